Background: an optimization exercise with open tools, aiming at small area. Do not read the settings as production practice.
RTL that was checked went through simulation tests only; none was proved equivalent to the original.
Order is by start time. A run may have started before the one above it ended, and the first run may already hold edits.
Some runs may be left out. An edit can pass the tests and still lose a function that they never use.
Function not checked in runs 2, 3 and 5: the RTL went through the layout flow alone.
Power is estimated from default activity; no workload was simulated.

File: flow/config.mk
export PLATFORM = sky130hd
export DESIGN_NAME = cross_bar_top
export DESIGN_NICKNAME = cross_bar_top
export VERILOG_FILES = /design/flow/design.v
export SDC_FILE = /design/flow/constraint.sdc
export NUM_CORES = 4
export LEC_CHECK = 0
export CAP_MARGIN = 20
export CORE_AREA = 6 6 294 294
export DIE_AREA = 0 0 300 300
export SLEW_MARGIN = 20
File: flow/constraint.sdc
create_clock -name core_clock -period 5.0 [get_ports {clk}]
set_input_delay 1.0000 -clock core_clock [delete_from_list [all_inputs] [get_ports {clk}]]
set_output_delay 1.0000 -clock core_clock [all_outputs]
set_load 0.01 [all_outputs]
File: flow/design.v
module cross_bar_rr_arbiter
#(
    parameter MASTER_N = 4  
)
(
    input  wire                  clk,
    input  wire                  aresetn,
    input  wire [MASTER_N - 1: 0] req,
    output reg  [MASTER_N - 1: 0] grant
);
reg  [MASTER_N - 1: 0] rotate_ptr;
wire [MASTER_N - 1: 0] mask_req;
wire [MASTER_N - 1: 0] mask_grant;
wire [MASTER_N - 1: 0] grant_comb;
wire                   nomask_req;
wire [MASTER_N - 1: 0] nomask_grant;
wire                   update_ptr;
reg [MASTER_N - 1: 0] rsync0;
always @(posedge clk or negedge aresetn)
  if (!aresetn)
      rsync0 <= {MASTER_N{1'b0}};
  else
      rsync0 <= req;
reg [MASTER_N - 1: 0] rsync1;
always @(posedge clk or negedge aresetn)
  if (!aresetn)
      rsync1 <= {MASTER_N{1'b0}};
  else
      rsync1 <= rsync0;
reg [MASTER_N - 1: 0] rsync2;
always @(posedge clk or negedge aresetn)
  if (!aresetn)
      rsync2 <= {MASTER_N{1'b0}};
  else
      rsync2 <= rsync1;
wire [MASTER_N - 1: 0] rsync;
assign rsync = ~rsync1 & rsync2;               
reg lsync0;
always @(posedge clk or negedge aresetn)
  if (!aresetn)
      lsync0 <= 1'b0;
  else
      lsync0 <= |req;
reg lsync1;
always @(posedge clk or negedge aresetn)
  if (!aresetn)
      lsync1 <= 1'b0;
  else
      lsync1 <= lsync0;
reg lsync2;
always @(posedge clk or negedge aresetn)
  if (!aresetn)
      lsync2 <= 1'b0;
  else
      lsync2 <= lsync1;
wire   lsync;
assign lsync = lsync1 & ~lsync2;               
wire   roll;
assign roll = |rsync | lsync;
assign update_ptr = |grant[MASTER_N - 1: 0];
always @(posedge clk or negedge aresetn)
  if (!aresetn)
  begin
      rotate_ptr[0] <= 1'b1;
      rotate_ptr[1] <= 1'b1;
  end
  else if (update_ptr)
  begin
      rotate_ptr[0] <= grant[MASTER_N - 1];
      rotate_ptr[1] <= grant[MASTER_N - 1] | grant[0];
  end
genvar i;
generate
  for (i = 2; i < MASTER_N; i = i + 1) begin: rotate_ptr_gen
      always @(posedge clk or negedge aresetn)
        if (!aresetn)
            rotate_ptr[i] <= 1'b1;
        else if (update_ptr)
            rotate_ptr[i] <= grant[MASTER_N - 1] | (|grant[i - 1: 0]);
  end
endgenerate
assign mask_req[MASTER_N - 1: 0] = req[MASTER_N - 1: 0] & rotate_ptr[MASTER_N - 1: 0];
assign mask_grant[0] = mask_req[0];
generate
  for (i = 1; i < MASTER_N; i = i + 1) begin: mask_grant_gen
      assign mask_grant[i] = (~(|mask_req[i - 1: 0])) & mask_req[i];
  end
endgenerate
assign nomask_grant[0] = req[0];
generate
  for (i = 1; i < MASTER_N; i = i + 1) begin: nomask_grant_gen
      assign nomask_grant[i] = (~(|req[i - 1: 0])) & req[i];
  end
endgenerate
assign nomask_req = ~(|mask_req[MASTER_N - 1: 0]);
assign grant_comb[MASTER_N - 1: 0] = mask_grant[MASTER_N - 1: 0] |
                                  (nomask_grant[MASTER_N - 1: 0] & {MASTER_N{nomask_req}});
always @(posedge clk or negedge aresetn)
  if (!aresetn)
      grant[MASTER_N - 1: 0] <= {MASTER_N{1'b0}};
  else if (roll)
      grant[MASTER_N - 1: 0] <= grant_comb[MASTER_N - 1: 0] & ~grant[MASTER_N - 1: 0];
endmodule
module cross_bar_master
#(
    parameter SLAVE_N = 4,
    parameter DATA_W  = 32
)
(
    output reg                            master_ack,
    output reg  [DATA_W - 1: 0]           master_rdata,
    input  wire [SLAVE_N - 1: 0]          slave_ack,
    input  wire [SLAVE_N * DATA_W - 1: 0] slave_rdata,
    input  wire [SLAVE_N - 1: 0]          sgrant
);
integer index;
always @*
begin
    master_ack   =         1'b0;
    master_rdata = {DATA_W{1'b0}};
    for (index = 0; index < SLAVE_N; index = index + 1)
    begin
        master_ack   = master_ack   | (        sgrant[index]   &   slave_ack[index]);
        master_rdata = master_rdata | ({DATA_W{sgrant[index]}} & slave_rdata[index * DATA_W +: DATA_W]);
    end
end
endmodule
module cross_bar_slave
#(
    parameter MASTER_N = 4,
    parameter SLAVE_N  = 4,
    parameter SLAVE_W  = 2,
    parameter ADDR_W   = 32,
    parameter DATA_W   = 32
)
(
    input  wire                             clk,
    input  wire                             aresetn,
    input  wire [MASTER_N - 1: 0]           master_req,
    input  wire [MASTER_N * ADDR_W - 1: 0]  master_addr,
    input  wire [MASTER_N - 1: 0]           master_cmd,
    input  wire [MASTER_N * DATA_W - 1: 0]  master_wdata,
    output reg                              slave_req,
    output reg  [ADDR_W - 1: 0]             slave_addr,
    output reg                              slave_cmd,
    output reg  [DATA_W - 1: 0]             slave_wdata,
    input  wire [SLAVE_N - 1: 0]            saddr,                       
    output wire [MASTER_N * SLAVE_N - 1: 0] msgrant
);
wire [MASTER_N - 1: 0] req;
wire [MASTER_N - 1: 0] grant;
genvar i;
generate
  for (i = 0; i < MASTER_N; i = i + 1) begin: req_gen
      assign req[i] =
                  (master_req[i] && saddr == (1 << master_addr[i * ADDR_W + ADDR_W - 1 -: SLAVE_W])) ? 1'b1 : 1'b0;
  end
endgenerate
cross_bar_rr_arbiter #(.MASTER_N(MASTER_N)) arbiter (
                              .clk     (clk),
                              .aresetn (aresetn),
                              .req     (req),
                              .grant   (grant)
                             );
integer index;
always @*
begin
    slave_req   =         1'b0;
    slave_addr  = {ADDR_W{1'b0}};
    slave_cmd   =         1'b0;
    slave_wdata = {DATA_W{1'b0}};
    for (index = 0; index < MASTER_N; index = index + 1)
    begin
        slave_req   = slave_req   | (        grant[index]   &   master_req[index]);
        slave_addr  = slave_addr  | ({ADDR_W{grant[index]}} &  master_addr[index * ADDR_W +: ADDR_W]);
        slave_cmd   = slave_cmd   | (        grant[index]   &   master_cmd[index]);
        slave_wdata = slave_wdata | ({DATA_W{grant[index]}} & master_wdata[index * DATA_W +: DATA_W]);
    end
end
generate
  for (i = 0; i < MASTER_N; i = i + 1) begin: msgrant_gen
      assign msgrant[i * SLAVE_N +: SLAVE_N] = (grant[i]) ? saddr : {SLAVE_N{1'b0}};
  end
endgenerate
endmodule
module cross_bar_top
(
    input  wire           clk,
    input  wire           aresetn,
    input  wire [3:0]     master_req,
    input  wire [127:0]   master_addr,
    input  wire [3:0]     master_cmd,
    input  wire [127:0]   master_wdata,
    output wire [3:0]     master_ack,
    output wire [127:0]   master_rdata,
    output wire [3:0]     slave_req,
    output wire [127:0]   slave_addr,
    output wire [3:0]     slave_cmd,
    output wire [127:0]   slave_wdata,
    input  wire [3:0]     slave_ack,
    input  wire [127:0]   slave_rdata
);
localparam MASTER_N = 4;                   
localparam SLAVE_N  = 4;                   
localparam SLAVE_W  = 2;                   
localparam ADDR_W   = 32;
localparam DATA_W   = 32;
wire [MASTER_N * SLAVE_N - 1: 0] msgrant [SLAVE_N - 1: 0];
reg  [MASTER_N * SLAVE_N - 1: 0] sgrant;
integer index;
always @*
begin
    sgrant = 0;
    for (index = 0; index < SLAVE_N; index = index + 1)
    begin
        sgrant = sgrant | msgrant[index];
    end
end
genvar i;
generate
  for (i = 0; i < MASTER_N; i = i + 1) begin: master_instance_gen
      cross_bar_master #(.SLAVE_N(SLAVE_N), .DATA_W(DATA_W)) mst (
                              .master_ack   (master_ack[i]),
                              .master_rdata (master_rdata[i * DATA_W +: DATA_W]),
                              .slave_ack    (slave_ack),
                              .slave_rdata  (slave_rdata),
                              .sgrant       (sgrant[i * SLAVE_N +: SLAVE_N])
                           );
  end
endgenerate
wire [SLAVE_N - 1: 0] saddr [SLAVE_N - 1: 0];
generate
  for (i = 0; i < SLAVE_N; i = i + 1) begin: slave_instance_gen
      assign saddr[i] = 1 << i;
      cross_bar_slave #(.MASTER_N(MASTER_N), .SLAVE_N(SLAVE_N), .SLAVE_W(SLAVE_W),
                        .ADDR_W(ADDR_W), .DATA_W(DATA_W)) slv (
                              .clk          (clk),
                              .aresetn      (aresetn),
                              .master_req   (master_req),
                              .master_addr  (master_addr),
                              .master_cmd   (master_cmd),
                              .master_wdata (master_wdata),
                              .slave_req    (slave_req[i]),
                              .slave_addr   (slave_addr[i * ADDR_W +: ADDR_W]),
                              .slave_cmd    (slave_cmd[i]),
                              .slave_wdata  (slave_wdata[i * DATA_W +: DATA_W]),
                              .saddr        (saddr[i]),  
                              .msgrant      (msgrant[i])
                           );
  end
endgenerate
endmodule
File: flow/run.sh
#!/bin/bash
# synth_recipe.tcl (not shown) runs the flow's synth.tcl, then flattens the netlist and writes it again
# the make line also repeats each setting of config.mk as NAME=value (left out here)
make -C /OpenROAD-flow-scripts/flow DESIGN_CONFIG=/design/flow/config.mk WORK_HOME=/design/flow/orfs CLKGATE_MAP_FILE= SYNTH_SCRIPT=/design/flow/synth_recipe.tcl finish
==> flow_summary.yaml, run 1 <==
clocking:
  cts_post_setup_buffers_inserted: 0
  cts_tree: "yes"
  cts_hold_buf: 0
  clock-sinks: 92
  htreeDepth: 3
  cts-root-buf: "clkbuf_16"
  numCtsBuffers: 9
  clkSlewWorstSetupHoldPaths_ps: 70
  clkLatencyLatePin_ps: 350
  cts_resized: 0
  clockBufferDepth: 2
worst_setup_path:
  endpoint_kind: "output pin"
  cpPeakStageDelay_ps: 970
  startpoint_type: "flop"
  cp.buffers_inverters: 2
  critical_path_class: "reg -> out"
  cp_slowest_cell: "dfrtp_4"
  path_cells: "buf_4, a22oi_1, nand2_1, clkdlybuf4s50_1"
  crit_arrival_ps: 2900
  required_ps: 4000
  crit_fanout: 45
  path_delay_family: "buffers and inverters"
synth:
  ys_seq_area_share_pct: 19.8
  synthTopCellsByCount: "a22oi_1, nand2_1, clkbuf_1"
  yosysWarningCount: 4
  async_flop_share_pct: 100
  ys_top_cells_by_area: "a22oi_1, dfrtp_1, nand2_1"
  synth_top_area_share_pct: 50.8
  syn_area_per_cell_um2: 7.07
  ys_types: 60
  synth_area_mm2: 0.0118
  ys.flop_type: "dfrtp_1"
  yosysMostFrequentCell: "a22oi_1"
  synth_edf_count: 0
  yosys.area.top_type: "a22oi_1"
  netlist_instances: 1664
  ys_ff_latch: 92
  synth.net_count: 2062
sta:
  setup-tns-final_ps: 0
  clock_skew_ps: 5.33
  period_needed_ps: 3900
  fmax_mhz: 256
  rsz0062_at_grt: "false"
  worst_slew_pin_slew_ps: 984
  timing.slew.headroom_pct: 34.4
  hold_viol: 0
  slew_viol_final: 0
  period_share_pct: 78.1
  setup_violations: 0
floorplanning:
  std_cell_rows: 105
  fp.dieW_um: 300
  die-area_mm2: 0.0900
  core_area_mm2: 0.0821
  io_pins: 794
  die_h_um: 300
  initial_core_util_pct: 14.3
finish:
  num-nets-final: 2720
  drive_gt1_share_pct: 5.41
  area_growth_pct: 81.0
  fin_util_pct: 25.9
  final_area_mm2: 0.0213
  final_cells: 3407
  fillerInstances: 8964
global_route:
  overflow: 0
  grt_pass1_vias: 17400
  grt_pass1_wl_mm: 140
  track_usage_pct: 20.9
  grt_max_degree: 68
  antenna_found_initial: 13
routing:
  drtIter0Drc: 2199
  drcViolationCount: 0
  first_pass_iters: 6
  vias: 18300
  wl_per_cell_um: 30.0
  drt-total-wl_mm: 102
  avgViaCountPerCell: 5.37
  ant_nets: 0
placement:
  place_inst: 3381
  portBuffers: 793
  gp_congestion: 0.958
  placed_area_mm2: 0.0209
  dpl.hpwl_mm: 78.7
power:
  vdd_drop_max_uv: 167
  p_leak_nw: 8.43
  powerDensity_mw_per_mm2: 287
run:
  maxCapViolCount: 0
min_path:
  hold_path_class: "reg -> reg"
run_status:
  status: "no timing/DRC/antenna violations"
==> report_power, final <==
part	internal (mW)	switching, mW
Combinational	1.99	2.17
Sequential	0.869	0.322
Clock	0.453	0.314
==> state kept, by name, indices dropped and copies added (netlist names) <==
name,count
slave_instance_gen.slv.arbiter.grant,16
slave_instance_gen.slv.arbiter.rotate_ptr,16
slave_instance_gen.slv.arbiter.rsync0,16
slave_instance_gen.slv.arbiter.rsync1,16
slave_instance_gen.slv.arbiter.rsync2,16
slave_instance_gen.slv.arbiter.lsync0,4
slave_instance_gen.slv.arbiter.lsync1,4
slave_instance_gen.slv.arbiter.lsync2,4
==> layout make-up <==
cell class	instances	area, um^2	share of cell area, %
antenna	10	25.0	0.118
clock buffer	9	225	1.06
clock inverter	7	116	0.547
inverter	37	139	0.653
multi-input combinational	1326	8420	39.6
sequential	92	2380	11.2
tap	1070	1340	6.29
timing repair buffer	856	8630	40.6
==> metal layers <==
layer  global-route usage (%)  routed length (um)
met5                        0                  43
met4                     4.38                2540
met3                     6.49               11100
met2                     33.1               46400
met1                     28.2               42200
==> cells by family after synthesis <==
kind of cell | share of synthesized area, %
compound gates | 54.6
buf+inv | 8.66
mux | 0.383
flops | 19.8
simple gates | 16.6
==> stage by stage <==
stage / total power [mW] / hold WS (ps) / worst slack, ps
6_report: 6.12 / 349 / 1100
5_1_grt: 6.40 / 354 / 1000
4_1_cts: 6.15 / 349 / 1120
3_5_place_dp: 5.36 / 335 / 1120
3_3_place_gp: 5.36 / 331 / 1130
2_1_floorplan: 2.56 / 331 / 2490
==> cells in the final DEF (no fill, tap or decap), types with 4 or more instances in the layout <==
cell	synthesis	routed
a211o_1	4	4
a21oi_1	6	6
a22o_1	5	5
a22oi_1	795	795
a31oi_1	5	5
a32o_1	6	6
buf_12	0	18
buf_4	18	46
clkbuf_16	0	9
clkdlybuf4s50_1	0	792
dfrtp_1	76	60
dfrtp_4	0	16
dfstp_2	16	16
diode_2	0	10
inv_1	36	36
nand2_1	409	409
nand3_1	6	6
nand3b_1	5	5
nand4b_1	4	4
nor2_1	13	13
nor3_1	4	4
==> path summary, 6_finish.rpt <==
kind / from / to / slack [ps] / depth (start not counted)
setup / recovery: slave_instance_gen[2].slv.arbiter.grant[2] / slave_wdata[68] / 1100 / 4
max in group asynchronous: aresetn / slave_instance_gen[0].slv.arbiter.rotate_ptr[0] / 3320 / 2
setup reg to reg: slave_instance_gen[2].slv.arbiter.grant[2] / slave_instance_gen[2].slv.arbiter.rotate_ptr[1] / 3210 / 3
hold / removal: slave_instance_gen[3].slv.arbiter.lsync0 / slave_instance_gen[3].slv.arbiter.lsync1 / 350 / 0
hold reg to reg: slave_instance_gen[3].slv.arbiter.lsync0 / slave_instance_gen[3].slv.arbiter.lsync1 / 350 / 0
min in group asynchronous: aresetn / slave_instance_gen[3].slv.arbiter.rsync2[3] / 740 / 1
==> inputs of run 2 (changes only) <==
==> flow/design.v (replaced) <==
module cross_bar_rr_arbiter
#(
    parameter SLAVE = 0                     
)
(
    input  wire [3:0] master_req,           
    input  wire [7:0] master_sel,           
    input  wire [3:0] preq_v,               
    input  wire [7:0] preq_s,
    input  wire       roll,
    input  wire [3:0] grant,
    input  wire [2:0] nptr,                 
    output wire       roll_early,
    output wire [3:0] grant_next,
    output wire [2:0] nptr_next
);
wire [3:0] req;
wire [3:0] preq;
genvar j;
generate
  for (j = 0; j < 4; j = j + 1) begin: req_gen
      assign req[j]  = master_req[j] & (master_sel[2 * j +: 2] == SLAVE);
      assign preq[j] = preq_v[j]     & (preq_s[2 * j +: 2]     == SLAVE);
  end
endgenerate
assign roll_early = (|(preq & ~req)) | (~(|preq) & (|req));
wire       update_ptr = |grant;
assign nptr_next[0] = update_ptr ? ~grant[3]                        : nptr[0];
assign nptr_next[1] = update_ptr ? ~(grant[3] | grant[0])           : nptr[1];
assign nptr_next[2] = update_ptr ? ~(grant[3] | grant[0] | grant[1]) : nptr[2];
wire [3:0] mask_req   = req & {1'b1, ~nptr};
wire [3:0] sel_req    = (|mask_req) ? mask_req : req;
wire [3:0] grant_comb = sel_req & ~(sel_req - 1'b1);
assign grant_next = roll ? (grant_comb & ~grant) : grant;
endmodule
module cross_bar_master
#(
    parameter SLAVE_N = 4,
    parameter DATA_W  = 32
)
(
    output wire                           master_ack,
    output wire [DATA_W - 1: 0]           master_rdata,
    input  wire [SLAVE_N - 1: 0]          slave_ack,
    input  wire [SLAVE_N * DATA_W - 1: 0] slave_rdata,
    input  wire [SLAVE_N - 1: 0]          sgrant
);
cross_bar_ao4 #(.W(1 + DATA_W)) mux (
                              .sel (sgrant),
                              .in0 ({slave_ack[0], slave_rdata[0 * DATA_W +: DATA_W]}),
                              .in1 ({slave_ack[1], slave_rdata[1 * DATA_W +: DATA_W]}),
                              .in2 ({slave_ack[2], slave_rdata[2 * DATA_W +: DATA_W]}),
                              .in3 ({slave_ack[3], slave_rdata[3 * DATA_W +: DATA_W]}),
                              .out ({master_ack, master_rdata})
                           );
endmodule
module cross_bar_ao4
#(
    parameter W = 1
)
(
    input  wire [3:0]     sel,
    input  wire [W - 1:0] in0,
    input  wire [W - 1:0] in1,
    input  wire [W - 1:0] in2,
    input  wire [W - 1:0] in3,
    output wire [W - 1:0] out
);
genvar b;
generate
  for (b = 0; b < W; b = b + 1) begin: bit_gen
      wire n012;
      wire n3;
      cross_bar_aoi222 g012 (.a0(sel[0]), .b0(in0[b]), .a1(sel[1]), .b1(in1[b]), .a2(sel[2]), .b2(in2[b]), .y(n012));
      cross_bar_nand2  g3   (.a(sel[3]), .b(in3[b]), .y(n3));
      cross_bar_nand2  gout (.a(n012),   .b(n3),     .y(out[b]));
  end
endgenerate
endmodule
module cross_bar_aoi222
(
    input  wire a0, b0, a1, b1, a2, b2,
    output wire y
);
assign y = ~((a0 & b0) | (a1 & b1) | (a2 & b2));
endmodule
module cross_bar_nand2
(
    input  wire a, b,
    output wire y
);
assign y = ~(a & b);
endmodule
module cross_bar_slave
#(
    parameter MASTER_N = 4,
    parameter ADDR_W   = 32,
    parameter DATA_W   = 32
)
(
    input  wire [MASTER_N - 1: 0]           grant,
    input  wire [MASTER_N - 1: 0]           master_req,
    input  wire [MASTER_N * ADDR_W - 1: 0]  master_addr,
    input  wire [MASTER_N - 1: 0]           master_cmd,
    input  wire [MASTER_N * DATA_W - 1: 0]  master_wdata,
    output wire                             slave_req,
    output wire [ADDR_W - 1: 0]             slave_addr,
    output wire                             slave_cmd,
    output wire [DATA_W - 1: 0]             slave_wdata
);
localparam W = 2 + ADDR_W + DATA_W;
wire [W - 1: 0] in0 = {master_req[0], master_cmd[0], master_addr[0 * ADDR_W +: ADDR_W], master_wdata[0 * DATA_W +: DATA_W]};
wire [W - 1: 0] in1 = {master_req[1], master_cmd[1], master_addr[1 * ADDR_W +: ADDR_W], master_wdata[1 * DATA_W +: DATA_W]};
wire [W - 1: 0] in2 = {master_req[2], master_cmd[2], master_addr[2 * ADDR_W +: ADDR_W], master_wdata[2 * DATA_W +: DATA_W]};
wire [W - 1: 0] in3 = {master_req[3], master_cmd[3], master_addr[3 * ADDR_W +: ADDR_W], master_wdata[3 * DATA_W +: DATA_W]};
cross_bar_ao4 #(.W(W)) mux (
                              .sel (grant),
                              .in0 (in0),
                              .in1 (in1),
                              .in2 (in2),
                              .in3 (in3),
                              .out ({slave_req, slave_cmd, slave_addr, slave_wdata})
                           );
endmodule
module cross_bar_top
(
    input  wire           clk,
    input  wire           aresetn,
    input  wire [3:0]     master_req,
    input  wire [127:0]   master_addr,
    input  wire [3:0]     master_cmd,
    input  wire [127:0]   master_wdata,
    output wire [3:0]     master_ack,
    output wire [127:0]   master_rdata,
    output wire [3:0]     slave_req,
    output wire [127:0]   slave_addr,
    output wire [3:0]     slave_cmd,
    output wire [127:0]   slave_wdata,
    input  wire [3:0]     slave_ack,
    input  wire [127:0]   slave_rdata
);
localparam MASTER_N = 4;
localparam SLAVE_N  = 4;
localparam ADDR_W   = 32;
localparam DATA_W   = 32;
reg [MASTER_N - 1: 0]     preq_v;
reg [2 * MASTER_N - 1: 0] preq_s;
integer m;
always @(posedge clk or negedge aresetn)
  if (!aresetn)
  begin
      preq_v <= {MASTER_N{1'b0}};
      preq_s <= {2 * MASTER_N{1'b0}};
  end
  else
  begin
      preq_v <= master_req;
      for (m = 0; m < MASTER_N; m = m + 1)
          preq_s[2 * m +: 2] <= master_addr[m * ADDR_W + ADDR_W - 1 -: 2];
  end
reg  [SLAVE_N - 1: 0]            roll_d1;
reg  [SLAVE_N - 1: 0]            roll;
reg  [SLAVE_N * MASTER_N - 1: 0] grant;              
reg  [SLAVE_N * 3 - 1: 0]        nptr;               
wire [SLAVE_N - 1: 0]            roll_early;
wire [SLAVE_N * MASTER_N - 1: 0] grant_next;
wire [SLAVE_N * 3 - 1: 0]        nptr_next;
genvar i;
generate
  for (i = 0; i < SLAVE_N; i = i + 1) begin: arbiter_gen
      cross_bar_rr_arbiter #(.SLAVE(i)) arbiter (
                              .master_req (master_req),
                              .master_sel ({master_addr[3 * ADDR_W + ADDR_W - 1 -: 2],
                                            master_addr[2 * ADDR_W + ADDR_W - 1 -: 2],
                                            master_addr[1 * ADDR_W + ADDR_W - 1 -: 2],
                                            master_addr[0 * ADDR_W + ADDR_W - 1 -: 2]}),
                              .preq_v     (preq_v),
                              .preq_s     (preq_s),
                              .roll       (roll[i]),
                              .grant      (grant[i * MASTER_N +: MASTER_N]),
                              .nptr       (nptr[i * 3 +: 3]),
                              .roll_early (roll_early[i]),
                              .grant_next (grant_next[i * MASTER_N +: MASTER_N]),
                              .nptr_next  (nptr_next[i * 3 +: 3])
                             );
  end
endgenerate
always @(posedge clk or negedge aresetn)
  if (!aresetn)
  begin
      roll_d1 <= {SLAVE_N{1'b0}};
      roll    <= {SLAVE_N{1'b0}};
      grant   <= {SLAVE_N * MASTER_N{1'b0}};
      nptr    <= {SLAVE_N * 3{1'b0}};
  end
  else
  begin
      roll_d1 <= roll_early;
      roll    <= roll_d1;
      grant   <= grant_next;
      nptr    <= nptr_next;
  end
generate
  for (i = 0; i < SLAVE_N; i = i + 1) begin: slave_instance_gen
      cross_bar_slave #(.MASTER_N(MASTER_N), .ADDR_W(ADDR_W), .DATA_W(DATA_W)) slv (
                              .grant        (grant[i * MASTER_N +: MASTER_N]),
                              .master_req   (master_req),
                              .master_addr  (master_addr),
                              .master_cmd   (master_cmd),
                              .master_wdata (master_wdata),
                              .slave_req    (slave_req[i]),
                              .slave_addr   (slave_addr[i * ADDR_W +: ADDR_W]),
                              .slave_cmd    (slave_cmd[i]),
                              .slave_wdata  (slave_wdata[i * DATA_W +: DATA_W])
                           );
  end
endgenerate
generate
  for (i = 0; i < MASTER_N; i = i + 1) begin: master_instance_gen
      cross_bar_master #(.SLAVE_N(SLAVE_N), .DATA_W(DATA_W)) mst (
                              .master_ack   (master_ack[i]),
                              .master_rdata (master_rdata[i * DATA_W +: DATA_W]),
                              .slave_ack    (slave_ack),
                              .slave_rdata  (slave_rdata),
                              .sgrant       ({grant[3 * MASTER_N + i], grant[2 * MASTER_N + i],
                                              grant[1 * MASTER_N + i], grant[0 * MASTER_N + i]})
                           );
  end
endgenerate
endmodule
==> flow/flow/run.sh (new file) <==
#!/bin/bash
# Standard layout, with every port buffered by the smallest buffer (buf_1) instead of the default
# choice, and pins allowed on every routing track.
set -euo pipefail
export BUFFER_PORTS_ARGS="-buffer_cell sky130_fd_sc_hd__buf_1"
export PLACE_PINS_ARGS="-min_distance 1 -min_distance_in_tracks"
bash standard.sh > standard.log 2>&1
==> flow/standard.sh (new file) <==
#!/bin/bash
# synth_recipe.tcl (not shown) runs the flow's synth.tcl, then flattens the netlist and writes it again
# the make line also repeats each setting of config.mk as NAME=value (left out here)
make -C /OpenROAD-flow-scripts/flow DESIGN_CONFIG=/design/flow/config.mk WORK_HOME=/design/flow/orfs CLKGATE_MAP_FILE= SYNTH_SCRIPT=/design/flow/synth_recipe.tcl "${@:-finish}"
--- a/flow/config.mk
+++ b/flow/config.mk
@@ -6,6 +6,7 @@
 export NUM_CORES = 4
 export LEC_CHECK = 0
 export CAP_MARGIN = 20
-export CORE_AREA = 6 6 294 294
-export DIE_AREA = 0 0 300 300
+export CORE_AREA = 4 4 156 156
+export DIE_AREA = 0 0 160 160
 export SLEW_MARGIN = 20
+export SYNTH_HIERARCHICAL = 1
removed: flow/run.sh
==> flow_summary.yaml, run 2 <==
synth:
  ys_top_cells_by_area: "a222oi_1, nand2_1, dfrtp_1"
  yosysWarningCount: 7
  yosysMostFrequentCell: "nand2_1"
  ys_types: 41
  synth_edf_count: 0
  yosys.area.top_type: "a222oi_1"
  synthTopCellsByCount: "nand2_1, a222oi_1, dfrtp_1"
  syn_area_per_cell_um2: 6.57
  ys_seq_area_share_pct: 13.0
  synth.net_count: 1806
  netlist_instances: 1408
  synth_area_mm2: 0.00925
  synth_top_area_share_pct: 42.9
  async_flop_share_pct: 100
  ys.flop_type: "dfrtp_1"
  ys_ff_latch: 48
clocking:
  clock-sinks: 48
  cts_hold_buf: 0
  cts_post_setup_buffers_inserted: 0
  cts-root-buf: "clkbuf_16"
  numCtsBuffers: 5
  clockBufferDepth: 2
  htreeDepth: 2
  cts_resized: 0
global_route:
  overflow: 4
  track_usage_pct: 51.7
  grt_pass1_wl_mm: 107
  grt_pass1_vias: 18500
  grt_max_degree: 86
placement:
  pre_cts_slack_ps: 1980
  dpl.hpwl_mm: 47.2
  portBuffers: 793
  gp_congestion: 1.18
run_status:
  haltStage: "5_1_grt"
  status: "stopped before the end"
  tool.error: "[ERROR GRT-0116] Global routing finished with congestion. Check the congestion regions in the DRC Viewer."
floorplanning:
  initial_core_util_pct: 40.7
  std_cell_rows: 55
  fp.dieW_um: 160
  die_h_um: 160
  io_pins: 794
==> run 2: power by group through the flow <==
stage                     Sequential (mW)  Combinational (mW)  Clock [mW]
after detailed placement            0.834                2.38           0
after CTS                           0.827                2.39       0.434
after floorplan                     0.763                1.23           0
after global placement              0.832                2.38           0
==> run 2: logic make-up after synthesis <==
| kind of cell | after synthesis | share of synthesized area (%) |
|---|---|---|
| flip-flops | 48 | 13.0 |
| AO/OA/AOI/OAI | 451 | 47.2 |
| buffers and inverters | 9 | 0.365 |
| AND/OR/NAND/NOR | 900 | 39.4 |
==> run 2: per-module statistics from Yosys, one instance, submodules excluded, a selection <==
module            cell area, um^2  copies in the design  cells  flip-flops and latches
cross_bar_aoi222             10.0                   396      1                       0
cross_bar_nand2              3.75                   792      1                       0
cross_bar_top                1200                     1     48                      48
==> run 2: worst min-delay path by stage <==
stage	startpoint	to	slack (ps)	cells past startpoint
after floorplan	roll_d1[0]	roll[0]	330	0
after global placement	roll_d1[2]	roll[2]	330	0
after detailed placement	roll_d1[3]	roll[3]	340	0
after CTS	roll_d1[0]	roll[0]	350	0
==> run 2: per-layer routing <==
metal	track usage, %	GRT overflow
met4	40.8	2
met2	74.8	2
met1	56.6	0
met3	26.5	0
met5	2.84	0
==> run 2: through the flow <==
stage | power (mW) | hold slack [ps] | cells | utilization [%] | area [um^2]
2_1_floorplan | 2.00 | 331 | 1408 | - | 9250
4_1_cts | 3.65 | 352 | 2522 | 57.6 | 13100
3_3_place_gp | 3.21 | 334 | 2514 | 56.8 | 12900
3_5_place_dp | 3.22 | 340 | 2514 | 56.8 | 12900
==> inputs of run 3 (changes only) <==
==> flow/run.sh (new file) <==
#!/bin/bash
# synth_recipe.tcl (not shown) runs the flow's synth.tcl, then flattens the netlist and writes it again
# the make line also repeats each setting of config.mk as NAME=value (left out here)
make -C /OpenROAD-flow-scripts/flow DESIGN_CONFIG=/design/flow/config.mk WORK_HOME=/design/flow/orfs CLKGATE_MAP_FILE= SYNTH_SCRIPT=/design/flow/synth_recipe.tcl finish
--- a/flow/config.mk
+++ b/flow/config.mk
@@ -6,7 +6,7 @@
 export NUM_CORES = 4
 export LEC_CHECK = 0
 export CAP_MARGIN = 20
-export CORE_AREA = 4 4 156 156
-export DIE_AREA = 0 0 160 160
+export CORE_AREA = 6 6 294 294
+export DIE_AREA = 0 0 300 300
 export SLEW_MARGIN = 20
 export SYNTH_HIERARCHICAL = 1
removed: flow/flow/run.sh
removed: flow/standard.sh
==> flow_summary.yaml, run 3 <==
run_status:
  status: "no timing/DRC/antenna violations"
worst_setup_path:
  path_delay_family: "buffers and inverters"
  endpoint_kind: "output pin"
  path_cells: "clkdlybuf4s50_1, a222oi_1, nand2_1, clkdlybuf4s50_1"
  cpPeakStageDelay_ps: 720
  critical_path_class: "in -> out"
  crit_arrival_ps: 3050
  crit_fanout: 4
  critPathMostFrequentCell: "clkdlybuf4s50_1"
  cp.buffers_inverters: 2
  startpoint_type: "input pin"
  required_ps: 4000
  reg2reg_slack_ps: 3190
  cp_slowest_cell: "a222oi_1"
power:
  powerDensity_mw_per_mm2: 261
  p_total_mw: 5.03
  p_leak_nw: 7.75
  vdd_drop_max_uv: 138
sta:
  hold_viol: 0
  worst_slew_pin_slew_ps: 1000
  slew_viol_final: 0
  period_needed_ps: 4050
  rsz0062_at_grt: "false"
  clock_skew_ps: 8.42
  fmax_mhz: 247
  setup-tns-final_ps: 0
  timing.slew.headroom_pct: 33.2
  setup_violations: 0
  period_share_pct: 81.0
  fin_ws_ps: 950
placement:
  place_inst: 3314
  gp_congestion: 0.965
  pre_cts_slack_ps: 954
  dpl.hpwl_mm: 74.0
  portBuffers: 793
floorplanning:
  die-area_mm2: 0.0900
  core_area_mm2: 0.0821
  io_pins: 794
  fp.dieW_um: 300
  initial_core_util_pct: 11.3
  std_cell_rows: 105
  die_h_um: 300
global_route:
  grt_max_degree: 59
  grt_pass1_vias: 17000
  grt_pass1_wl_mm: 133
  antenna_found_initial: 25
  track_usage_pct: 19.6
  overflow: 0
routing:
  first_pass_iters: 15
  wl_per_cell_um: 29.5
  drtIter0Drc: 4091
  drt-total-wl_mm: 98.4
  vias: 18300
  avgViaCountPerCell: 5.50
  ant_nets: 0
  drcViolationCount: 0
synth:
  ys_top_cells_by_area: "a222oi_1, nand2_1, dfrtp_1"
  synth_area_mm2: 0.00925
  synthTopCellsByCount: "nand2_1, a222oi_1, dfrtp_1"
  yosys.area.top_type: "a222oi_1"
  ys_ff_latch: 48
  synth_top_area_share_pct: 42.9
  synth.net_count: 1806
  ys_seq_area_share_pct: 13.0
  ys_types: 41
  netlist_instances: 1408
  yosysWarningCount: 7
  yosysMostFrequentCell: "nand2_1"
  syn_area_per_cell_um2: 6.57
  async_flop_share_pct: 100
  ys.flop_type: "dfrtp_1"
  synth_edf_count: 0
clocking:
  cts_tree: "yes"
  clock-sinks: 48
  cts_post_setup_buffers_inserted: 0
  cts-root-buf: "clkbuf_16"
  cts_resized: 0
  htreeDepth: 2
  clkLatencyLatePin_ps: 290
  numCtsBuffers: 5
  clockBufferDepth: 2
  cts_hold_buf: 0
  clkSlewWorstSetupHoldPaths_ps: 60
finish:
  fin_util_pct: 23.5
  seqCellArea_mm2: 0.00126
  area_growth_pct: 108
  largestRegisters: "grant (16), nptr (12), preq_s (8)"
  drive_gt1_share_pct: 3.91
  final_common_cell: "nand2_1"
  final_cells: 3331
  largest_reg_flops: 16
  layout_common_cells: "nand2_1, clkdlybuf4s50_1, a222oi_1"
  largest_register: "grant"
  fillerInstances: 9014
  multi_input_area_mm2: 0.00802
  num-nets-final: 2649
run:
  maxCapViolCount: 0
min_path:
  hold_path_class: "reg -> reg"
run 3: final timing paths:
kind / from / cells after the start / endpoint
worst max-delay path: master_addr[85] / 4 / slave_addr[21]
worst min-delay path: roll_d1[2] / 0 / roll[2]
worst max register to register: grant[4] / 4 / grant[4]
worst min register to register: roll_d1[2] / 0 / roll[2]
max in group asynchronous: aresetn / 2 / grant[8]
min in group asynchronous: aresetn / 2 / grant[1]
run 3: power breakdown:
group          internal, mW  switching, mW  total (mW)
Sequential            0.466          0.315       0.781
Clock                 0.287          0.142       0.429
Combinational          1.90           1.92        3.82
run 3: final cells by class:
cell class / instances / area share (%)
inverter: 9 / 0.175
tap: 1070 / 6.94
clock inverter: 2 / 0.312
clock buffer: 6 / 0.668
antenna: 9 / 0.117
timing repair buffer: 836 / 43.7
multi-input combinational: 1351 / 41.6
sequential: 48 / 6.54
run 3: layer usage:
layer	GRT usage (%)	vias up	routed length, um
met5	0	-	122
met4	4.87	18	2980
li1	-	7700	-
met3	8.38	200	14500
met1	24.8	8800	37500
met2	31.0	1601	43300
run 3: kinds of logic (layout without fill, tap and decap cells):
kind of cell,count (synthesis),in the layout,synth area share (%)
AOI/OAI and AO/OA,451,451,47.2
and+or+nand+nor,900,900,39.4
DFF,48,48,13.0
other,0,9,0
buffers and inverters,9,853,0.365
run 3: modules after synthesis (local to each module, per instance), a selection:
module,cells inside,copies in the design,flip-flops and latches,area [um^2]
cross_bar_top,48,1,48,1200
cross_bar_aoi222,1,396,0,10.0
cross_bar_nand2,1,792,0,3.75
run 3: stage by stage:
| stage | hold slack (ps) | cell area (um^2) |
|---|---|---|
| 6_report | 352 | 19300 |
| 5_1_grt | 360 | 19300 |
| 4_1_cts | 358 | 19300 |
| 3_5_place_dp | 341 | 19100 |
| 3_3_place_gp | 333 | 19100 |
| 2_1_floorplan | 331 | 9250 |
==> inputs of run 4 (changes only) <==
==> flow/design.v: back to that of run 1 <==
==> flow/flow/run.sh (new file) <==
#!/bin/bash
# Standard layout, with every port buffered by the smallest buffer (buf_1) instead of the default
# choice.
set -euo pipefail
export BUFFER_PORTS_ARGS="-buffer_cell sky130_fd_sc_hd__buf_1"
bash standard.sh > standard.log 2>&1
==> flow/standard.sh (new file) <==
#!/bin/bash
# synth_recipe.tcl (not shown) runs the flow's synth.tcl, then flattens the netlist and writes it again
# the make line also repeats each setting of config.mk as NAME=value (left out here)
make -C /OpenROAD-flow-scripts/flow DESIGN_CONFIG=/design/flow/config.mk WORK_HOME=/design/flow/orfs CLKGATE_MAP_FILE= SYNTH_SCRIPT=/design/flow/synth_recipe.tcl "${@:-finish}"
--- a/flow/config.mk
+++ b/flow/config.mk
@@ -9,4 +9,3 @@
 export CORE_AREA = 6 6 294 294
 export DIE_AREA = 0 0 300 300
 export SLEW_MARGIN = 20
-export SYNTH_HIERARCHICAL = 1
removed: flow/run.sh
==> flow_summary.yaml, run 4 <==
worst_setup_path:
  crit_arrival_ps: 2450
  startpoint_type: "flop"
  crit_fanout: 70
  path_delay_family: "flip-flops"
  reg2reg_slack_ps: 2790
  critical_path_class: "reg -> out"
  cp.buffers_inverters: 1
  cpPeakStageDelay_ps: 1070
  required_ps: 4000
  path_cells: "a22oi_1, nand2_1, buf_1"
  cp_slowest_cell: "dfrtp_4"
  endpoint_kind: "output pin"
floorplanning:
  die_h_um: 300
  io_pins: 794
  std_cell_rows: 105
  fp.dieW_um: 300
  core_area_mm2: 0.0821
  initial_core_util_pct: 14.3
  die-area_mm2: 0.0900
sta:
  period_share_pct: 69.0
  fmax_mhz: 290
  fin_ws_ps: 1550
  setup-tns-final_ps: 0
  rsz0062_at_grt: "false"
  period_needed_ps: 3450
  worst_slew_pin_slew_ps: 1130
  slew_viol_final: 0
  hold_viol: 0
  timing.slew.headroom_pct: 24.5
  clock_skew_ps: 6.68
  setup_violations: 0
finish:
  layout_common_cells: "a22oi_1, buf_1, nand2_1"
  fillerInstances: 9482
  area_growth_pct: 36.0
  drive_gt1_share_pct: 4.05
  num-nets-final: 2688
  final_common_cell: "a22oi_1"
synth:
  synth_area_mm2: 0.0118
  syn_area_per_cell_um2: 7.07
  async_flop_share_pct: 100
  synthTopCellsByCount: "a22oi_1, nand2_1, clkbuf_1"
  yosysMostFrequentCell: "a22oi_1"
  yosys.area.top_type: "a22oi_1"
  synth_edf_count: 0
  synth.net_count: 2062
  ys_top_cells_by_area: "a22oi_1, dfrtp_1, nand2_1"
  synth_top_area_share_pct: 50.8
  ys.flop_type: "dfrtp_1"
  ys_ff_latch: 92
  ys_seq_area_share_pct: 19.8
  ys_types: 60
  yosysWarningCount: 4
  netlist_instances: 1664
placement:
  gp_congestion: 0.943
  dpl.hpwl_mm: 74.5
  pre_cts_slack_ps: 1420
  portBuffers: 793
clocking:
  cts-root-buf: "clkbuf_16"
  numCtsBuffers: 9
  clock-sinks: 92
  cts_resized: 0
  clockBufferDepth: 2
  clkSlewWorstSetupHoldPaths_ps: 70
  cts_post_setup_buffers_inserted: 0
  clkLatencyLatePin_ps: 340
  htreeDepth: 3
  cts_tree: "yes"
  cts_hold_buf: 0
routing:
  wl_per_cell_um: 28.1
  first_pass_iters: 7
  ant_nets: 0
  drtIter0Drc: 2462
  drt-total-wl_mm: 95.2
  drcViolationCount: 0
  avgViaCountPerCell: 5.43
  vias: 18400
power:
  powerDensity_mw_per_mm2: 302
  p_leak_nw: 6.20
  vdd_drop_max_uv: 171
global_route:
  grt_pass1_vias: 17400
  antenna_found_initial: 23
  grt_pass1_wl_mm: 132
  grt_max_degree: 74
  overflow: 0
  track_usage_pct: 19.4
run_status:
  status: "no timing/DRC/antenna violations"
run:
  maxCapViolCount: 0
min_path:
  hold_path_class: "reg -> reg"
==> run 4: kinds of logic after synthesis <==
family                 share of synthesized area (%)
muxes                                          0.383
AOI/OAI and AO/OA                               54.6
and+or+nand+nor                                 16.6
DFF                                             19.8
buffers and inverters                           8.66
==> run 4: layout make-up <==
cell class / instances / area [um^2] / area share (%)
antenna: 17 / 42.5 / 0.266
sequential: 92 / 2380 / 14.9
clock buffer: 12 / 256 / 1.60
inverter: 37 / 139 / 0.869
clock inverter: 4 / 32.5 / 0.204
timing repair buffer: 824 / 3380 / 21.1
multi-input combinational: 1326 / 8420 / 52.7
tap: 1070 / 1340 / 8.38
==> run 4: routing by layer <==
metal	wire length (um)	up-vias	GRT usage, %
met5	69	-	0
met4	2880	14	4.54
met3	11300	182	6.48
met2	42900	1458	31.2
met1	38000	8905	25.3
li1	-	7812	-
==> run 4: metrics by stage <==
| stage | power, mW | cell area [um^2] | hold slack (ps) | instances | utilization (%) |
|---|---|---|---|---|---|
| 6_report | 4.83 | 16000 | 345 | 3382 | 19.5 |
| 5_1_grt | 5.10 | 16000 | 349 | 3370 | 19.4 |
| 4_1_cts | 4.85 | 15900 | 347 | 3365 | 19.4 |
| 3_5_place_dp | 4.19 | 15700 | 335 | 3349 | 19.1 |
| 3_3_place_gp | 4.18 | 15700 | 332 | 3349 | 19.1 |
| 2_1_floorplan | 2.56 | 11800 | 331 | 1664 | - |
==> run 4: path summary, 6_finish.rpt <==
check,start,endpoint,cells after the start
worst min-delay path,slave_instance_gen[3].slv.arbiter.rsync0[0],slave_instance_gen[3].slv.arbiter.rsync1[0],0
max in group asynchronous,aresetn,slave_instance_gen[2].slv.arbiter.rotate_ptr[0],2
worst max register to register,slave_instance_gen[3].slv.arbiter.grant[1],slave_instance_gen[3].slv.arbiter.rotate_ptr[3],3
worst max-delay path,slave_instance_gen[2].slv.arbiter.grant[0],slave_wdata[85],3
worst min register to register,slave_instance_gen[3].slv.arbiter.rsync0[0],slave_instance_gen[3].slv.arbiter.rsync1[0],0
min in group asynchronous,aresetn,slave_instance_gen[0].slv.arbiter.rsync2[1],1
==> run 4: power by group <==
| part | leakage [nW] | total [mW] | internal [mW] | switching (mW) |
|---|---|---|---|---|
| combinational | 4.91 | 2.97 | 0.919 | 2.05 |
| clock | 0.136 | 0.647 | 0.367 | 0.280 |
| sequential | 1.15 | 1.22 | 0.868 | 0.351 |
| total | 6.20 | 4.83 | 2.15 | 2.68 |
==> inputs of run 5 (changes only) <==
==> flow/design.v (replaced) <==
module cross_bar_rr_arbiter
(
    input  wire [3:0] r,                    
    input  wire [3:0] nq,                   
    input  wire       roll,
    input  wire [3:0] grant,
    input  wire [2:0] ptr,
    output wire       roll_early,
    output wire [3:0] grant_next,
    output wire [2:0] ptr_next
);
wire fall01, fall23, any_q, none_r, rise;
cross_bar_o22ai  u_fall01 (.a1(nq[0]), .a2(r[0]), .b1(nq[1]), .b2(r[1]), .y(fall01));
cross_bar_o22ai  u_fall23 (.a1(nq[2]), .a2(r[2]), .b1(nq[3]), .b2(r[3]), .y(fall23));
cross_bar_nand4  u_any_q  (.a(nq[0]), .b(nq[1]), .c(nq[2]), .d(nq[3]), .y(any_q));
cross_bar_nor4   u_none_r (.a(r[0]), .b(r[1]), .c(r[2]), .d(r[3]), .y(none_r));
cross_bar_nor2   u_rise   (.a(any_q), .b(none_r), .y(rise));
cross_bar_or3    u_roll   (.a(fall01), .b(fall23), .c(rise), .y(roll_early));
wire nm0, nm2, nm01, u0, u1, u2;
wire [3:0] x;
cross_bar_nand2   u_nm0  (.a(r[0]), .b(ptr[0]), .y(nm0));
cross_bar_nand2   u_nm2  (.a(r[2]), .b(ptr[2]), .y(nm2));
cross_bar_a22oi   u_nm01 (.a1(r[0]), .a2(ptr[0]), .b1(r[1]), .b2(ptr[1]), .y(nm01));
cross_bar_and3b   u_u0   (.an(r[3]), .b(nm2), .c(nm01), .y(u0));
cross_bar_nor3b   u_u1   (.a(r[0]), .b(r[3]), .cn(nm2), .y(u1));
cross_bar_nor3    u_u2   (.a(r[0]), .b(r[1]), .c(r[3]), .y(u2));
cross_bar_o211ai  u_x0   (.a1(ptr[0]), .a2(u0), .b1(r[0]), .c1(roll), .y(x[0]));
cross_bar_o2111ai u_x1   (.a1(ptr[1]), .a2(u1), .b1(r[1]), .c1(nm0), .d1(roll), .y(x[1]));
cross_bar_o2111ai u_x2   (.a1(ptr[2]), .a2(u2), .b1(r[2]), .c1(nm01), .d1(roll), .y(x[2]));
cross_bar_nand4   u_x3   (.a(roll), .b(r[3]), .c(nm01), .d(nm2), .y(x[3]));
genvar k;
generate
  for (k = 0; k < 4; k = k + 1) begin: next_gen
      cross_bar_mux2i u_next (.s(grant[k]), .a0(x[k]), .a1(roll), .y(grant_next[k]));
  end
endgenerate
wire h0, h1, h2;
cross_bar_nor2 u_h0 (.a(grant[3]), .b(ptr[0]), .y(h0));
cross_bar_nor4 u_p0 (.a(grant[0]), .b(grant[1]), .c(grant[2]), .d(h0), .y(ptr_next[0]));
cross_bar_nor3 u_h1 (.a(grant[3]), .b(grant[0]), .c(ptr[1]), .y(h1));
cross_bar_nor3 u_p1 (.a(grant[1]), .b(grant[2]), .c(h1), .y(ptr_next[1]));
cross_bar_nor4 u_h2 (.a(grant[3]), .b(grant[0]), .c(grant[1]), .d(ptr[2]), .y(h2));
cross_bar_nor2 u_p2 (.a(grant[2]), .b(h2), .y(ptr_next[2]));
endmodule
module cross_bar_nand3  (input wire a, b, c, output wire y);         assign y = ~(a & b & c);          endmodule
module cross_bar_nand3b (input wire an, b, c, output wire y);        assign y = ~(~an & b & c);        endmodule
module cross_bar_nand4  (input wire a, b, c, d, output wire y);      assign y = ~(a & b & c & d);      endmodule
module cross_bar_and3   (input wire a, b, c, output wire y);         assign y = a & b & c;             endmodule
module cross_bar_and3b  (input wire an, b, c, output wire y);        assign y = ~an & b & c;           endmodule
module cross_bar_nor2   (input wire a, b, output wire y);            assign y = ~(a | b);              endmodule
module cross_bar_nor3   (input wire a, b, c, output wire y);         assign y = ~(a | b | c);          endmodule
module cross_bar_nor3b  (input wire a, b, cn, output wire y);        assign y = ~(a | b | ~cn);        endmodule
module cross_bar_nor4   (input wire a, b, c, d, output wire y);      assign y = ~(a | b | c | d);      endmodule
module cross_bar_or3    (input wire a, b, c, output wire y);         assign y = a | b | c;             endmodule
module cross_bar_or3b   (input wire a, b, cn, output wire y);        assign y = a | b | ~cn;           endmodule
module cross_bar_a22oi  (input wire a1, a2, b1, b2, output wire y);  assign y = ~((a1 & a2) | (b1 & b2)); endmodule
module cross_bar_o22ai  (input wire a1, a2, b1, b2, output wire y);  assign y = ~((a1 | a2) & (b1 | b2)); endmodule
module cross_bar_o211ai (input wire a1, a2, b1, c1, output wire y);  assign y = ~((a1 | a2) & b1 & c1);   endmodule
module cross_bar_o2111ai(input wire a1, a2, b1, c1, d1, output wire y); assign y = ~((a1 | a2) & b1 & c1 & d1); endmodule
module cross_bar_mux2i  (input wire s, a0, a1, output wire y);       assign y = ~(s ? a1 : a0);        endmodule
module cross_bar_master
#(
    parameter SLAVE_N = 4,
    parameter DATA_W  = 32
)
(
    output wire                           master_ack,
    output wire [DATA_W - 1: 0]           master_rdata,
    input  wire [SLAVE_N - 1: 0]          slave_ack,
    input  wire [SLAVE_N * DATA_W - 1: 0] slave_rdata,
    input  wire [SLAVE_N - 1: 0]          sgrant
);
cross_bar_ao4 #(.W(1 + DATA_W)) mux (
                              .sel (sgrant),
                              .in0 ({slave_ack[0], slave_rdata[0 * DATA_W +: DATA_W]}),
                              .in1 ({slave_ack[1], slave_rdata[1 * DATA_W +: DATA_W]}),
                              .in2 ({slave_ack[2], slave_rdata[2 * DATA_W +: DATA_W]}),
                              .in3 ({slave_ack[3], slave_rdata[3 * DATA_W +: DATA_W]}),
                              .out ({master_ack, master_rdata})
                           );
endmodule
module cross_bar_ao4
#(
    parameter W = 1
)
(
    input  wire [3:0]     sel,
    input  wire [W - 1:0] in0,
    input  wire [W - 1:0] in1,
    input  wire [W - 1:0] in2,
    input  wire [W - 1:0] in3,
    output wire [W - 1:0] out
);
genvar b;
generate
  for (b = 0; b < W; b = b + 1) begin: bit_gen
      wire n012;
      wire n3;
      cross_bar_aoi222 g012 (.a0(sel[0]), .b0(in0[b]), .a1(sel[1]), .b1(in1[b]), .a2(sel[2]), .b2(in2[b]), .y(n012));
      cross_bar_nand2  g3   (.a(sel[3]), .b(in3[b]), .y(n3));
      cross_bar_nand2  gout (.a(n012),   .b(n3),     .y(out[b]));
  end
endgenerate
endmodule
module cross_bar_aoi222
(
    input  wire a0, b0, a1, b1, a2, b2,
    output wire y
);
assign y = ~((a0 & b0) | (a1 & b1) | (a2 & b2));
endmodule
module cross_bar_nand2
(
    input  wire a, b,
    output wire y
);
assign y = ~(a & b);
endmodule
module cross_bar_slave
#(
    parameter MASTER_N = 4,
    parameter ADDR_W   = 32,
    parameter DATA_W   = 32
)
(
    input  wire [MASTER_N - 1: 0]           grant,
    input  wire [MASTER_N - 1: 0]           master_req,
    input  wire [MASTER_N * ADDR_W - 1: 0]  master_addr,
    input  wire [MASTER_N - 1: 0]           master_cmd,
    input  wire [MASTER_N * DATA_W - 1: 0]  master_wdata,
    output wire                             slave_req,
    output wire [ADDR_W - 1: 0]             slave_addr,
    output wire                             slave_cmd,
    output wire [DATA_W - 1: 0]             slave_wdata
);
localparam W = 2 + ADDR_W + DATA_W;
wire [W - 1: 0] in0 = {master_req[0], master_cmd[0], master_addr[0 * ADDR_W +: ADDR_W], master_wdata[0 * DATA_W +: DATA_W]};
wire [W - 1: 0] in1 = {master_req[1], master_cmd[1], master_addr[1 * ADDR_W +: ADDR_W], master_wdata[1 * DATA_W +: DATA_W]};
wire [W - 1: 0] in2 = {master_req[2], master_cmd[2], master_addr[2 * ADDR_W +: ADDR_W], master_wdata[2 * DATA_W +: DATA_W]};
wire [W - 1: 0] in3 = {master_req[3], master_cmd[3], master_addr[3 * ADDR_W +: ADDR_W], master_wdata[3 * DATA_W +: DATA_W]};
cross_bar_ao4 #(.W(W)) mux (
                              .sel (grant),
                              .in0 (in0),
                              .in1 (in1),
                              .in2 (in2),
                              .in3 (in3),
                              .out ({slave_req, slave_cmd, slave_addr, slave_wdata})
                           );
endmodule
module cross_bar_top
(
    input  wire           clk,
    input  wire           aresetn,
    input  wire [3:0]     master_req,
    input  wire [127:0]   master_addr,
    input  wire [3:0]     master_cmd,
    input  wire [127:0]   master_wdata,
    output wire [3:0]     master_ack,
    output wire [127:0]   master_rdata,
    output wire [3:0]     slave_req,
    output wire [127:0]   slave_addr,
    output wire [3:0]     slave_cmd,
    output wire [127:0]   slave_wdata,
    input  wire [3:0]     slave_ack,
    input  wire [127:0]   slave_rdata
);
localparam MASTER_N = 4;
localparam SLAVE_N  = 4;
localparam ADDR_W   = 32;
localparam DATA_W   = 32;
reg [MASTER_N - 1: 0] preq_v;
reg [MASTER_N - 1: 0] preq_s1;
reg [MASTER_N - 1: 0] preq_s0;
integer m;
always @(posedge clk or negedge aresetn)
  if (!aresetn)
  begin
      preq_v  <= {MASTER_N{1'b0}};
      preq_s1 <= {MASTER_N{1'b0}};
      preq_s0 <= {MASTER_N{1'b0}};
  end
  else
  begin
      preq_v <= master_req;
      for (m = 0; m < MASTER_N; m = m + 1)
      begin
          preq_s1[m] <= master_addr[m * ADDR_W + ADDR_W - 1];
          preq_s0[m] <= master_addr[m * ADDR_W + ADDR_W - 2];
      end
  end
wire [SLAVE_N * MASTER_N - 1: 0] r;
wire [SLAVE_N * MASTER_N - 1: 0] nq;
genvar i;
generate
  for (i = 0; i < MASTER_N; i = i + 1) begin: decode_gen
      wire v  = master_req[i];
      wire a1 = master_addr[i * ADDR_W + ADDR_W - 1];
      wire a0 = master_addr[i * ADDR_W + ADDR_W - 2];
      cross_bar_nor3b u_r0  (.a(a1), .b(a0), .cn(v), .y(r[0 * MASTER_N + i]));
      cross_bar_and3b u_r1  (.an(a1), .b(a0), .c(v), .y(r[1 * MASTER_N + i]));
      cross_bar_and3b u_r2  (.an(a0), .b(a1), .c(v), .y(r[2 * MASTER_N + i]));
      cross_bar_and3  u_r3  (.a(a1), .b(a0), .c(v), .y(r[3 * MASTER_N + i]));
      cross_bar_or3b  u_nq0 (.a(preq_s1[i]), .b(preq_s0[i]), .cn(preq_v[i]), .y(nq[0 * MASTER_N + i]));
      cross_bar_nand3b u_nq1 (.an(preq_s1[i]), .b(preq_s0[i]), .c(preq_v[i]), .y(nq[1 * MASTER_N + i]));
      cross_bar_nand3b u_nq2 (.an(preq_s0[i]), .b(preq_s1[i]), .c(preq_v[i]), .y(nq[2 * MASTER_N + i]));
      cross_bar_nand3 u_nq3 (.a(preq_s1[i]), .b(preq_s0[i]), .c(preq_v[i]), .y(nq[3 * MASTER_N + i]));
  end
endgenerate
reg  [SLAVE_N - 1: 0]            roll_d1;
reg  [SLAVE_N - 1: 0]            roll;
reg  [SLAVE_N * MASTER_N - 1: 0] grant;              
reg  [SLAVE_N * 3 - 1: 0]        ptr;                
wire [SLAVE_N - 1: 0]            roll_early;
wire [SLAVE_N * MASTER_N - 1: 0] grant_next;
wire [SLAVE_N * 3 - 1: 0]        ptr_next;
generate
  for (i = 0; i < SLAVE_N; i = i + 1) begin: arbiter_gen
      cross_bar_rr_arbiter arbiter (
                              .r          (r[i * MASTER_N +: MASTER_N]),
                              .nq         (nq[i * MASTER_N +: MASTER_N]),
                              .roll       (roll[i]),
                              .grant      (grant[i * MASTER_N +: MASTER_N]),
                              .ptr        (ptr[i * 3 +: 3]),
                              .roll_early (roll_early[i]),
                              .grant_next (grant_next[i * MASTER_N +: MASTER_N]),
                              .ptr_next   (ptr_next[i * 3 +: 3])
                             );
  end
endgenerate
always @(posedge clk or negedge aresetn)
  if (!aresetn)
  begin
      roll_d1 <= {SLAVE_N{1'b0}};
      roll    <= {SLAVE_N{1'b0}};
      grant   <= {SLAVE_N * MASTER_N{1'b0}};
      ptr     <= {SLAVE_N * 3{1'b1}};
  end
  else
  begin
      roll_d1 <= roll_early;
      roll    <= roll_d1;
      grant   <= grant_next;
      ptr     <= ptr_next;
  end
generate
  for (i = 0; i < SLAVE_N; i = i + 1) begin: slave_instance_gen
      cross_bar_slave #(.MASTER_N(MASTER_N), .ADDR_W(ADDR_W), .DATA_W(DATA_W)) slv (
                              .grant        (grant[i * MASTER_N +: MASTER_N]),
                              .master_req   (master_req),
                              .master_addr  (master_addr),
                              .master_cmd   (master_cmd),
                              .master_wdata (master_wdata),
                              .slave_req    (slave_req[i]),
                              .slave_addr   (slave_addr[i * ADDR_W +: ADDR_W]),
                              .slave_cmd    (slave_cmd[i]),
                              .slave_wdata  (slave_wdata[i * DATA_W +: DATA_W])
                           );
  end
endgenerate
generate
  for (i = 0; i < MASTER_N; i = i + 1) begin: master_instance_gen
      cross_bar_master #(.SLAVE_N(SLAVE_N), .DATA_W(DATA_W)) mst (
                              .master_ack   (master_ack[i]),
                              .master_rdata (master_rdata[i * DATA_W +: DATA_W]),
                              .slave_ack    (slave_ack),
                              .slave_rdata  (slave_rdata),
                              .sgrant       ({grant[3 * MASTER_N + i], grant[2 * MASTER_N + i],
                                              grant[1 * MASTER_N + i], grant[0 * MASTER_N + i]})
                           );
  end
endgenerate
endmodule
==> flow/flow/run.sh (replaced) <==
#!/bin/bash
# Standard layout (standard.sh), with two changes:
#  - every port is buffered by the smallest buffer (buf_1) instead of the default choice;
#  - before floorplan, combinational cells that synthesis sized up get their smallest drive strength
#    (flow/downsize.tcl); the flow's own repair steps size up again where timing needs it.
# Each tool's full output stays in orfs/logs/; the output of standard.sh is also kept in standard.log.
set -euo pipefail
export BUFFER_PORTS_ARGS="-buffer_cell sky130_fd_sc_hd__buf_1"
export PRE_FLOORPLAN_TCL="$PWD/flow/downsize.tcl"
bash standard.sh > standard.log 2>&1
==> flow/flow/downsize.tcl (new file) <==
# Sourced before floorplan (PRE_FLOORPLAN_TCL): give every combinational cell that synthesis sized up
# the smallest drive strength of its kind (same function, _0 or _1). Timing repair later in the flow
# sizes cells up again where a path needs it. Registers, taps and fill cells are left alone.
set db [ord::get_db]
set block [ord::get_db_block]
set swapped 0
foreach inst [$block getInsts] {
  set master [$inst getMaster]
  set name [$master getName]
  if {![regexp {^(sky130_fd_sc_hd__([a-z0-9]+))_([0-9]+)$} $name -> base kind drive]} { continue }
  if {[regexp {^(df|sdf|edf|dl|tap|fill|decap|conb|diode|clk)} $kind]} { continue }
  set best $master
  set best_area [expr {[$master getWidth] * [$master getHeight]}]
  foreach d {0 1} {
    set cand [$db findMaster ${base}_$d]
    if {$cand eq "NULL" || $cand eq ""} { continue }
    set area [expr {[$cand getWidth] * [$cand getHeight]}]
    if {$area < $best_area} { set best $cand; set best_area $area }
  }
  if {$best ne $master} {
    $inst swapMaster $best
    incr swapped
  }
}
puts "downsize: $swapped cells given their smallest drive strength"
==> flow/config.mk (replaced) <==
export PLATFORM = sky130hd
export DESIGN_NAME = cross_bar_top
export DESIGN_NICKNAME = cross_bar_top
export VERILOG_FILES = /design/flow/design.v
export SDC_FILE = /design/flow/constraint.sdc
export NUM_CORES = 4
export LEC_CHECK = 0
export CAP_MARGIN = 5
export CELL_PAD_IN_SITES_DETAIL_PLACEMENT = 1
export CELL_PAD_IN_SITES_GLOBAL_PLACEMENT = 2
export CORE_AREA = 4 4 196 196
export CTS_BUF_LIST = sky130_fd_sc_hd__clkbuf_8
export DIE_AREA = 0 0 200 200
export GPL_TIMING_DRIVEN = 0
export SLEW_MARGIN = 5
export SYNTH_HIERARCHICAL = 1
==> flow_summary.yaml, run 5 <==
run_status:
  tool.error: "[ERROR PPL-0024] Number of IO pins (794) exceeds maximum number of available positions (718). Increase the die perimeter from 800.00um to 1079.84um."
  status: "stopped before the end"
  haltStage: "3_2_place_iop"
floorplanning:
  fp.dieW_um: 200
  die_h_um: 200
  std_cell_rows: 70
  initial_core_util_pct: 24.9
synth:
  synth.net_count: 1770
  netlist_instances: 1372
  yosysWarningCount: 7
==> inputs of run 6 (changes only) <==
--- a/flow/design.v
+++ b/flow/design.v
@@ -4,10 +4,10 @@
     input  wire [3:0] nq,                   
     input  wire       roll,
     input  wire [3:0] grant,
-    input  wire [2:0] ptr,
+    input  wire [1:0] ptr_e,
     output wire       roll_early,
     output wire [3:0] grant_next,
-    output wire [2:0] ptr_next
+    output wire [1:0] ptr_e_next
 );
 wire fall01, fall23, any_q, none_r, rise;
 cross_bar_o22ai  u_fall01 (.a1(nq[0]), .a2(r[0]), .b1(nq[1]), .b2(r[1]), .y(fall01));
@@ -16,6 +16,10 @@
 cross_bar_nor4   u_none_r (.a(r[0]), .b(r[1]), .c(r[2]), .d(r[3]), .y(none_r));
 cross_bar_nor2   u_rise   (.a(any_q), .b(none_r), .y(rise));
 cross_bar_or3    u_roll   (.a(fall01), .b(fall23), .c(rise), .y(roll_early));
+wire [2:0] ptr;
+cross_bar_and2    u_ptr0 (.a(ptr_e[1]), .b(ptr_e[0]), .y(ptr[0]));
+assign ptr[1] = ptr_e[1];
+cross_bar_or2     u_ptr2 (.a(ptr_e[1]), .b(ptr_e[0]), .y(ptr[2]));
 wire nm0, nm2, nm01, u0, u1, u2;
 wire [3:0] x;
 cross_bar_nand2   u_nm0  (.a(r[0]), .b(ptr[0]), .y(nm0));
@@ -34,19 +38,19 @@
       cross_bar_mux2i u_next (.s(grant[k]), .a0(x[k]), .a1(roll), .y(grant_next[k]));
   end
 endgenerate
-wire h0, h1, h2;
-cross_bar_nor2 u_h0 (.a(grant[3]), .b(ptr[0]), .y(h0));
-cross_bar_nor4 u_p0 (.a(grant[0]), .b(grant[1]), .c(grant[2]), .d(h0), .y(ptr_next[0]));
-cross_bar_nor3 u_h1 (.a(grant[3]), .b(grant[0]), .c(ptr[1]), .y(h1));
-cross_bar_nor3 u_p1 (.a(grant[1]), .b(grant[2]), .c(h1), .y(ptr_next[1]));
-cross_bar_nor4 u_h2 (.a(grant[3]), .b(grant[0]), .c(grant[1]), .d(ptr[2]), .y(h2));
-cross_bar_nor2 u_p2 (.a(grant[2]), .b(h2), .y(ptr_next[2]));
+wire h1, h0;
+cross_bar_nor3 u_h1 (.a(grant[3]), .b(grant[0]), .c(ptr_e[1]), .y(h1));
+cross_bar_nor3 u_p1 (.a(grant[1]), .b(grant[2]), .c(h1), .y(ptr_e_next[1]));
+cross_bar_nor3 u_h0 (.a(grant[3]), .b(grant[1]), .c(ptr_e[0]), .y(h0));
+cross_bar_nor3 u_p0 (.a(grant[0]), .b(grant[2]), .c(h0), .y(ptr_e_next[0]));
 endmodule
 module cross_bar_nand3  (input wire a, b, c, output wire y);         assign y = ~(a & b & c);          endmodule
 module cross_bar_nand3b (input wire an, b, c, output wire y);        assign y = ~(~an & b & c);        endmodule
 module cross_bar_nand4  (input wire a, b, c, d, output wire y);      assign y = ~(a & b & c & d);      endmodule
 module cross_bar_and3   (input wire a, b, c, output wire y);         assign y = a & b & c;             endmodule
 module cross_bar_and3b  (input wire an, b, c, output wire y);        assign y = ~an & b & c;           endmodule
+module cross_bar_and2   (input wire a, b, output wire y);            assign y = a & b;                 endmodule
+module cross_bar_or2    (input wire a, b, output wire y);            assign y = a | b;                 endmodule
 module cross_bar_nor2   (input wire a, b, output wire y);            assign y = ~(a | b);              endmodule
 module cross_bar_nor3   (input wire a, b, c, output wire y);         assign y = ~(a | b | c);          endmodule
 module cross_bar_nor3b  (input wire a, b, cn, output wire y);        assign y = ~(a | b | ~cn);        endmodule
@@ -209,10 +213,10 @@
 reg  [SLAVE_N - 1: 0]            roll_d1;
 reg  [SLAVE_N - 1: 0]            roll;
 reg  [SLAVE_N * MASTER_N - 1: 0] grant;              
-reg  [SLAVE_N * 3 - 1: 0]        ptr;                
+reg  [SLAVE_N * 2 - 1: 0]        ptr_e;              
 wire [SLAVE_N - 1: 0]            roll_early;
 wire [SLAVE_N * MASTER_N - 1: 0] grant_next;
-wire [SLAVE_N * 3 - 1: 0]        ptr_next;
+wire [SLAVE_N * 2 - 1: 0]        ptr_e_next;
 generate
   for (i = 0; i < SLAVE_N; i = i + 1) begin: arbiter_gen
       cross_bar_rr_arbiter arbiter (
@@ -220,10 +224,10 @@
                               .nq         (nq[i * MASTER_N +: MASTER_N]),
                               .roll       (roll[i]),
                               .grant      (grant[i * MASTER_N +: MASTER_N]),
-                              .ptr        (ptr[i * 3 +: 3]),
+                              .ptr_e      (ptr_e[i * 2 +: 2]),
                               .roll_early (roll_early[i]),
                               .grant_next (grant_next[i * MASTER_N +: MASTER_N]),
-                              .ptr_next   (ptr_next[i * 3 +: 3])
+                              .ptr_e_next (ptr_e_next[i * 2 +: 2])
                              );
   end
 endgenerate
@@ -233,14 +237,14 @@
       roll_d1 <= {SLAVE_N{1'b0}};
       roll    <= {SLAVE_N{1'b0}};
       grant   <= {SLAVE_N * MASTER_N{1'b0}};
-      ptr     <= {SLAVE_N * 3{1'b1}};
+      ptr_e   <= {SLAVE_N * 2{1'b1}};
   end
   else
   begin
       roll_d1 <= roll_early;
       roll    <= roll_d1;
       grant   <= grant_next;
-      ptr     <= ptr_next;
+      ptr_e   <= ptr_e_next;
   end
 generate
   for (i = 0; i < SLAVE_N; i = i + 1) begin: slave_instance_gen
==> flow/flow/run.sh (replaced) <==
#!/bin/bash
# Standard layout (standard.sh), with these changes:
#  - every port is buffered by the smallest buffer (buf_1) instead of the default choice;
#  - pins may sit on every routing track (the die is smaller than the default pin spacing allows);
#  - before floorplan, combinational cells that synthesis sized up get their smallest drive strength
#    (flow/downsize.tcl); the flow's own repair steps size up again where timing needs it.
# Each tool's full output stays in orfs/logs/; the output of standard.sh is also kept in standard.log.
set -euo pipefail
export BUFFER_PORTS_ARGS="-buffer_cell sky130_fd_sc_hd__buf_1"
export PLACE_PINS_ARGS="-min_distance 1 -min_distance_in_tracks"
export PRE_FLOORPLAN_TCL="$PWD/flow/downsize.tcl"
bash standard.sh > standard.log 2>&1
--- a/flow/config.mk
+++ b/flow/config.mk
@@ -8,9 +8,9 @@
 export CAP_MARGIN = 5
 export CELL_PAD_IN_SITES_DETAIL_PLACEMENT = 1
 export CELL_PAD_IN_SITES_GLOBAL_PLACEMENT = 2
-export CORE_AREA = 4 4 196 196
+export CORE_AREA = 5 5 215 215
 export CTS_BUF_LIST = sky130_fd_sc_hd__clkbuf_8
-export DIE_AREA = 0 0 200 200
+export DIE_AREA = 0 0 220 220
 export GPL_TIMING_DRIVEN = 0
 export SLEW_MARGIN = 5
 export SYNTH_HIERARCHICAL = 1
==> flow_summary.yaml, run 6 <==
run_status:
  status: "no timing/DRC/antenna violations"
sta:
  timing.slew.headroom_pct: 37.2
  fin_ws_ps: 1690
  setup_violations: 0
  worst_slew_pin_slew_ps: 942
  setup-tns-final_ps: 0
  fmax_mhz: 302
  slew_viol_final: 0
  period_share_pct: 66.2
  period_needed_ps: 3310
  clock_skew_ps: 9.96
  hold_ws_ps: 354
  rsz0062_at_grt: "false"
  hold_viol: 0
global_route:
  overflow: 0
  track_usage_pct: 33.4
  grt_max_degree: 62
  antenna_found_initial: 57
  grt_pass1_wl_mm: 123
  grt_pass1_vias: 17400
clocking:
  cts_tree: "yes"
  clkLatencyLatePin_ps: 300
  clock-sinks: 44
  cts-root-buf: "clkbuf_8"
  htreeDepth: 2
  clockBufferDepth: 2
  clkSlewWorstSetupHoldPaths_ps: 100
  cts_hold_buf: 0
  cts_post_setup_buffers_inserted: 0
  cts_resized: 0
  numCtsBuffers: 5
finish:
  largestRegisters: "grant (16), ptr_e (8)"
  largest_register: "grant"
  final_common_cell: "nand2_1"
  final_cells: 2832
  drive_gt1_share_pct: 2.47
  largest_reg_flops: 16
  num-nets-final: 2587
  layout_common_cells: "nand2_1, buf_1, a222oi_1"
worst_setup_path:
  startpoint_type: "flop"
  required_ps: 4000
  critical_path_class: "reg -> out"
  r2r-start: "grant[1]"
  crit_arrival_ps: 2310
  startpoint: "grant[2]"
  crit_fanout: 57
  endpoint_kind: "output pin"
min_path:
  hold_start: "roll_d1[3]"
  hold_path_class: "reg -> reg"
floorplanning:
  initial_core_util_pct: 20.5
  fp.dieW_um: 220
  io_pins: 794
  core_area_mm2: 0.0439
  die-area_mm2: 0.0484
  std_cell_rows: 77
  die_h_um: 220
routing:
  wl_per_cell_um: 31.5
  first_pass_iters: 14
  ant_nets: 0
  avgViaCountPerCell: 6.42
  drcViolationCount: 0
  drt-total-wl_mm: 89.1
  drtIter0Drc: 3547
  vias: 18200
power:
  powerDensity_mw_per_mm2: 295
  p_total_mw: 4.00
  vdd_drop_max_uv: 143
  p_leak_nw: 5.43
synth:
  synth.net_count: 1766
  yosysWarningCount: 7
  netlist_instances: 1368
placement:
  pre_cts_slack_ps: 2030
  portBuffers: 793
  gp_congestion: 0.944
  dpl.hpwl_mm: 59.8
  place_inst: 2774
run:
  maxCapViolCount: 0
[run 6: cell type report]
type,count,area [um^2]
well taps,592,741
repair buffers,814,3530
diodes,50,125
flip-flops and latches,44,1170
fillers,5953,30400
clock buffers,6,82.6
clock inverters,2,15.0
multi-input cells,1324,7880
[run 6: per-stage QoR]
stage	util, %	instance area (um^2)
2_1_floorplan	-	8990
3_3_place_gp	28.9	12700
3_5_place_dp	30.3	13300
4_1_cts	30.5	13400
5_1_grt	30.8	13500
6_report	30.8	13500
[run 6: worst paths after layout]
path,to,slack (ps),cells after the start
max,master_rdata[87],1690,4
min,roll[3],350,0
max reg2reg,ptr_e[0],3350,3
min reg2reg,roll[3],350,0
max in group asynchronous,ptr_e[3],3690,2
min in group asynchronous,grant[1],690,1
[run 6: worst max-delay path: stages, from the launching register on]
cell and delay (ps):
dfrtp_4 900, buf_16 370, a222oi_1 190, nand2_1 90
buf_1 350
[run 6: where the power goes]
group	leakage, nW	internal [mW]	switching [mW]
combinational	4.88	1.00	1.97
clock	0.0437	0.112	0.133
sequential	0.505	0.447	0.337
[run 6: layer usage]
layer  vias up  wire [um]  global-route usage [%]
met1      8995      32200                    38.5
met2      1256      40800                    52.0
met5         -        108                       0
met3       325       8610                    10.1
li1       7578          -                       -
met4        16       7490                    25.0
==> inputs of run 7 (changes only) <==
==> flow/flow/run.sh (replaced) <==
#!/bin/bash
# Standard layout (standard.sh), with these changes:
#  - every port is buffered by the smallest buffer (buf_1) instead of the default choice;
#  - pins may sit on every routing track (the die is smaller than the default pin spacing allows);
#  - before floorplan, combinational cells that synthesis sized up get their smallest drive strength
#    (flow/downsize.tcl); the flow's own repair steps size up again where timing needs it;
#  - before repair_design, each net with 40 or more loads is split into groups of at most 50 nearby
#    loads, each driven by a buf_2 at its centre (flow/fanout.tcl).
# Each tool's full output stays in orfs/logs/; the output of standard.sh is also kept in standard.log.
set -euo pipefail
export BUFFER_PORTS_ARGS="-buffer_cell sky130_fd_sc_hd__buf_1"
export PLACE_PINS_ARGS="-min_distance 1 -min_distance_in_tracks"
export PRE_FLOORPLAN_TCL="$PWD/flow/downsize.tcl"
export PRE_RESIZE_TCL="$PWD/flow/fanout.tcl"
bash standard.sh > standard.log 2>&1
==> flow/flow/fanout.tcl (new file) <==
# Sourced before repair_design (PRE_RESIZE_TCL), after global placement: split each high-fanout signal net
# into groups of nearby loads and give each group a small buffer at the group's centre, instead of
# leaving repair_design to drive the whole net through one large buffer.
set fo_max   50
set fo_cell  sky130_fd_sc_hd__buf_2
set fo_limit 40

proc fo_split {items maxn} {
  # items: list of {x y name}; recursive bisection along the wider side
  if {[llength $items] <= $maxn} { return [list $items] }
  set xs [lmap i $items {lindex $i 0}]
  set ys [lmap i $items {lindex $i 1}]
  set dx [expr {[tcl::mathfunc::max {*}$xs] - [tcl::mathfunc::min {*}$xs]}]
  set dy [expr {[tcl::mathfunc::max {*}$ys] - [tcl::mathfunc::min {*}$ys]}]
  set k [expr {$dx >= $dy ? 0 : 1}]
  set sorted [lsort -real -index $k $items]
  set n [llength $sorted]
  # split so that the first half holds a multiple of maxn where possible
  set groups [expr {($n + $maxn - 1) / $maxn}]
  set h [expr {(($groups + 1) / 2) * $n / $groups}]
  return [concat [fo_split [lrange $sorted 0 [expr {$h - 1}]] $maxn] [fo_split [lrange $sorted $h end] $maxn]]
}

set block [ord::get_db_block]
set dbu [$block getDbUnitsPerMicron]
set nbuf 0
set nnet 0
foreach net [$block getNets] {
  if {[$net getSigType] ne "SIGNAL"} { continue }
  if {[llength [$net getBTerms]] > 0} { continue }
  set snet [sta::db_net_to_sta $net]
  set loads {}
  foreach pin [sta::net_load_pins $snet] {
    set it [sta::sta_to_db_pin $pin]
    if {$it eq "NULL" || $it eq ""} { continue }
    set b [[$it getInst] getBBox]
    lappend loads [list [expr {([$b xMin] + [$b xMax]) / 2}] [expr {([$b yMin] + [$b yMax]) / 2}] $pin]
  }
  if {[llength $loads] < $fo_limit} { continue }
  incr nnet
  foreach g [fo_split $loads $fo_max] {
    set sx 0; set sy 0
    foreach i $g { set sx [expr {$sx + [lindex $i 0]}]; set sy [expr {$sy + [lindex $i 1]}] }
    set cx [expr {$sx / [llength $g] / double($dbu)}]
    set cy [expr {$sy / [llength $g] / double($dbu)}]
    set pins [lmap i $g {lindex $i 2}]
    insert_buffer -buffer_cell $fo_cell -net $snet -load_pins $pins -location [list $cx $cy]
    incr nbuf
  }
}
puts "fanout: $nbuf buffers ($fo_cell, groups of at most $fo_max) on $nnet nets"
==> flow_summary.yaml, run 7 <==
power:
  p_leak_nw: 5.49
  p_sw_mw: 2.49
  powerDensity_mw_per_mm2: 303
  switching_share_pct: 62.6
  power_frac_seq_pct: 13.5
  power_frac_clock_pct: 6.2
  p_int_mw: 1.49
  vdd_drop_max_uv: 112
  combPwrFrac_pct: 80.2
placement:
  gp_congestion: 0.944
  place_inst: 2802
  placed_area_mm2: 0.0130
  dpl.hpwl_mm: 63.2
  portBuffers: 793
run:
  maxCapViolCount: 0
routing:
  drt-total-wl_mm: 92.9
  wl_per_cell_um: 32.5
  avgViaCountPerCell: 6.50
  first_pass_iters: 13
  ant_nets: 0
  vias: 18600
  drtIter0Drc: 3332
  drcViolationCount: 0
clocking:
  clockBufferDepth: 2
  htreeDepth: 2
  cts-root-buf: "clkbuf_8"
  cts_tree: "yes"
  cts_hold_buf: 0
  clkSlewWorstSetupHoldPaths_ps: 100
  numCtsBuffers: 5
  cts_post_setup_buffers_inserted: 0
  clkLatencyLatePin_ps: 300
  clock-sinks: 44
  cts_resized: 0
finish:
  final_area_mm2: 0.0132
  largest_reg_flops: 16
  largest_register: "grant"
  num-nets-final: 2615
  fillerInstances: 6044
  largestRegisters: "grant (16), ptr_e (8)"
  layout_common_cells: "nand2_1, buf_1, a222oi_1"
  final_common_cell: "nand2_1"
  drive_gt1_share_pct: 2.93
  final_cells: 2858
global_route:
  grt_max_degree: 45
  antenna_found_initial: 61
  grt.busiest_layer: "met2"
  gr-usage-met1_pct: 39.5
  track_usage_pct: 34.7
  grt_pass1_wl_mm: 127
  use_met3_pct: 10.9
  grt_pass1_vias: 17700
  overflow: 0
  use_met2_pct: 53.9
floorplanning:
  initial_core_util_pct: 20.5
  core_area_mm2: 0.0439
  std_cell_rows: 77
  fp.dieW_um: 220
  io_pins: 794
  die_h_um: 220
  die-area_mm2: 0.0484
sta:
  hold_viol: 0
  period_share_pct: 71.4
  slew_viol_final: 0
  setup-tns-final_ps: 0
  worst_slew_pin_slew_ps: 1040
  setup_violations: 0
  rsz0062_at_grt: "false"
  timing.slew.headroom_pct: 30.4
  fmax_mhz: 280
  clock_skew_ps: 14.0
  hold_ws_ps: 354
  period_needed_ps: 3570
worst_setup_path:
  crit_arrival_ps: 2570
  reg2reg_slack_ps: 3040
  r2r-start: "grant[1]"
  startpoint_type: "flop"
  path_cells: "buf_2, a222oi_1, nand2_1, buf_1"
  endpoint_kind: "output pin"
  r2r-end: "ptr_e[0]"
  cp_slowest_cell: "buf_2"
  cpPeakStageDelay_ps: 840
  crit_fanout: 34
  required_ps: 4000
  critical_path_class: "reg -> out"
  r2r_cells: 3
run_status:
  status: "no timing/DRC/antenna violations"
synth:
  netlist_instances: 1368
  yosysWarningCount: 7
  synth.net_count: 1766
min_path:
  hold_depth: 0
  hold_path_class: "reg -> reg"
  hold_path_end: "roll[3]"
  hold_start: "roll_d1[3]"
## run 7: through the flow
stage | power [mW] | utilization (%) | worst slack [ps]
after floorplan | 2.08 | - | 1630
after global placement | 3.66 | 28.9 | -1030
after CTS | 3.89 | 29.7 | 1550
after global routing | 4.17 | 29.9 | 1390
after detailed placement | 3.63 | 29.5 | 1900
final | 3.98 | 30.0 | 1430
## run 7: cell type report
| cell class | count | area, um^2 | area share, % |
|---|---|---|---|
| clock buffer | 6 | 82.6 | 0.627 |
| clock inverter | 2 | 13.8 | 0.105 |
| sequential | 44 | 1110 | 8.44 |
| antenna | 48 | 120 | 0.912 |
| tap | 592 | 741 | 5.63 |
| timing repair buffer | 842 | 3220 | 24.5 |
| multi-input combinational | 1324 | 7880 | 59.8 |
## run 7: worst max path at each step
stage / to / start / cells after the start
after floorplan: master_ack[1] / grant[1] / 2
final: master_rdata[45] / grant[1] / 4
after detailed placement: master_rdata[45] / grant[1] / 4
after global routing: master_rdata[109] / grant[3] / 4
after global placement: master_rdata[124] / grant[3] / 3
after CTS: master_rdata[45] / grant[1] / 4
## run 7: layer usage
metal | vias to the layer above | wire [um]
met5 | - | 184
met4 | 28 | 8160
met3 | 366 | 10600
met2 | 1507 | 41700
met1 | 9057 | 32200
li1 | 7625 | -
## run 7: power groups by stage
stage / Sequential (mW) / Clock (mW) / Combinational [mW]
finish: 0.539 / 0.248 / 3.20
global route: 0.547 / 0.269 / 3.35
CTS: 0.535 / 0.253 / 3.10
detailed placement: 0.542 / 0 / 3.09
global placement: 1.12 / 0 / 2.54
floorplan: 0.754 / 0 / 1.33
## run 7: critical path: cells and delay by family, from the launching register on
family / cells / cell delay [ps]
AO/OA/AOI/OAI: 1 / 260
flip-flops: 1 / 720
AND/OR/NAND/NOR: 1 / 120
buffers and inverters: 2 / 1120
==> inputs of run 8 (changes only) <==
--- a/flow/flow/run.sh
+++ b/flow/flow/run.sh
@@ -5,11 +5,13 @@
 #  - before floorplan, combinational cells that synthesis sized up get their smallest drive strength
 #    (flow/downsize.tcl); the flow's own repair steps size up again where timing needs it;
 #  - before repair_design, each net with 40 or more loads is split into groups of at most 50 nearby
-#    loads, each driven by a buf_2 at its centre (flow/fanout.tcl).
+#    loads, each driven by a buf_2 at its centre (flow/fanout.tcl);
+#  - clock tree synthesis inserts no dummy loads.
 # Each tool's full output stays in orfs/logs/; the output of standard.sh is also kept in standard.log.
 set -euo pipefail
 export BUFFER_PORTS_ARGS="-buffer_cell sky130_fd_sc_hd__buf_1"
 export PLACE_PINS_ARGS="-min_distance 1 -min_distance_in_tracks"
 export PRE_FLOORPLAN_TCL="$PWD/flow/downsize.tcl"
 export PRE_RESIZE_TCL="$PWD/flow/fanout.tcl"
+export CTS_ARGS="-sink_clustering_enable -repair_clock_nets -buf_list sky130_fd_sc_hd__clkbuf_8 -dont_use_dummy_load"
 bash standard.sh > standard.log 2>&1
==> flow_summary.yaml, run 8 <==
run_status:
  status: "no timing/DRC/antenna violations"
synth:
  yosysWarningCount: 7
  synth.net_count: 1766
  netlist_instances: 1368
global_route:
  grt_max_degree: 45
  track_usage_pct: 34.7
  grt_pass1_vias: 17700
  antenna_found_initial: 61
  grt_pass1_wl_mm: 127
  overflow: 0
floorplanning:
  io_pins: 794
  die_h_um: 220
  core_area_mm2: 0.0439
  std_cell_rows: 77
  die-area_mm2: 0.0484
  initial_core_util_pct: 20.5
  fp.dieW_um: 220
clocking:
  cts_tree: "yes"
  clkLatencyLatePin_ps: 300
  htreeDepth: 2
  clkSlewWorstSetupHoldPaths_ps: 70
  cts_post_setup_buffers_inserted: 0
  clock-sinks: 44
  cts_resized: 0
  cts_hold_buf: 0
  clockBufferDepth: 2
  numCtsBuffers: 5
  cts-root-buf: "clkbuf_8"
worst_setup_path:
  worstSetupEndpoint: "master_rdata[109]"
  required_ps: 4000
  startpoint: "grant[3]"
  cpPeakStageDelay_ps: 830
  crit_fanout: 34
  r2r-start: "grant[1]"
  path_cells: "buf_2, a222oi_1, nand2_1, buf_1"
  crit_arrival_ps: 2580
  cp_slowest_cell: "buf_2"
  critical_path_class: "reg -> out"
  r2r-end: "ptr_e[0]"
  r2r_cells: 3
  startpoint_type: "flop"
  endpoint_kind: "output pin"
  reg2reg_slack_ps: 3060
finish:
  final_area_mm2: 0.0131
  num-nets-final: 2615
  layout_common_cells: "nand2_1, buf_1, a222oi_1"
  largest_register: "grant"
  multi_input_area_mm2: 0.00788
  final_common_cell: "nand2_1"
  largestRegisters: "grant (16), ptr_e (8)"
  drive_gt1_share_pct: 2.80
  seqCellArea_mm2: 0.00111
  fillerInstances: 6042
  largest_reg_flops: 16
run:
  maxCapViolCount: 0
power:
  vdd_drop_max_uv: 112
  p_leak_nw: 5.47
  powerDensity_mw_per_mm2: 300
routing:
  wl_per_cell_um: 32.5
  drcViolationCount: 0
  avgViaCountPerCell: 6.50
  vias: 18600
  ant_nets: 0
  drt-total-wl_mm: 92.9
  drtIter0Drc: 3504
  first_pass_iters: 14
sta:
  slew_viol_final: 0
  rsz0062_at_grt: "false"
  period_needed_ps: 3580
  clock_skew_ps: 32.0
  hold_viol: 0
  fmax_mhz: 279
  fin_ws_ps: 1420
  period_share_pct: 71.6
  hold_ws_ps: 351
  worst_slew_pin_slew_ps: 1030
  timing.slew.headroom_pct: 31.2
  setup_violations: 0
placement:
  portBuffers: 793
  dpl.hpwl_mm: 63.2
  placed_area_mm2: 0.0130
  gp_congestion: 0.944
  pre_cts_slack_ps: 1900
min_path:
  hold_path_class: "reg -> reg"
[run 8: final cells by class]
type / instances / share of cell area (%)
clock buffers: 5 / 0.523
flip-flops and latches: 44 / 8.45
well taps: 592 / 5.63
diodes: 51 / 0.971
repair buffers: 842 / 24.5
multi-input cells: 1324 / 59.9
[run 8: layer usage]
metal | up-vias | global-route usage, % | part of all wire, %
met3 | 352 | 10.9 | 11
met2 | 1443 | 53.9 | 45
met1 | 9121 | 39.5 | 36
li1 | 7627 | - | -
met4 | 24 | 26.7 | 8.7
met5 | - | 0 | 0.16
[run 8: stage by stage]
| stage | power [mW] | std cells | util, % | TNS, ps |
|---|---|---|---|---|
| finish | 3.94 | 2858 | 29.9 | 0 |
| global route | 4.13 | 2851 | 29.9 | 0 |
| CTS | 3.85 | 2807 | 29.6 | 0 |
| detailed placement | 3.63 | 2802 | 29.5 | 0 |
| global placement | 3.66 | 2753 | 28.9 | -330070 |
| floorplan | 2.08 | 1368 | - | 0 |
[run 8: power breakdown]
part           internal [mW]  switching, mW  total (mW)
logic                  0.937           2.26        3.20
registers              0.441         0.0972       0.539
clock network         0.0904          0.116       0.206
total                   1.47           2.47        3.94
[run 8: worst min-delay path by stage]
stage | startpoint | to | slack [ps] | cells past startpoint
6_report | roll_d1[3] | roll[3] | 350 | 0
5_1_grt | roll_d1[0] | roll[0] | 360 | 0
4_1_cts | roll_d1[3] | roll[3] | 350 | 0
3_5_place_dp | roll_d1[3] | roll[3] | 340 | 0
3_3_place_gp | roll_d1[2] | roll[2] | 330 | 0
2_1_floorplan | roll_d1[0] | roll[0] | 330 | 0
[run 8: critical path, delay by kind of cell (launching register included)]
family	cells	cell delay, ps
AOI/OAI and AO/OA	1	260
DFF	1	650
and+or+nand+nor	1	110
buffers and inverters	2	1260
==> inputs of run 9 (changes only) <==
==> flow/flow/run.sh (replaced) <==
#!/bin/bash
# Standard layout (standard.sh), with these changes:
#  - every port is buffered by the smallest buffer (buf_1) instead of the default choice;
#  - before floorplan, combinational cells that synthesis sized up get their smallest drive strength
#    (flow/downsize.tcl); the flow's own repair steps size up again where timing needs it;
#  - before repair_design, each net with 40 or more loads is split into groups of at most 50 nearby
#    loads, each driven by a buf_2 at its centre (flow/fanout.tcl);
#  - clock tree synthesis inserts no dummy loads.
# Each tool's full output stays in orfs/logs/; the output of standard.sh is also kept in standard.log.
set -euo pipefail
export BUFFER_PORTS_ARGS="-buffer_cell sky130_fd_sc_hd__buf_1"
export PRE_FLOORPLAN_TCL="$PWD/flow/downsize.tcl"
export PRE_RESIZE_TCL="$PWD/flow/fanout.tcl"
export CTS_ARGS="-sink_clustering_enable -repair_clock_nets -buf_list sky130_fd_sc_hd__clkbuf_8 -dont_use_dummy_load"
bash standard.sh > standard.log 2>&1
--- a/flow/config.mk
+++ b/flow/config.mk
@@ -8,9 +8,9 @@
 export CAP_MARGIN = 5
 export CELL_PAD_IN_SITES_DETAIL_PLACEMENT = 1
 export CELL_PAD_IN_SITES_GLOBAL_PLACEMENT = 2
-export CORE_AREA = 5 5 215 215
+export CORE_AREA = 5 5 285 125
 export CTS_BUF_LIST = sky130_fd_sc_hd__clkbuf_8
-export DIE_AREA = 0 0 220 220
+export DIE_AREA = 0 0 290 130
 export GPL_TIMING_DRIVEN = 0
 export SLEW_MARGIN = 5
 export SYNTH_HIERARCHICAL = 1
==> flow_summary.yaml, run 9 <==
run_status:
  status: "no timing/DRC/antenna violations"
floorplanning:
  std_cell_rows: 43
  io_pins: 794
  core_area_mm2: 0.0327
  die_h_um: 130
  die-area_mm2: 0.0377
  fp.dieW_um: 290
  initial_core_util_pct: 27.5
worst_setup_path:
  crit_fanout: 34
  required_ps: 4000
  startpoint_type: "flop"
  r2r_cells: 3
  r2r-start: "grant[12]"
  reg2reg_slack_ps: 3130
  crit_arrival_ps: 2800
  critical_path_class: "reg -> out"
  endpoint_kind: "output pin"
  r2r-end: "ptr_e[7]"
min_path:
  hold_depth: 0
  hold_path_end: "roll[3]"
  hold_path_class: "reg -> reg"
  hold_start: "roll_d1[3]"
sta:
  rsz0062_at_grt: "false"
  clock_skew_ps: 16.6
  fmax_mhz: 263
  worst_slew_pin_slew_ps: 1040
  timing.slew.headroom_pct: 30.4
  period_share_pct: 76.1
  setup_violations: 0
  fin_ws_ps: 1200
  slew_viol_final: 0
  hold_viol: 0
  period_needed_ps: 3800
global_route:
  grt_pass1_wl_mm: 132
  antenna_found_initial: 62
  use_met3_pct: 30.9
  gr-usage-met1_pct: 61.4
  grt_max_degree: 45
  use_met2_pct: 65.5
  track_usage_pct: 47.4
  grt_pass1_vias: 16400
  overflow: 0
  grt.busiest_layer: "met2"
clocking:
  cts-root-buf: "clkbuf_8"
  htreeDepth: 2
  cts_tree: "yes"
  clock-sinks: 44
  clkLatencyLatePin_ps: 320
  cts_resized: 0
  cts_post_setup_buffers_inserted: 0
  numCtsBuffers: 5
  cts_hold_buf: 0
  clkSlewWorstSetupHoldPaths_ps: 90
  clockBufferDepth: 2
finish:
  layout_common_cells: "nand2_1, buf_1, a222oi_1"
  final_common_cell: "nand2_1"
  largest_register: "grant"
  final_cells: 2703
  largest_reg_flops: 16
  fin_util_pct: 39.6
  drive_gt1_share_pct: 2.80
  largestRegisters: "grant (16), ptr_e (8)"
  fillerInstances: 4635
  num-nets-final: 2615
placement:
  place_inst: 2660
  pre_cts_slack_ps: 1830
  portBuffers: 793
  dpl.hpwl_mm: 73.5
  gp_congestion: 0.969
routing:
  drt-total-wl_mm: 99.1
  drcViolationCount: 0
  first_pass_iters: 15
  ant_nets: 0
  avgViaCountPerCell: 7.08
  drtIter0Drc: 5367
  wl_per_cell_um: 36.7
  vias: 19100
power:
  powerDensity_mw_per_mm2: 309
  p_leak_nw: 5.47
  vdd_drop_max_uv: 133
synth:
  yosysWarningCount: 7
  synth.net_count: 1766
  netlist_instances: 1368
run:
  maxCapViolCount: 0
run 9: worst max-delay path, cell delays in order (launching register included):
cell	delay (ps)
dfrtp_1	640
buf_2	810
a222oi_1	270
nand2_1	490
buf_1	260
run 9: metal layers:
metal	vias to the layer above	wire length [um]
met5	-	494
met2	1841	38500
li1	7630	-
met3	334	20900
met1	9253	36000
met4	76	3190
run 9: worst max path at each step:
| stage | startpoint | end |
|---|---|---|
| after floorplan | grant[1] | master_ack[1] |
| after global placement | grant[3] | master_rdata[99] |
| after detailed placement | grant[1] | master_rdata[35] |
| after CTS | grant[1] | master_rdata[35] |
| after global routing | grant[2] | master_rdata[67] |
| final | grant[1] | master_rdata[35] |
run 9: cell type report:
| class | count | area [um^2] | area share [%] |
|---|---|---|---|
| multi-input cells | 1324 | 7880 | 60.9 |
| clock buffers | 5 | 68.8 | 0.532 |
| repair buffers | 842 | 3220 | 24.9 |
| well taps | 450 | 563 | 4.35 |
| flip-flops and latches | 44 | 1110 | 8.59 |
| diodes | 38 | 95.1 | 0.735 |
run 9: report_power, final:
group | switching (mW) | internal, mW
logic | 2.30 | 0.936
registers | 0.101 | 0.442
clock network | 0.124 | 0.0904
run 9: through the flow:
| stage | instance area [um^2] | hold WS (ps) | power [mW] | TNS, ps |
|---|---|---|---|---|
| 2_1_floorplan | 8990 | 331 | 2.08 | 0 |
| 3_3_place_gp | 12500 | 333 | 3.64 | -189040 |
| 3_5_place_dp | 12800 | 336 | 3.63 | 0 |
| 4_1_cts | 12800 | 356 | 3.85 | 0 |
| 5_1_grt | 12900 | 363 | 4.12 | 0 |
| 6_report | 12900 | 353 | 3.99 | 0 |
==> inputs of run 10 (changes only) <==
--- a/flow/design.v
+++ b/flow/design.v
@@ -72,15 +72,18 @@
     output wire [DATA_W - 1: 0]           master_rdata,
     input  wire [SLAVE_N - 1: 0]          slave_ack,
     input  wire [SLAVE_N * DATA_W - 1: 0] slave_rdata,
-    input  wire [SLAVE_N - 1: 0]          sgrant
+    input  wire [DATA_W: 0]               nslave3,
+    input  wire [SLAVE_N - 1: 0]          sgrant,
+    input  wire                           nsgrant3               
 );
 cross_bar_ao4 #(.W(1 + DATA_W)) mux (
-                              .sel (sgrant),
-                              .in0 ({slave_ack[0], slave_rdata[0 * DATA_W +: DATA_W]}),
-                              .in1 ({slave_ack[1], slave_rdata[1 * DATA_W +: DATA_W]}),
-                              .in2 ({slave_ack[2], slave_rdata[2 * DATA_W +: DATA_W]}),
-                              .in3 ({slave_ack[3], slave_rdata[3 * DATA_W +: DATA_W]}),
-                              .out ({master_ack, master_rdata})
+                              .sel  (sgrant[2:0]),
+                              .nsel3(nsgrant3),
+                              .in0  ({slave_ack[0], slave_rdata[0 * DATA_W +: DATA_W]}),
+                              .in1  ({slave_ack[1], slave_rdata[1 * DATA_W +: DATA_W]}),
+                              .in2  ({slave_ack[2], slave_rdata[2 * DATA_W +: DATA_W]}),
+                              .nin3 (nslave3),
+                              .out  ({master_ack, master_rdata})
                            );
 endmodule
 module cross_bar_ao4
@@ -88,21 +91,20 @@
     parameter W = 1
 )
 (
-    input  wire [3:0]     sel,
+    input  wire [2:0]     sel,
+    input  wire           nsel3,
     input  wire [W - 1:0] in0,
     input  wire [W - 1:0] in1,
     input  wire [W - 1:0] in2,
-    input  wire [W - 1:0] in3,
+    input  wire [W - 1:0] nin3,
     output wire [W - 1:0] out
 );
 genvar b;
 generate
   for (b = 0; b < W; b = b + 1) begin: bit_gen
       wire n012;
-      wire n3;
       cross_bar_aoi222 g012 (.a0(sel[0]), .b0(in0[b]), .a1(sel[1]), .b1(in1[b]), .a2(sel[2]), .b2(in2[b]), .y(n012));
-      cross_bar_nand2  g3   (.a(sel[3]), .b(in3[b]), .y(n3));
-      cross_bar_nand2  gout (.a(n012),   .b(n3),     .y(out[b]));
+      cross_bar_o21ai  gout (.a1(nsel3), .a2(nin3[b]), .b1(n012), .y(out[b]));
   end
 endgenerate
 endmodule
@@ -112,6 +114,20 @@
     output wire y
 );
 assign y = ~((a0 & b0) | (a1 & b1) | (a2 & b2));
+endmodule
+module cross_bar_o21ai
+(
+    input  wire a1, a2, b1,
+    output wire y
+);
+assign y = ~((a1 | a2) & b1);
+endmodule
+module cross_bar_inv
+(
+    input  wire a,
+    output wire y
+);
+assign y = ~a;
 endmodule
 module cross_bar_nand2
 (
@@ -128,6 +144,8 @@
 )
 (
     input  wire [MASTER_N - 1: 0]           grant,
+    input  wire                             ngrant3,
+    input  wire [1 + 1 + ADDR_W + DATA_W - 1: 0] nmaster3,    
     input  wire [MASTER_N - 1: 0]           master_req,
     input  wire [MASTER_N * ADDR_W - 1: 0]  master_addr,
     input  wire [MASTER_N - 1: 0]           master_cmd,
@@ -141,14 +159,14 @@
 wire [W - 1: 0] in0 = {master_req[0], master_cmd[0], master_addr[0 * ADDR_W +: ADDR_W], master_wdata[0 * DATA_W +: DATA_W]};
 wire [W - 1: 0] in1 = {master_req[1], master_cmd[1], master_addr[1 * ADDR_W +: ADDR_W], master_wdata[1 * DATA_W +: DATA_W]};
 wire [W - 1: 0] in2 = {master_req[2], master_cmd[2], master_addr[2 * ADDR_W +: ADDR_W], master_wdata[2 * DATA_W +: DATA_W]};
-wire [W - 1: 0] in3 = {master_req[3], master_cmd[3], master_addr[3 * ADDR_W +: ADDR_W], master_wdata[3 * DATA_W +: DATA_W]};
 cross_bar_ao4 #(.W(W)) mux (
-                              .sel (grant),
-                              .in0 (in0),
-                              .in1 (in1),
-                              .in2 (in2),
-                              .in3 (in3),
-                              .out ({slave_req, slave_cmd, slave_addr, slave_wdata})
+                              .sel  (grant[2:0]),
+                              .nsel3(ngrant3),
+                              .in0  (in0),
+                              .in1  (in1),
+                              .in2  (in2),
+                              .nin3 (nmaster3),
+                              .out  ({slave_req, slave_cmd, slave_addr, slave_wdata})
                            );
 endmodule
 module cross_bar_top
@@ -246,10 +264,35 @@
       grant   <= grant_next;
       ptr_e   <= ptr_e_next;
   end
+localparam MW = 1 + 1 + ADDR_W + DATA_W;
+localparam SW = 1 + DATA_W;
+wire [MW - 1: 0] master3 = {master_req[3], master_cmd[3], master_addr[3 * ADDR_W +: ADDR_W], master_wdata[3 * DATA_W +: DATA_W]};
+wire [SW - 1: 0] slave3  = {slave_ack[3], slave_rdata[3 * DATA_W +: DATA_W]};
+wire [MW - 1: 0] nmaster3;
+wire [SW - 1: 0] nslave3;
+wire [SLAVE_N - 1: 0]  ngrant_m3;                   
+wire [MASTER_N - 1: 0] ngrant_s3;                   
+generate
+  for (i = 0; i < MW; i = i + 1) begin: nmaster3_gen
+      cross_bar_inv u_inv (.a(master3[i]), .y(nmaster3[i]));
+  end
+  for (i = 0; i < SW; i = i + 1) begin: nslave3_gen
+      cross_bar_inv u_inv (.a(slave3[i]), .y(nslave3[i]));
+  end
+  for (i = 0; i < SLAVE_N; i = i + 1) begin: ngrant_m3_gen
+      cross_bar_inv u_inv (.a(grant[i * MASTER_N + 3]), .y(ngrant_m3[i]));
+  end
+  for (i = 0; i < MASTER_N - 1; i = i + 1) begin: ngrant_s3_gen
+      cross_bar_inv u_inv (.a(grant[3 * MASTER_N + i]), .y(ngrant_s3[i]));
+  end
+endgenerate
+assign ngrant_s3[MASTER_N - 1] = ngrant_m3[SLAVE_N - 1];
 generate
   for (i = 0; i < SLAVE_N; i = i + 1) begin: slave_instance_gen
       cross_bar_slave #(.MASTER_N(MASTER_N), .ADDR_W(ADDR_W), .DATA_W(DATA_W)) slv (
                               .grant        (grant[i * MASTER_N +: MASTER_N]),
+                              .ngrant3      (ngrant_m3[i]),
+                              .nmaster3     (nmaster3),
                               .master_req   (master_req),
                               .master_addr  (master_addr),
                               .master_cmd   (master_cmd),
@@ -268,6 +311,8 @@
                               .master_rdata (master_rdata[i * DATA_W +: DATA_W]),
                               .slave_ack    (slave_ack),
                               .slave_rdata  (slave_rdata),
+                              .nslave3      (nslave3),
+                              .nsgrant3     (ngrant_s3[i]),
                               .sgrant       ({grant[3 * MASTER_N + i], grant[2 * MASTER_N + i],
                                               grant[1 * MASTER_N + i], grant[0 * MASTER_N + i]})
                            );
--- a/flow/config.mk
+++ b/flow/config.mk
@@ -8,9 +8,9 @@
 export CAP_MARGIN = 5
 export CELL_PAD_IN_SITES_DETAIL_PLACEMENT = 1
 export CELL_PAD_IN_SITES_GLOBAL_PLACEMENT = 2
-export CORE_AREA = 5 5 285 125
+export CORE_AREA = 5 5 270 270
 export CTS_BUF_LIST = sky130_fd_sc_hd__clkbuf_8
-export DIE_AREA = 0 0 290 130
+export DIE_AREA = 0 0 275 275
 export GPL_TIMING_DRIVEN = 0
 export SLEW_MARGIN = 5
 export SYNTH_HIERARCHICAL = 1
==> flow_summary.yaml, run 10 <==
clocking:
  clockBufferDepth: 2
  numCtsBuffers: 5
  clock-sinks: 44
  htreeDepth: 2
  clkSlewWorstSetupHoldPaths_ps: 80
  clkLatencyLatePin_ps: 290
  cts_post_setup_buffers_inserted: 0
  cts-root-buf: "clkbuf_8"
  cts_resized: 0
  cts_tree: "yes"
  cts_hold_buf: 0
placement:
  gp_congestion: 0.874
  pre_cts_slack_ps: 1120
  place_inst: 2856
  placed_area_mm2: 0.0128
  dpl.hpwl_mm: 66.6
  portBuffers: 793
global_route:
  grt_pass1_vias: 16800
  grt_max_degree: 51
  overflow: 0
  track_usage_pct: 21.5
  antenna_found_initial: 14
  grt_pass1_wl_mm: 124
finish:
  final_area_mm2: 0.0129
  final_common_cell: "buf_1"
  largestRegisters: "grant (16), ptr_e (8)"
  final_cells: 2871
  drive_gt1_share_pct: 3.38
  num-nets-final: 2322
  layout_common_cells: "buf_1, a222oi_1, o21ai_1"
  fillerInstances: 8829
  largest_register: "grant"
  fin_util_pct: 18.5
  largest_reg_flops: 16
worst_setup_path:
  critical_path_class: "reg -> out"
  required_ps: 4000
  startpoint: "grant[14]"
  crit_fanout: 35
  crit_arrival_ps: 3200
  r2r-start: "grant[6]"
  startpoint_type: "flop"
  endpoint_kind: "output pin"
sta:
  timing.slew.headroom_pct: 7.39
  period_share_pct: 84.1
  fin_ws_ps: 797
  clock_skew_ps: 17.6
  slew_viol_final: 0
  worst_slew_pin_slew_ps: 1390
  rsz0062_at_grt: "false"
  hold_viol: 0
  setup_violations: 0
  period_needed_ps: 4200
  fmax_mhz: 238
  hold_ws_ps: 354
  setup-tns-final_ps: 0
routing:
  wl_per_cell_um: 31.7
  ant_nets: 0
  vias: 17100
  drtIter0Drc: 3357
  first_pass_iters: 14
  avgViaCountPerCell: 5.96
  drt-total-wl_mm: 91.0
  drcViolationCount: 0
power:
  p_total_mw: 3.89
  vdd_drop_max_uv: 108
  powerDensity_mw_per_mm2: 301
  p_leak_nw: 3.85
min_path:
  hold_path_class: "reg -> reg"
  hold_start: "roll_d1[1]"
floorplanning:
  initial_core_util_pct: 12.0
  die-area_mm2: 0.0756
  std_cell_rows: 97
  die_h_um: 275
  fp.dieW_um: 275
  io_pins: 794
  core_area_mm2: 0.0698
synth:
  netlist_instances: 1078
  yosysWarningCount: 7
  synth.net_count: 1476
run:
  maxCapViolCount: 0
run_status:
  status: "no timing/DRC/antenna violations"
==> run 10: area by class of cell <==
| cell class | instances | area, um^2 | share of cell area, % |
|---|---|---|---|
| diodes | 9 | 22.5 | 0.174 |
| inverters | 106 | 398 | 3.08 |
| well taps | 940 | 1180 | 9.09 |
| repair buffers | 839 | 3270 | 25.3 |
| multi-input cells | 928 | 6890 | 53.2 |
| clock buffers | 5 | 68.8 | 0.532 |
| flip-flops and latches | 44 | 1110 | 8.62 |
==> run 10: power breakdown <==
group | internal, mW | switching [mW]
clock network | 0.0901 | 0.106
logic | 0.943 | 2.21
registers | 0.442 | 0.101
==> run 10: worst max-delay path: stages (launching register included) <==
cell and delay, ps:
dfrtp_1 510, buf_2 910, inv_2 670, o21ai_1 520, buf_1 240
==> run 10: worst paths after layout <==
path | to | slack (ps) | depth (start not counted)
worst min-delay path | roll[1] | 350 | 0
worst max-delay path | master_rdata[66] | 800 | 4
max in group asynchronous | grant[7] | 3250 | 2
worst min register to register | roll[1] | 350 | 0
min in group asynchronous | preq_s0[0] | 1060 | 2
worst max register to register | grant[6] | 2990 | 2
==> run 10: per-layer routing <==
layer  track usage [%]  vias up  part of all wire (%)
met5                 0        -                     0
met4              7.71        0                   3.6
met3              4.64      173                    11
met2              36.5     1371                    48
met1              26.7     8539                    38
li1                  -     7015                     -

==> separate check: timing with driven ports <==
The flow's constraints put no driver on any port. The routed layouts listed below were extracted and timed again, unchanged, in two steps.
Step 1: set_driving_cell puts a clkbuf_16 on clk and a buf_2 on each other input, an assumption about the parent block.
Step 2 moves the port delays by t, midway between the first and last clock arrival at a register: inputs arrive t later, outputs are due t later. That takes back most of the time a late clock gives input paths.
a / b / c = no drivers / after step 1 / after step 2; a / b = the first two.
run	t (ns)	setup slack, ns	worst register clock-pin slew, ns	cell pins on the clock port's net
run 1	0.385	1.097 / 1.055 / 1.184	0.07 / 0.07	1
run 3	0.328	0.950 / 0.911 / 0.911	0.07 / 0.07	1
run 4	0.374	1.551 / 1.511 / 1.621	0.07 / 0.07	1
run 6	0.336	1.689 / 1.653 / 1.989	0.10 / 0.10	1
run 7	0.337	1.431 / 1.393 / 1.730	0.10 / 0.10	1
run 8	0.323	1.418 / 1.380 / 1.703	0.10 / 0.10	1
run 9	0.345	1.197 / 1.159 / 1.504	0.09 / 0.09	1
run 10	0.315	0.797 / 0.768 / 1.083	0.08 / 0.08	1
After both steps setup and hold are still met in every run listed. The setup slack of run 3, which loses most, moves by -0.039 ns with the drivers and by -0.039 ns with both steps.
